Source: an optimization exercise on an open RTL-to-GDS flow (aim: small area, a short achievable clock period and few clock cycles). Production flows keep margins and buffers that such runs may drop. Function was checked by simulation only, so behaviour that the tests miss may differ from the original. Order is by start time. A run may have started before the one above it ended, and the first run may already hold edits. Not every run is shown, and edits may drop behaviour that the tests do not exercise.

<file path="design/flow/run.sh">
#!/bin/bash
# synth_recipe.tcl (not shown) runs the flow's synth.tcl, then flattens the netlist and writes it again
# the make line also repeats each setting of config.mk as NAME=value (left out here)
make -C /OpenROAD-flow-scripts/flow DESIGN_CONFIG=/design/flow/config.mk WORK_HOME=/design/flow/orfs CLKGATE_MAP_FILE= SYNTH_SCRIPT=/design/flow/synth_recipe.tcl finish
</file>
<file path="design/flow/config.mk">
export PLATFORM = sky130hd
export DESIGN_NAME = core_top
export DESIGN_NICKNAME = core_top
export VERILOG_FILES = /design/flow/design.v
export SDC_FILE = /design/flow/constraint.sdc
export NUM_CORES = 4
export LEC_CHECK = 0
export CAP_MARGIN = 20
export CORE_MARGIN = 2
export CORE_UTILIZATION = 30
export PLACE_DENSITY = 0.45
export SLEW_MARGIN = 20
</file>
<file path="design/flow/constraint.sdc">
create_clock -name core_clock -period 15.0 [get_ports {clk_i}]
set_input_delay 3.0000 -clock core_clock [delete_from_list [all_inputs] [get_ports {clk_i}]]
set_output_delay 3.0000 -clock core_clock [all_outputs]
set_load 0.01 [all_outputs]
</file>
<file path="design/flow/design.v">
module core_top(
    input  wire        rst_i,
    input  wire        clk_i,
    output wire        rom_ce_o,
    output wire [31:0] rom_addr_o,
    input  wire [31:0] rom_data_i,
    output wire        ram_ce_o,
    output wire [31:0] ram_addr_o,
    output wire [31:0] ram_wdata_o,
    input  wire [31:0] ram_rdata_i,
    output wire        ram_we_o
);
    wire        ex_stall;      
    wire        mem_stall;     
    wire        id_hazard;     
    wire        id_stall = id_hazard | ex_stall;
    wire        ex_redirect;   
    wire [31:0] ex_target;
    wire        id_redirect;   
    wire [31:0] id_target;
    reg  [31:0] pc;
    reg         ce_q;
    assign rom_addr_o = pc;
    assign rom_ce_o   = ce_q;
    always @(posedge clk_i) begin
        if (rst_i)
            ce_q <= 1'b1;
        if (rst_i)
            pc <= 32'h80;
        else if (ex_redirect)
            pc <= ex_target;
        else if (id_stall)
            pc <= pc;
        else if (id_redirect)
            pc <= id_target;
        else
            pc <= pc + 32'd4;
    end
    reg         d_valid;
    reg  [31:0] d_pc;
    reg  [31:0] d_ins;
    always @(posedge clk_i) begin
        if (rst_i | ex_redirect)
            d_valid <= 1'b0;
        else if (!id_stall)
            d_valid <= ~id_redirect;
        if (!id_stall) begin
            d_pc  <= pc;
            d_ins <= rom_data_i;
        end
    end
    wire [6:0] opc = d_ins[6:0];
    wire [2:0] f3  = d_ins[14:12];
    wire [4:0] rs1 = d_ins[19:15];
    wire [4:0] rs2 = d_ins[24:20];
    wire [4:0] rd  = d_ins[11:7];
    wire i_op    = (opc == 7'b0110011);
    wire i_opimm = (opc == 7'b0010011);
    wire i_lui   = (opc == 7'b0110111);
    wire i_auipc = (opc == 7'b0010111);
    wire i_jal   = (opc == 7'b1101111);
    wire i_jalr  = (opc == 7'b1100111);
    wire i_br    = (opc == 7'b1100011);
    wire i_ld    = (opc == 7'b0000011);
    wire i_st    = (opc == 7'b0100011);
    wire i_csr   = (opc == 7'b1110011) & (f3[1:0] != 2'b00);
    wire i_m     = i_op & (d_ins[31:25] == 7'b0000001);
    wire use1 = i_op | i_opimm | i_jalr | i_br | i_ld | i_st | (i_csr & ~f3[2]);
    wire use2 = i_op | i_br | i_st;
    wire wr_rd = (i_op | i_opimm | i_lui | i_auipc | i_jal | i_jalr | i_ld | i_csr) & (rd != 5'd0);
    wire [31:0] imm_i = {{20{d_ins[31]}}, d_ins[31:20]};
    wire [31:0] imm_s = {{20{d_ins[31]}}, d_ins[31:25], d_ins[11:7]};
    wire [31:0] imm_b = {{19{d_ins[31]}}, d_ins[31], d_ins[7], d_ins[30:25], d_ins[11:8], 1'b0};
    wire [31:0] imm_u = {d_ins[31:12], 12'b0};
    wire [31:0] imm_j = {{11{d_ins[31]}}, d_ins[31], d_ins[19:12], d_ins[20], d_ins[30:21], 1'b0};
    wire [31:0] pc_imm = d_pc + (i_jal ? imm_j : i_br ? imm_b : imm_u);
    wire [31:0] pc_4   = d_pc + 32'd4;
    wire        pred   = i_jal | (i_br & d_ins[31]);
    assign id_redirect = d_valid & pred;
    assign id_target   = pc_imm;
    reg  [31:0] rf [1:31];
    wire        w_wen;
    wire [4:0]  w_rd_w;
    wire [31:0] w_res;
    always @(posedge clk_i) begin
        if (w_wen)
            rf[w_rd_w] <= w_res;
    end
    wire        e_fwd_ok;      
    wire [4:0]  e_rd_w;
    wire [31:0] ex_result;
    wire        m_fwd_ok;
    wire [4:0]  m_rd_w;
    wire [31:0] m_res_w;
    function [31:0] fwd;
        input [4:0]  r;
        input        e_ok;  input [4:0] e_r;  input [31:0] e_v;
        input        m_ok;  input [4:0] m_r;  input [31:0] m_v;
        input        w_ok;  input [4:0] w_r;  input [31:0] w_v;
        input [31:0] rf_v;
        begin
            if (r == 5'd0)                 fwd = 32'd0;
            else if (e_ok && e_r == r)     fwd = e_v;
            else if (m_ok && m_r == r)     fwd = m_v;
            else if (w_ok && w_r == r)     fwd = w_v;
            else                           fwd = rf_v;
        end
    endfunction
    wire [31:0] rf1 = rf[rs1];
    wire [31:0] rf2 = rf[rs2];
    wire [31:0] v1 = fwd(rs1, e_fwd_ok, e_rd_w, ex_result, m_fwd_ok, m_rd_w, m_res_w, w_wen, w_rd_w, w_res, rf1);
    wire [31:0] v2 = fwd(rs2, e_fwd_ok, e_rd_w, ex_result, m_fwd_ok, m_rd_w, m_res_w, w_wen, w_rd_w, w_res, rf2);
    reg         e_valid, e_ld;
    reg  [4:0]  e_rd;
    reg         e_wr;
    reg         m_valid, m_ld, m_wrd;
    reg  [4:0]  m_rd;
    wire e_ld_hit = e_valid & e_ld & e_wr;
    wire m_ld_hit = m_valid & m_ld & m_wrd;
    assign id_hazard = d_valid & (
        (use1 & ((e_ld_hit & (e_rd == rs1)) | (m_ld_hit & (m_rd == rs1)))) |
        (use2 & ((e_ld_hit & (e_rd == rs2)) | (m_ld_hit & (m_rd == rs2)))));
    wire [11:0] csra = d_ins[31:20];
    wire [8:0] csel = {
        csra == 12'hF12,    
        csra == 12'h301,    
        csra == 12'h304,    
        csra == 12'h300,    
        csra == 12'h343,    
        csra == 12'h342,    
        csra == 12'h341,    
        csra == 12'h305,    
        csra == 12'h340};   
    reg  [31:0] e_op1, e_op2, e_aux;
    reg  [2:0]  e_f3;
    reg         e_alt;      
    reg         e_sub;      
    reg         e_alu, e_br, e_pred, e_jalr, e_st, e_csr, e_mul, e_div, e_auxres;
    reg  [8:0]  e_csel;
    always @(posedge clk_i) begin
        if (rst_i | ex_redirect)
            e_valid <= 1'b0;
        else if (!ex_stall)
            e_valid <= d_valid & ~id_hazard;
        if (!ex_stall) begin
            e_rd    <= rd;
            e_wr    <= wr_rd;
            e_ld    <= i_ld;
            e_op1   <= (i_csr & f3[2]) ? {27'd0, rs1} : v1;
            e_op2   <= (i_op | i_br) ? v2 : (i_st ? imm_s : imm_i);
            e_aux   <= i_st ? v2 : (i_lui ? imm_u : ((i_auipc | (i_br & ~pred)) ? pc_imm : pc_4));
            e_f3    <= (i_op | i_opimm | i_br | i_ld | i_st | i_csr) ? f3 : 3'b000;
            e_alt   <= (i_op & d_ins[30]) | (i_opimm & (f3 == 3'b101) & d_ins[30]);
            e_sub   <= (i_op & d_ins[30]) | ((i_op | i_opimm) & (f3[2:1] == 2'b01)) | i_br;
            e_alu   <= (i_op & ~i_m) | i_opimm | i_ld | i_st | i_jalr;
            e_br    <= i_br;
            e_pred  <= pred;
            e_jalr  <= i_jalr;
            e_st    <= i_st;
            e_csr   <= i_csr;
            e_mul   <= i_m & ~f3[2];
            e_div   <= i_m & f3[2];
            e_auxres<= i_lui | i_auipc | i_jal | i_jalr;
            e_csel  <= csel;
        end
    end
    wire [31:0] a = e_op1;
    wire [31:0] b = e_op2;
    wire [31:0] b_x = b ^ {32{e_sub}};
    wire [32:0] sum = {1'b0, a} + {1'b0, b_x} + {32'd0, e_sub};
    wire        lt_u = ~sum[32];
    wire        lt_s = (a[31] ^ b[31]) ? a[31] : sum[31];
    wire        eq   = (a == b);
    function [31:0] rev32;
        input [31:0] x;
        integer k;
        begin
            for (k = 0; k < 32; k = k + 1) rev32[k] = x[31-k];
        end
    endfunction
    wire        shl   = (e_f3 == 3'b001);
    wire [31:0] sh_in = shl ? rev32(a) : a;
    wire [32:0] sh_x  = {e_alt & a[31], sh_in};
    wire [32:0] sh_r  = $signed(sh_x) >>> b[4:0];
    wire [31:0] sh_o  = shl ? rev32(sh_r[31:0]) : sh_r[31:0];
    reg [31:0] alu_o;
    always @(*) begin
        case (e_f3)
            3'b000: alu_o = sum[31:0];
            3'b001: alu_o = sh_o;
            3'b010: alu_o = {31'd0, lt_s};
            3'b011: alu_o = {31'd0, lt_u};
            3'b100: alu_o = a ^ b;
            3'b101: alu_o = sh_o;
            3'b110: alu_o = a | b;
            default: alu_o = a & b;
        endcase
    end
    reg taken;
    always @(*) begin
        case (e_f3)
            3'b000: taken = eq;
            3'b001: taken = ~eq;
            3'b100: taken = lt_s;
            3'b101: taken = ~lt_s;
            3'b110: taken = lt_u;
            default: taken = ~lt_u;
        endcase
    end
    assign ex_redirect = e_valid & ~ex_stall & ((e_br & (taken ^ e_pred)) | e_jalr);
    assign ex_target   = e_jalr ? {sum[31:1], 1'b0} : e_aux;
    reg [31:0] mscratch, mtvec, mepc, mcause, mtval;
    reg        mst_mie, mst_mpie, mie_s, mie_t, mie_e;
    wire [31:0] csr_old =
        ({32{e_csel[0]}} & mscratch) |
        ({32{e_csel[1]}} & mtvec) |
        ({32{e_csel[2]}} & mepc) |
        ({32{e_csel[3]}} & mcause) |
        ({32{e_csel[4]}} & mtval) |
        ({32{e_csel[5]}} & {19'd0, 2'b11, 3'd0, mst_mpie, 3'd0, mst_mie, 3'd0}) |
        ({32{e_csel[6]}} & {20'd0, mie_e, 3'd0, mie_t, 3'd0, mie_s, 3'd0}) |
        ({32{e_csel[7]}} & 32'h4000_1100) |
        ({32{e_csel[8]}} & 32'd22);
    wire [31:0] csr_new = (e_f3[1:0] == 2'b01) ? a :
                          (e_f3[1:0] == 2'b10) ? (csr_old | a) : (csr_old & ~a);
    wire csr_we = e_valid & e_csr & ~ex_stall;
    always @(posedge clk_i) begin
        if (rst_i) begin
            mscratch <= 32'd0; mtvec <= 32'd0; mepc <= 32'd0; mcause <= 32'd0; mtval <= 32'd0;
            mst_mie <= 1'b0; mst_mpie <= 1'b1; mie_s <= 1'b0; mie_t <= 1'b0; mie_e <= 1'b0;
        end else if (csr_we) begin
            if (e_csel[0]) mscratch <= csr_new;
            if (e_csel[1]) mtvec <= csr_new;
            if (e_csel[2]) mepc <= csr_new;
            if (e_csel[3]) mcause <= csr_new;
            if (e_csel[4]) mtval <= csr_new;
            if (e_csel[5]) begin mst_mie <= csr_new[3]; mst_mpie <= csr_new[7]; end
            if (e_csel[6]) begin mie_s <= csr_new[3]; mie_t <= csr_new[7]; mie_e <= csr_new[11]; end
        end
    end
    reg  [1:0]  mcnt;
    reg  [33:0] macc;      
    reg  [32:0] mlo;       
    wire        m_asgn = (e_f3[1:0] == 2'b01) | (e_f3[1:0] == 2'b10);    
    wire        m_bsgn = (e_f3[1:0] == 2'b01);                           
    wire [32:0] ma = {m_asgn & a[31], a};
    wire [32:0] mb = {m_bsgn & b[31], b};
    wire        a_zero = (a == 32'd0);
    wire        b_zero = (b == 32'd0);
    reg  [11:0] mchunk;
    always @(*) begin
        case (mcnt)
            2'd0: mchunk = {1'b0, mb[10:0]};
            2'd1: mchunk = {1'b0, mb[21:11]};
            default: mchunk = {mb[32], mb[32:22]};
        endcase
    end
    wire [44:0] mpp  = $signed(ma) * $signed(mchunk);
    wire [44:0] msum = $signed(mpp) + $signed({{11{macc[33]}}, macc});
    wire        mul_done = (mcnt == 2'd3) | a_zero | b_zero;
    wire [31:0] mul_res  = (a_zero | b_zero) ? 32'd0 :
                           (e_f3[1:0] == 2'b00) ? mlo[31:0] : {macc[30:0], mlo[32]};
    always @(posedge clk_i) begin
        if (rst_i | ~ex_stall) begin
            mcnt <= 2'd0;
            macc <= 34'd0;
        end else if (e_valid & e_mul & ~mul_done) begin
            mcnt <= mcnt + 2'd1;
            macc <= msum[44:11];
            mlo  <= {msum[10:0], mlo[32:11]};
        end
    end
    function [4:0] clz32;
        input [31:0] x;
        reg [31:0] y;
        begin
            y = x;
            clz32[4] = (y[31:16] == 16'd0); y = clz32[4] ? {y[15:0], 16'd0} : y;
            clz32[3] = (y[31:24] == 8'd0);  y = clz32[3] ? {y[23:0], 8'd0}  : y;
            clz32[2] = (y[31:28] == 4'd0);  y = clz32[2] ? {y[27:0], 4'd0}  : y;
            clz32[1] = (y[31:30] == 2'd0);  y = clz32[1] ? {y[29:0], 2'd0}  : y;
            clz32[0] = ~y[31];
        end
    endfunction
    reg  [1:0]  dst;        
    reg  [31:0] drem, ddvs, dq;
    reg  [5:0]  dd;         
    reg  [4:0]  dcnt;       
    reg         dqneg, drneg;
    wire        d_sgn = ~e_f3[0];
    wire        d_isrem = e_f3[1];
    wire        d_aneg = d_sgn & a[31];
    wire        d_bneg = d_sgn & b[31];
    wire [31:0] d_aabs = d_aneg ? (32'd0 - a) : a;
    wire [31:0] d_babs = d_bneg ? (32'd0 - b) : b;
    wire [5:0]  d_diff = {1'b0, clz32(d_babs)} - {1'b0, clz32(d_aabs)};
    wire [31:0] d_dvs  = (dst == 2'd1) ? (ddvs << dd[4:0]) : ddvs;
    wire [32:0] d_sub  = {1'b0, drem} - {1'b0, d_dvs};
    wire        d_ge   = ~d_sub[32];
    wire        d_special = (dst == 2'd0) & (b_zero | a_zero);
    wire        d_small   = (dst == 2'd1) & dd[5];
    wire        div_done  = d_special | d_small | (dst == 2'd3);
    wire [31:0] d_q = dqneg ? (32'd0 - dq) : dq;
    wire [31:0] d_r = drneg ? (32'd0 - drem) : drem;
    reg  [31:0] div_res;
    always @(*) begin
        if (dst == 2'd0)
            div_res = b_zero ? (d_isrem ? a : 32'hFFFF_FFFF) : 32'd0;
        else if (dst == 2'd1)
            div_res = d_isrem ? a : 32'd0;
        else
            div_res = d_isrem ? d_r : d_q;
    end
    always @(posedge clk_i) begin
        if (rst_i | ~ex_stall)
            dst <= 2'd0;
        else if (e_valid & e_div & ~div_done) begin
            case (dst)
                2'd0: begin
                    drem  <= d_aabs;
                    ddvs  <= d_babs;
                    dq    <= 32'd0;
                    dd    <= d_diff;
                    dqneg <= d_aneg ^ d_bneg;
                    drneg <= d_aneg;
                    dst   <= 2'd1;
                end
                default: begin
                    if (d_ge) drem <= d_sub[31:0];
                    dq   <= {dq[30:0], d_ge};
                    ddvs <= {1'b0, d_dvs[31:1]};
                    if (dst == 2'd1) begin
                        dcnt <= dd[4:0];
                        dst  <= (dd[4:0] == 5'd0) ? 2'd3 : 2'd2;
                    end else begin
                        dcnt <= dcnt - 5'd1;
                        if (dcnt == 5'd1) dst <= 2'd3;
                    end
                end
            endcase
        end
    end
    wire ex_busy = e_valid & ((e_mul & ~mul_done) | (e_div & ~div_done));
    assign ex_stall = ex_busy | mem_stall;
    assign ex_result = e_auxres ? e_aux :
                       e_csr    ? csr_old :
                       e_mul    ? mul_res :
                       e_div    ? div_res : alu_o;
    assign e_fwd_ok = e_valid & e_wr & ~e_ld;
    assign e_rd_w   = e_rd;
    reg  [31:0] m_res;      
    reg  [31:0] m_wdata;
    reg  [3:0]  m_mask;
    reg  [2:0]  m_f3;
    reg         m_st, m_ce, m_wr, m_ph;
    wire        e_mem = e_ld | e_st;
    wire [1:0]  e_alo = sum[1:0];
    always @(posedge clk_i) begin
        if (rst_i) begin
            m_valid <= 1'b0;
            m_ce <= 1'b0;
            m_wr <= 1'b0;
            m_ph <= 1'b0;
        end else if (mem_stall) begin
            m_wr <= 1'b1;
            m_ph <= 1'b1;
        end else begin
            m_valid <= e_valid & ~ex_busy;
            m_ce    <= e_valid & ~ex_busy & e_mem;
            m_wr    <= e_valid & ~ex_busy & e_st & (e_f3[1:0] == 2'b10);
            m_ph    <= 1'b0;
        end
        if (mem_stall) begin
            m_wdata <= (ram_rdata_i & ~{{8{m_mask[3]}}, {8{m_mask[2]}}, {8{m_mask[1]}}, {8{m_mask[0]}}}) |
                       (m_wdata & {{8{m_mask[3]}}, {8{m_mask[2]}}, {8{m_mask[1]}}, {8{m_mask[0]}}});
        end else begin
            m_rd    <= e_rd;
            m_wrd   <= e_wr;
            m_ld    <= e_ld;
            m_st    <= e_st;
            m_f3    <= e_f3;
            m_res   <= e_mem ? sum[31:0] : ex_result;
            m_wdata <= (e_f3[1:0] == 2'b00) ? {4{e_aux[7:0]}} :
                       (e_f3[1:0] == 2'b01) ? {2{e_aux[15:0]}} : e_aux;
            m_mask  <= (e_f3[1:0] == 2'b00) ? (4'b0001 << e_alo) :
                       (e_f3[1:0] == 2'b01) ? (e_alo[1] ? 4'b1100 : 4'b0011) : 4'b1111;
        end
    end
    assign mem_stall = m_valid & m_st & (m_f3[1:0] != 2'b10) & ~m_ph;
    assign m_fwd_ok = m_valid & m_wrd & ~m_ld;
    assign m_rd_w   = m_rd;
    assign m_res_w  = m_res;
    assign ram_ce_o    = m_ce;
    assign ram_we_o    = m_wr;
    assign ram_addr_o  = m_res;
    assign ram_wdata_o = m_wdata;
    reg         w_valid, w_wrd, w_ld;
    reg  [4:0]  w_rd;
    reg  [2:0]  w_f3;
    reg  [1:0]  w_alo;
    reg  [31:0] w_data;
    always @(posedge clk_i) begin
        if (rst_i)
            w_valid <= 1'b0;
        else
            w_valid <= m_valid & ~mem_stall;
        w_rd   <= m_rd;
        w_wrd  <= m_wrd;
        w_ld   <= m_ld;
        w_f3   <= m_f3;
        w_alo  <= m_res[1:0];
        w_data <= m_ld ? ram_rdata_i : m_res;
    end
    wire [31:0] w_sh = w_data >> {w_alo, 3'b000};
    wire [31:0] w_ldv = (w_f3[1:0] == 2'b00) ? {{24{~w_f3[2] & w_sh[7]}}, w_sh[7:0]} :
                        (w_f3[1:0] == 2'b01) ? {{16{~w_f3[2] & w_sh[15]}}, w_sh[15:0]} : w_data;
    assign w_res  = w_ld ? w_ldv : w_data;
    assign w_wen  = w_valid & w_wrd;
    assign w_rd_w = w_rd;
endmodule
</file>
==> impl_metrics.py, run 1 <==
metrics = {
    "logic_synthesis": {
        "syn_area_um2": 109000,
        "ys_types": 105,
        "syn_nets": 10100,
        "ys_ff_latch": 1698,
        "synth_enable_flop_cells": 1402,
        "yosys_warnings": 1,
        "ys_async_sr_fraction_pct": 0,
        "syn_avg_cell_area_um2": 11.6,
        "yosysSeqAreaShare_pct": 44.1,
        "synth_ff_type": "edfxtp_1",
        "postSynthCellCount": 9390,
    },
    "critical_path": {
        "reg2reg_slack_ns": 5.77,
        "crit_start": "mcnt[0]",
        "r2r-start": "mcnt[0]",
        "rr_worst_depth": 27,
        "cpPeakStageDelay_ns": 0.59,
        "criticalPathCategory": "reg -> reg",
        "endpoint_kind": "flip-flop",
        "crit_arrival_ns": 9.97,
        "cp_max_fo": 33,
        "cp-start-kind": "flip-flop",
        "crit_slowest_cell": "a221oi_1",
        "cp.required_ns": 15.74,
    },
    "timing": {
        "worst_slew_pin_slew_ns": 1.36,
        "rsz0062_at_grt": "false",
        "final_max_slew_viol_count": 0,
        "hold_viol_final": 0,
        "fin_crit_ns": 9.23,
        "setup_viol": 0,
        "fin_crit_sh_pct": 61.5,
        "whs_ns": 0.361,
        "max_freq_ghz": 0.108,
        "fin_worst_skew_ns": 0.137,
        "relSlewSlack_pct": 9.09,
        "tns_ns": 0,
    },
    "route": {
        "vias_per_cell": 5.89,
        "first_iter_violations": 10700,
        "dr.pass1.iters": 6,
        "wl_um": 501000,
        "wl_per_cell_um": 34.8,
        "drcViolationCount": 0,
        "antenna_left": 0,
        "vias": 84700,
    },
    "floorplanning": {
        "core_um2": 362000,
        "dieArea_um2": 368000,
        "ios": 165,
        "rows": 221,
        "die_w_um": 607,
        "start_util_pct": 30.1,
        "fp.dieH_um": 607,
    },
    "global_route": {
        "first_global_vias": 83200,
        "antenna_found_initial": 37,
        "track_usage_pct": 26.6,
        "grt_max_degree": 152,
        "use_met1_pct": 35.8,
        "grt_pass1_wl_um": 686000,
        "grt-busiest-layer": "met2",
        "globalRouteOverflowTotal": 0,
        "use_met2_pct": 41.2,
        "use_met3_pct": 5.75,
    },
    "run_status": {
        "outcome": "complete, no violations",
    },
    "clocking": {
        "cts-root-buf": "clkbuf_16",
        "cts-buffers-inserted": 207,
        "path_clk_slew_ns": 0.06,
        "postCtsSetupRepairBufs": 0,
        "htree_levels": 4,
        "clock_path_buffers": 4,
        "holdBufCountCts": 0,
        "cts-resized-gates": 0,
        "clkLatencyLatePin_ns": 1.00,
        "cts_sinks": 1698,
        "cts_tree": "done",
    },
    "cells_and_area": {
        "final_layout_size_suffix_gt1_share_pct": 15.6,
        "syn2layout_area_growth_pct": 13.7,
        "nets": 10100,
        "final_util_pct": 34.2,
    },
    "place": {
        "io_buffers": 163,
        "hpwlAfterDp_um": 351000,
        "finalWeightedCongestion": 1.03,
    },
    "min_path": {
        "hold_depth": 0,
        "hp-class": "reg -> reg",
        "min_from": "m_f3[2]",
    },
    "flow_run": {
        "maxCapViolations": 0,
    },
}
## sequential cells by signal (all words and copies together) (netlist names), 6 cells and up, named ones only
name	flops
drem	32
d_pc	32
ddvs	32
e_op2	32
mcause	32
mtval	32
mtvec	32
pc	32
m_res	32
dq	32
mscratch	32
macc	34
mepc	32
rf	992
e_op1	32
e_aux	32
w_data	32
d_ins	32
mlo	33
dd	6
e_csel	9
## cell usage in the layout, fill, tap and decap left out, types with 118 or more instances in the layout
cell type and n:
a211oi_1 323, nand3_1 118, xnor2_1 195, dfxtp_1 285, clkdlybuf4s50_1 162, nand2_1 873, a21oi_1 526, ha_1 282
nor2_1 819, mux2i_1 321, o21ai_0 451, buf_4 303, inv_1 480, edfxtp_1 1402, clkbuf_16 211, xor2_1 132
mux4_2 625, fa_1 386
## kinds of logic (layout without fill, tap and decap cells)
group,count (synthesis),after routing,synth area share [%]
XOR/XNOR,333,333,2.68
AND/OR/NAND/NOR,2407,2407,9.86
buffers and inverters,1197,1368,4.16
multiplexers,1020,1020,16.6
flip-flops,1698,1698,44.1
adder cells (fa/ha/maj),670,670,10.3
AO/OA/AOI/OAI,2064,2064,12.3
other,1,25,0.00344
## final cells by class
type	instances	area, um^2
fillers	35700	238000
multi-input cells	6495	57000
flip-flops and latches	1698	48100
well taps	4794	6000
clock buffers	247	5450
repair buffers	474	4050
inverters	514	1940
clock inverters	133	1380
diodes	24	60.1
## routing by layer
layer | part of all wire [%] | vias to the layer above
li1 | - | 35200
met1 | 42 | 44000
met2 | 45 | 4434
met3 | 8.7 | 951
met4 | 5.0 | 14
met5 | 0.019 | -
## synth_stat cells, types with 18 or more instances
| master | count | area share [%] |
|---|---|---|
| edfxtp_1 | 1402 | 39 |
| nand2_1 | 882 | 3.0 |
| nor2_1 | 854 | 2.9 |
| mux4_2 | 625 | 13 |
| a21oi_1 | 537 | 2.5 |
| clkbuf_1 | 525 | 1.8 |
| inv_1 | 483 | 1.7 |
| o21ai_0 | 462 | 2.1 |
| fa_1 | 386 | 7.1 |
| a211oi_1 | 328 | 2.3 |
| mux2i_1 | 321 | 2.9 |
| dfxtp_1 | 296 | 5.4 |
| ha_1 | 284 | 3.3 |
| xnor2_1 | 200 | 1.6 |
| buf_1 | 136 | 0.47 |
| xor2_1 | 133 | 1.1 |
| nand3_1 | 119 | 0.55 |
| a21o_1 | 85 | 0.59 |
| and2_1 | 84 | 0.48 |
| nor3_1 | 81 | 0.37 |
| o211ai_1 | 75 | 0.52 |
| mux2_2 | 73 | 0.75 |
| a22oi_1 | 69 | 0.48 |
| o31ai_1 | 68 | 0.47 |
| and3_1 | 48 | 0.28 |
| nand2b_1 | 44 | 0.25 |
| or3_1 | 44 | 0.25 |
| a221oi_1 | 42 | 0.34 |
| o22ai_1 | 42 | 0.24 |
| nor2b_1 | 39 | 0.22 |
| nand3b_1 | 38 | 0.26 |
| nand4_1 | 38 | 0.22 |
| nor4_1 | 36 | 0.21 |
| a31oi_1 | 34 | 0.20 |
| o21a_1 | 33 | 0.23 |
| o221ai_1 | 31 | 0.25 |
| a222oi_1 | 27 | 0.25 |
| o41ai_1 | 27 | 0.22 |
| or4_1 | 27 | 0.19 |
| clkinv_1 | 24 | 0.083 |
| a22o_1 | 19 | 0.15 |
| buf_2 | 18 | 0.083 |
## per-stage QoR
stage	cells	instance area (um^2)	setup WS, ns
final	14400	124000	5.77
after global routing	14400	124000	5.19
after CTS	14400	124000	5.78
after detailed placement	14000	117000	5.81
after global placement	14000	117000	5.76
after floorplan	9390	109000	6.46
## final timing paths
| path | endpoint |
|---|---|
| worst min-delay path | w_f3[2] |
| worst max-delay path | macc[33] |
| worst max register to register | macc[33] |
| worst min register to register | w_f3[2] |
## critical path, delay by kind of cell, from the launching register on
family / cells / cell delay, ns
flops: 1 / 0.41
fa+ha+maj: 8 / 3.14
compound gates: 8 / 2.89
simple gates: 8 / 2.31
buf+inv: 3 / 0.34
Testbench counts, summed over its fixed seeds: cycles 109,824.
Power of run 1 is not shown: the default activity estimate is doubtful for this run.
==> run 2, diff against run 1 <==
--- a/design/flow/design.v
+++ b/design/flow/design.v
@@ -65,6 +65,7 @@
     wire i_st    = (opc == 7'b0100011);
     wire i_csr   = (opc == 7'b1110011) & (f3[1:0] != 2'b00);
     wire i_m     = i_op & (d_ins[31:25] == 7'b0000001);
+    wire i_alu   = (i_op & ~i_m) | i_opimm;
     wire use1 = i_op | i_opimm | i_jalr | i_br | i_ld | i_st | (i_csr & ~f3[2]);
     wire use2 = i_op | i_br | i_st;
     wire wr_rd = (i_op | i_opimm | i_lui | i_auipc | i_jal | i_jalr | i_ld | i_csr) & (rd != 5'd0);
@@ -92,30 +93,22 @@
     wire        m_fwd_ok;
     wire [4:0]  m_rd_w;
     wire [31:0] m_res_w;
-    function [31:0] fwd;
-        input [4:0]  r;
-        input        e_ok;  input [4:0] e_r;  input [31:0] e_v;
-        input        m_ok;  input [4:0] m_r;  input [31:0] m_v;
-        input        w_ok;  input [4:0] w_r;  input [31:0] w_v;
-        input [31:0] rf_v;
-        begin
-            if (r == 5'd0)                 fwd = 32'd0;
-            else if (e_ok && e_r == r)     fwd = e_v;
-            else if (m_ok && m_r == r)     fwd = m_v;
-            else if (w_ok && w_r == r)     fwd = w_v;
-            else                           fwd = rf_v;
-        end
-    endfunction
     wire [31:0] rf1 = rf[rs1];
     wire [31:0] rf2 = rf[rs2];
-    wire [31:0] v1 = fwd(rs1, e_fwd_ok, e_rd_w, ex_result, m_fwd_ok, m_rd_w, m_res_w, w_wen, w_rd_w, w_res, rf1);
-    wire [31:0] v2 = fwd(rs2, e_fwd_ok, e_rd_w, ex_result, m_fwd_ok, m_rd_w, m_res_w, w_wen, w_rd_w, w_res, rf2);
-    reg         e_valid, e_ld;
+    wire hitE1 = e_fwd_ok & (e_rd_w == rs1);
+    wire hitE2 = e_fwd_ok & (e_rd_w == rs2);
+    wire hitM1 = m_fwd_ok & (m_rd_w == rs1);
+    wire hitM2 = m_fwd_ok & (m_rd_w == rs2);
+    wire hitW1 = w_wen & (w_rd_w == rs1);
+    wire hitW2 = w_wen & (w_rd_w == rs2);
+    wire [31:0] o1 = hitM1 ? m_res_w : hitW1 ? w_res : (rs1 == 5'd0) ? 32'd0 : rf1;
+    wire [31:0] o2 = hitM2 ? m_res_w : hitW2 ? w_res : (rs2 == 5'd0) ? 32'd0 : rf2;
+    reg         e_valid, e_ld, e_mul;
     reg  [4:0]  e_rd;
     reg         e_wr;
     reg         m_valid, m_ld, m_wrd;
     reg  [4:0]  m_rd;
-    wire e_ld_hit = e_valid & e_ld & e_wr;
+    wire e_ld_hit = e_valid & (e_ld | e_mul) & e_wr;
     wire m_ld_hit = m_valid & m_ld & m_wrd;
     assign id_hazard = d_valid & (
         (use1 & ((e_ld_hit & (e_rd == rs1)) | (m_ld_hit & (m_rd == rs1)))) |
@@ -131,12 +124,21 @@
         csra == 12'h341,    
         csra == 12'h305,    
         csra == 12'h340};   
+    wire        op1_imm = i_csr & f3[2];
+    wire [31:0] o1x = op1_imm ? {27'd0, rs1} : o1;
+    wire        sel1E = hitE1 & ~op1_imm;
+    wire        op2_reg = i_op | i_br;
+    wire [31:0] o2x = op2_reg ? o2 : (i_st ? imm_s : imm_i);
+    wire        sel2E = hitE2 & op2_reg;
+    wire [31:0] ax  = i_st ? o2 : (i_lui ? imm_u : ((i_auipc | (i_br & ~pred)) ? pc_imm : pc_4));
+    wire        selAE = hitE2 & i_st;
     reg  [31:0] e_op1, e_op2, e_aux;
     reg  [2:0]  e_f3;
     reg         e_alt;      
     reg         e_sub;      
-    reg         e_alu, e_br, e_pred, e_jalr, e_st, e_csr, e_mul, e_div, e_auxres;
+    reg         e_br, e_pred, e_jalr, e_st, e_csr, e_div;
     reg  [8:0]  e_csel;
+    reg         r_add, r_sh, r_slt, r_sltu, r_xor, r_or, r_and, r_aux, r_csr, r_md;
     always @(posedge clk_i) begin
         if (rst_i | ex_redirect)
             e_valid <= 1'b0;
@@ -146,13 +148,12 @@
             e_rd    <= rd;
             e_wr    <= wr_rd;
             e_ld    <= i_ld;
-            e_op1   <= (i_csr & f3[2]) ? {27'd0, rs1} : v1;
-            e_op2   <= (i_op | i_br) ? v2 : (i_st ? imm_s : imm_i);
-            e_aux   <= i_st ? v2 : (i_lui ? imm_u : ((i_auipc | (i_br & ~pred)) ? pc_imm : pc_4));
-            e_f3    <= (i_op | i_opimm | i_br | i_ld | i_st | i_csr) ? f3 : 3'b000;
-            e_alt   <= (i_op & d_ins[30]) | (i_opimm & (f3 == 3'b101) & d_ins[30]);
-            e_sub   <= (i_op & d_ins[30]) | ((i_op | i_opimm) & (f3[2:1] == 2'b01)) | i_br;
-            e_alu   <= (i_op & ~i_m) | i_opimm | i_ld | i_st | i_jalr;
+            e_op1   <= sel1E ? ex_result : o1x;
+            e_op2   <= sel2E ? ex_result : o2x;
+            e_aux   <= selAE ? ex_result : ax;
+            e_f3    <= f3;
+            e_alt   <= d_ins[30];
+            e_sub   <= (i_op & ~i_m & d_ins[30]) | (i_alu & (f3[2:1] == 2'b01)) | i_br;
             e_br    <= i_br;
             e_pred  <= pred;
             e_jalr  <= i_jalr;
@@ -160,8 +161,17 @@
             e_csr   <= i_csr;
             e_mul   <= i_m & ~f3[2];
             e_div   <= i_m & f3[2];
-            e_auxres<= i_lui | i_auipc | i_jal | i_jalr;
             e_csel  <= csel;
+            r_add   <= i_alu & (f3 == 3'b000);
+            r_sh    <= i_alu & (f3[1:0] == 2'b01);
+            r_slt   <= i_alu & (f3 == 3'b010);
+            r_sltu  <= i_alu & (f3 == 3'b011);
+            r_xor   <= i_alu & (f3 == 3'b100);
+            r_or    <= i_alu & (f3 == 3'b110);
+            r_and   <= i_alu & (f3 == 3'b111);
+            r_aux   <= i_lui | i_auipc | i_jal | i_jalr;
+            r_csr   <= i_csr;
+            r_md    <= i_m;
         end
     end
     wire [31:0] a = e_op1;
@@ -178,24 +188,11 @@
             for (k = 0; k < 32; k = k + 1) rev32[k] = x[31-k];
         end
     endfunction
-    wire        shl   = (e_f3 == 3'b001);
+    wire        shl   = ~e_f3[2];
     wire [31:0] sh_in = shl ? rev32(a) : a;
-    wire [32:0] sh_x  = {e_alt & a[31], sh_in};
+    wire [32:0] sh_x  = {e_f3[2] & e_alt & a[31], sh_in};
     wire [32:0] sh_r  = $signed(sh_x) >>> b[4:0];
     wire [31:0] sh_o  = shl ? rev32(sh_r[31:0]) : sh_r[31:0];
-    reg [31:0] alu_o;
-    always @(*) begin
-        case (e_f3)
-            3'b000: alu_o = sum[31:0];
-            3'b001: alu_o = sh_o;
-            3'b010: alu_o = {31'd0, lt_s};
-            3'b011: alu_o = {31'd0, lt_u};
-            3'b100: alu_o = a ^ b;
-            3'b101: alu_o = sh_o;
-            3'b110: alu_o = a | b;
-            default: alu_o = a & b;
-        endcase
-    end
     reg taken;
     always @(*) begin
         case (e_f3)
@@ -207,7 +204,7 @@
             default: taken = ~lt_u;
         endcase
     end
-    assign ex_redirect = e_valid & ~ex_stall & ((e_br & (taken ^ e_pred)) | e_jalr);
+    assign ex_redirect = e_valid & ~mem_stall & ((e_br & (taken ^ e_pred)) | e_jalr);
     assign ex_target   = e_jalr ? {sum[31:1], 1'b0} : e_aux;
     reg [31:0] mscratch, mtvec, mepc, mcause, mtval;
     reg        mst_mie, mst_mpie, mie_s, mie_t, mie_e;
@@ -223,7 +220,7 @@
         ({32{e_csel[8]}} & 32'd22);
     wire [31:0] csr_new = (e_f3[1:0] == 2'b01) ? a :
                           (e_f3[1:0] == 2'b10) ? (csr_old | a) : (csr_old & ~a);
-    wire csr_we = e_valid & e_csr & ~ex_stall;
+    wire csr_we = e_valid & e_csr & ~mem_stall;
     always @(posedge clk_i) begin
         if (rst_i) begin
             mscratch <= 32'd0; mtvec <= 32'd0; mepc <= 32'd0; mcause <= 32'd0; mtval <= 32'd0;
@@ -238,38 +235,6 @@
             if (e_csel[6]) begin mie_s <= csr_new[3]; mie_t <= csr_new[7]; mie_e <= csr_new[11]; end
         end
     end
-    reg  [1:0]  mcnt;
-    reg  [33:0] macc;      
-    reg  [32:0] mlo;       
-    wire        m_asgn = (e_f3[1:0] == 2'b01) | (e_f3[1:0] == 2'b10);    
-    wire        m_bsgn = (e_f3[1:0] == 2'b01);                           
-    wire [32:0] ma = {m_asgn & a[31], a};
-    wire [32:0] mb = {m_bsgn & b[31], b};
-    wire        a_zero = (a == 32'd0);
-    wire        b_zero = (b == 32'd0);
-    reg  [11:0] mchunk;
-    always @(*) begin
-        case (mcnt)
-            2'd0: mchunk = {1'b0, mb[10:0]};
-            2'd1: mchunk = {1'b0, mb[21:11]};
-            default: mchunk = {mb[32], mb[32:22]};
-        endcase
-    end
-    wire [44:0] mpp  = $signed(ma) * $signed(mchunk);
-    wire [44:0] msum = $signed(mpp) + $signed({{11{macc[33]}}, macc});
-    wire        mul_done = (mcnt == 2'd3) | a_zero | b_zero;
-    wire [31:0] mul_res  = (a_zero | b_zero) ? 32'd0 :
-                           (e_f3[1:0] == 2'b00) ? mlo[31:0] : {macc[30:0], mlo[32]};
-    always @(posedge clk_i) begin
-        if (rst_i | ~ex_stall) begin
-            mcnt <= 2'd0;
-            macc <= 34'd0;
-        end else if (e_valid & e_mul & ~mul_done) begin
-            mcnt <= mcnt + 2'd1;
-            macc <= msum[44:11];
-            mlo  <= {msum[10:0], mlo[32:11]};
-        end
-    end
     function [4:0] clz32;
         input [31:0] x;
         reg [31:0] y;
@@ -282,71 +247,169 @@
             clz32[0] = ~y[31];
         end
     endfunction
-    reg  [1:0]  dst;        
-    reg  [31:0] drem, ddvs, dq;
+    reg  [2:0]  st;         
+    reg  [31:0] drem;       
+    reg  [32:0] ddvs;       
+    reg  [31:0] dq;         
     reg  [5:0]  dd;         
-    reg  [4:0]  dcnt;       
+    reg  [4:0]  dcnt;
     reg         dqneg, drneg;
-    wire        d_sgn = ~e_f3[0];
-    wire        d_isrem = e_f3[1];
-    wire        d_aneg = d_sgn & a[31];
-    wire        d_bneg = d_sgn & b[31];
-    wire [31:0] d_aabs = d_aneg ? (32'd0 - a) : a;
-    wire [31:0] d_babs = d_bneg ? (32'd0 - b) : b;
-    wire [5:0]  d_diff = {1'b0, clz32(d_babs)} - {1'b0, clz32(d_aabs)};
-    wire [31:0] d_dvs  = (dst == 2'd1) ? (ddvs << dd[4:0]) : ddvs;
-    wire [32:0] d_sub  = {1'b0, drem} - {1'b0, d_dvs};
-    wire        d_ge   = ~d_sub[32];
-    wire        d_special = (dst == 2'd0) & (b_zero | a_zero);
-    wire        d_small   = (dst == 2'd1) & dd[5];
-    wire        div_done  = d_special | d_small | (dst == 2'd3);
-    wire [31:0] d_q = dqneg ? (32'd0 - dq) : dq;
-    wire [31:0] d_r = drneg ? (32'd0 - drem) : drem;
-    reg  [31:0] div_res;
+    reg  [32:0] mS, mC;     
+    reg         mcin;
+    wire        a_zero = (a == 32'd0);
+    wire        b_zero = (b == 32'd0);
+    wire        is_md  = e_mul | e_div;
+    wire        asgn   = e_div ? ~e_f3[0] : (e_f3[1] ^ e_f3[0]);
+    wire        bsgn   = e_div ? ~e_f3[0] : (e_f3[1:0] == 2'b01);
+    wire        aneg   = asgn & a[31];
+    wire        bneg   = bsgn & b[31];
+    wire [31:0] a_abs  = aneg ? (32'd0 - a) : a;
+    wire [31:0] b_abs  = bneg ? (32'd0 - b) : b;
+    wire [4:0]  clz_a  = clz32(a ^ {32{aneg}});
+    wire [4:0]  clz_b  = clz32(b ^ {32{bneg}});
+    wire [5:0]  d_diff = {1'b0, clz_b} - {1'b0, clz_a} + {5'd0, aneg};
+    wire [31:0] ma  = drem;
+    wire [15:0] mch = ddvs[15:0];
+    wire [48:0] pp0 = {17'd0, ma & {32{mch[0]}}};
+    wire [48:0] pp1 = {16'd0, ma & {32{mch[1]}}, mcin};
+    wire [48:0] pp2 = {15'd0, ma & {32{mch[2]}}, 2'd0};
+    wire [48:0] pp3 = {14'd0, ma & {32{mch[3]}}, 3'd0};
+    wire [48:0] pp4 = {13'd0, ma & {32{mch[4]}}, 4'd0};
+    wire [48:0] pp5 = {12'd0, ma & {32{mch[5]}}, 5'd0};
+    wire [48:0] pp6 = {11'd0, ma & {32{mch[6]}}, 6'd0};
+    wire [48:0] pp7 = {10'd0, ma & {32{mch[7]}}, 7'd0};
+    wire [48:0] pp8 = {9'd0, ma & {32{mch[8]}}, 8'd0};
+    wire [48:0] pp9 = {8'd0, ma & {32{mch[9]}}, 9'd0};
+    wire [48:0] pp10 = {7'd0, ma & {32{mch[10]}}, 10'd0};
+    wire [48:0] pp11 = {6'd0, ma & {32{mch[11]}}, 11'd0};
+    wire [48:0] pp12 = {5'd0, ma & {32{mch[12]}}, 12'd0};
+    wire [48:0] pp13 = {4'd0, ma & {32{mch[13]}}, 13'd0};
+    wire [48:0] pp14 = {3'd0, ma & {32{mch[14]}}, 14'd0};
+    wire [48:0] pp15 = {2'd0, ma & {32{mch[15]}}, 15'd0};
+    wire [48:0] ppS = {16'd0, mS};
+    wire [48:0] ppC = {16'd0, mC};
+    wire [48:0] cs0_0s = pp0 ^ pp1 ^ pp2;
+    wire [48:0] cs0_0c = {((pp0 & pp1) | (pp0 & pp2) | (pp1 & pp2))} << 1;
+    wire [48:0] cs0_1s = pp3 ^ pp4 ^ pp5;
+    wire [48:0] cs0_1c = {((pp3 & pp4) | (pp3 & pp5) | (pp4 & pp5))} << 1;
+    wire [48:0] cs0_2s = pp6 ^ pp7 ^ pp8;
+    wire [48:0] cs0_2c = {((pp6 & pp7) | (pp6 & pp8) | (pp7 & pp8))} << 1;
+    wire [48:0] cs0_3s = pp9 ^ pp10 ^ pp11;
+    wire [48:0] cs0_3c = {((pp9 & pp10) | (pp9 & pp11) | (pp10 & pp11))} << 1;
+    wire [48:0] cs0_4s = pp12 ^ pp13 ^ pp14;
+    wire [48:0] cs0_4c = {((pp12 & pp13) | (pp12 & pp14) | (pp13 & pp14))} << 1;
+    wire [48:0] cs0_5s = pp15 ^ ppS ^ ppC;
+    wire [48:0] cs0_5c = {((pp15 & ppS) | (pp15 & ppC) | (ppS & ppC))} << 1;
+    wire [48:0] cs1_0s = cs0_0s ^ cs0_0c ^ cs0_1s;
+    wire [48:0] cs1_0c = {((cs0_0s & cs0_0c) | (cs0_0s & cs0_1s) | (cs0_0c & cs0_1s))} << 1;
+    wire [48:0] cs1_1s = cs0_1c ^ cs0_2s ^ cs0_2c;
+    wire [48:0] cs1_1c = {((cs0_1c & cs0_2s) | (cs0_1c & cs0_2c) | (cs0_2s & cs0_2c))} << 1;
+    wire [48:0] cs1_2s = cs0_3s ^ cs0_3c ^ cs0_4s;
+    wire [48:0] cs1_2c = {((cs0_3s & cs0_3c) | (cs0_3s & cs0_4s) | (cs0_3c & cs0_4s))} << 1;
+    wire [48:0] cs1_3s = cs0_4c ^ cs0_5s ^ cs0_5c;
+    wire [48:0] cs1_3c = {((cs0_4c & cs0_5s) | (cs0_4c & cs0_5c) | (cs0_5s & cs0_5c))} << 1;
+    wire [48:0] cs2_0s = cs1_0s ^ cs1_0c ^ cs1_1s;
+    wire [48:0] cs2_0c = {((cs1_0s & cs1_0c) | (cs1_0s & cs1_1s) | (cs1_0c & cs1_1s))} << 1;
+    wire [48:0] cs2_1s = cs1_1c ^ cs1_2s ^ cs1_2c;
+    wire [48:0] cs2_1c = {((cs1_1c & cs1_2s) | (cs1_1c & cs1_2c) | (cs1_2s & cs1_2c))} << 1;
+    wire [48:0] cs3_0s = cs2_0s ^ cs2_0c ^ cs2_1s;
+    wire [48:0] cs3_0c = {((cs2_0s & cs2_0c) | (cs2_0s & cs2_1s) | (cs2_0c & cs2_1s))} << 1;
+    wire [48:0] cs3_1s = cs2_1c ^ cs1_3s ^ cs1_3c;
+    wire [48:0] cs3_1c = {((cs2_1c & cs1_3s) | (cs2_1c & cs1_3c) | (cs1_3s & cs1_3c))} << 1;
+    wire [48:0] cs4_0s = cs3_0s ^ cs3_0c ^ cs3_1s;
+    wire [48:0] cs4_0c = {((cs3_0s & cs3_0c) | (cs3_0s & cs3_1s) | (cs3_0c & cs3_1s))} << 1;
+    wire [48:0] cs5_0s = cs4_0s ^ cs4_0c ^ cs3_1c;
+    wire [48:0] cs5_0c = {((cs4_0s & cs4_0c) | (cs4_0s & cs3_1c) | (cs4_0c & cs3_1c))} << 1;
+    wire [48:0] msum_s = cs5_0s;
+    wire [48:0] msum_c = cs5_0c;
+    wire [16:0] mlow = {1'b0, msum_s[15:0]} + {1'b0, msum_c[15:0]};
+    reg         mz;
+    wire [31:0] hx1   = mS[31:0] ^ {32{dqneg}};
+    wire [31:0] hx2   = mC[31:0] ^ {32{dqneg}};
+    wire [1:0]  hk    = dqneg ? ({1'b0, ~mcin} + {1'b0, mz}) : {1'b0, mcin};
+    wire [31:0] hx3   = {30'd0, hk};
+    wire [31:0] hs    = hx1 ^ hx2 ^ hx3;
+    wire [31:0] hc    = {((hx1 & hx2) | (hx1 & hx3) | (hx2 & hx3)), 1'b0};
+    wire [31:0] mhi   = hs + hc;
+    wire [33:0] d_sub = {2'b0, drem} - {1'b0, ddvs};
+    wire        d_ge  = ~d_sub[33];
+    wire [31:0] d_q   = dqneg ? (32'd0 - dq) : dq;
+    wire [31:0] d_r   = drneg ? (32'd0 - drem) : drem;
+    wire        md_special = (st == 3'd0) & (a_zero | b_zero);
+    wire        d_small    = (st == 3'd1) & dd[5];
+    wire        m_lowres = (e_f3[1:0] == 2'b00) | ~dqneg;
+    wire        md_done = md_special | (e_div & d_small) | (st == 3'd5) |
+                          ((st == 3'd4) & (e_div | m_lowres));
+    reg  [31:0] md_res;
     always @(*) begin
-        if (dst == 2'd0)
-            div_res = b_zero ? (d_isrem ? a : 32'hFFFF_FFFF) : 32'd0;
-        else if (dst == 2'd1)
-            div_res = d_isrem ? a : 32'd0;
+        if (st == 3'd0)
+            md_res = (e_div & b_zero) ? (e_f3[1] ? a : 32'hFFFF_FFFF) : 32'd0;
+        else if (e_mul)
+            md_res = (e_f3[1:0] == 2'b00) ? dq : mhi;
+        else if (st == 3'd1)
+            md_res = e_f3[1] ? a : 32'd0;
         else
-            div_res = d_isrem ? d_r : d_q;
+            md_res = e_f3[1] ? d_r : d_q;
     end
     always @(posedge clk_i) begin
-        if (rst_i | ~ex_stall)
-            dst <= 2'd0;
-        else if (e_valid & e_div & ~div_done) begin
-            case (dst)
-                2'd0: begin
-                    drem  <= d_aabs;
-                    ddvs  <= d_babs;
+        if (rst_i | ~ex_stall) begin
+            st <= 3'd0;
+        end else if (e_valid & is_md & ~md_done) begin
+            case (st)
+                3'd0: begin
+                    drem  <= a_abs;
+                    ddvs  <= {1'b0, b_abs};
                     dq    <= 32'd0;
                     dd    <= d_diff;
-                    dqneg <= d_aneg ^ d_bneg;
-                    drneg <= d_aneg;
-                    dst   <= 2'd1;
+                    dqneg <= aneg ^ bneg;
+                    drneg <= aneg;
+                    mS    <= 33'd0;
+                    mC    <= 33'd0;
+                    mcin  <= 1'b0;
+                    st    <= 3'd1;
                 end
-                default: begin
-                    if (d_ge) drem <= d_sub[31:0];
-                    dq   <= {dq[30:0], d_ge};
-                    ddvs <= {1'b0, d_dvs[31:1]};
-                    if (dst == 2'd1) begin
+                3'd1, 3'd2: begin
+                    if (e_mul) begin
+                        mS   <= msum_s[48:16];
+                        mC   <= msum_c[48:16];
+                        mcin <= mlow[16];
+                        dq   <= {mlow[15:0], dq[31:16]};
+                        ddvs <= {16'd0, ddvs[32:16]};
+                        st   <= (st == 3'd1) ? 3'd2 : 3'd4;
+                    end else if (st == 3'd1) begin
+                        ddvs <= ddvs << dd[4:0];
                         dcnt <= dd[4:0];
-                        dst  <= (dd[4:0] == 5'd0) ? 2'd3 : 2'd2;
-                    end else begin
-                        dcnt <= dcnt - 5'd1;
-                        if (dcnt == 5'd1) dst <= 2'd3;
+                        st   <= 3'd3;
                     end
                 end
+                3'd4: begin       
+                    mz <= (dq == 32'd0);
+                    st <= 3'd5;
+                end
+                default: begin    
+                    if (d_ge) drem <= d_sub[31:0];
+                    dq   <= {dq[30:0], d_ge};
+                    ddvs <= {1'b0, ddvs[32:1]};
+                    dcnt <= dcnt - 5'd1;
+                    if (dcnt == 5'd0) st <= 3'd4;
+                end
             endcase
         end
     end
-    wire ex_busy = e_valid & ((e_mul & ~mul_done) | (e_div & ~div_done));
+    wire ex_busy = e_valid & is_md & ~md_done;
     assign ex_stall = ex_busy | mem_stall;
-    assign ex_result = e_auxres ? e_aux :
-                       e_csr    ? csr_old :
-                       e_mul    ? mul_res :
-                       e_div    ? div_res : alu_o;
-    assign e_fwd_ok = e_valid & e_wr & ~e_ld;
+    assign ex_result =
+        ({32{r_add}}  & sum[31:0]) |
+        ({32{r_sh}}   & sh_o) |
+        ({32{r_slt}}  & {31'd0, lt_s}) |
+        ({32{r_sltu}} & {31'd0, lt_u}) |
+        ({32{r_xor}}  & (a ^ b)) |
+        ({32{r_or}}   & (a | b)) |
+        ({32{r_and}}  & (a & b)) |
+        ({32{r_aux}}  & e_aux) |
+        ({32{r_csr}}  & csr_old) |
+        ({32{r_md & ~e_mul}} & md_res);
+    assign e_fwd_ok = e_valid & e_wr & ~e_ld & ~e_mul;
     assign e_rd_w   = e_rd;
     reg  [31:0] m_res;      
     reg  [31:0] m_wdata;
@@ -379,7 +442,7 @@
             m_ld    <= e_ld;
             m_st    <= e_st;
             m_f3    <= e_f3;
-            m_res   <= e_mem ? sum[31:0] : ex_result;
+            m_res   <= e_mem ? sum[31:0] : e_mul ? md_res : ex_result;
             m_wdata <= (e_f3[1:0] == 2'b00) ? {4{e_aux[7:0]}} :
                        (e_f3[1:0] == 2'b01) ? {2{e_aux[15:0]}} : e_aux;
             m_mask  <= (e_f3[1:0] == 2'b00) ? (4'b0001 << e_alo) :
==> design/flow/flow/run.sh (new file) <==
#!/bin/bash
# The standard ORFS layout (standard.sh), unchanged except that the
# timing repair steps (floorplan, CTS, global route) aim 10 ns below the
# clock period instead of at it, so that they keep shortening the critical
# paths. All of make's output goes to flow_orfs.log; each ORFS step also
# keeps its own log under orfs/logs/.
set -euo pipefail
bash standard.sh SETUP_SLACK_MARGIN=10 finish > flow_orfs.log 2>&1
==> design/flow/standard.sh (new file) <==
#!/bin/bash
# synth_recipe.tcl (not shown) runs the flow's synth.tcl, then flattens the netlist and writes it again
# the make line also repeats each setting of config.mk as NAME=value (left out here)
make -C /OpenROAD-flow-scripts/flow DESIGN_CONFIG=/design/flow/config.mk WORK_HOME=/design/flow/orfs CLKGATE_MAP_FILE= SYNTH_SCRIPT=/design/flow/synth_recipe.tcl "${@:-finish}"
removed: design/flow/run.sh
==> run 2 against run 1 <==
Net effect:
- count of clock-buffer cells in the layout increased by 4
- register-to-register slack improved by 3.6 ns
- area after synthesis increased by 6.4%
- non-clock buffer count increased by 181
- worst setup slack improved by 3.6 ns
- synthesized cell count increased by 7.9%
- clock skew decreased by 0.044 ns
- via count increased by 6.9%
- die area increased by 6.4%
- final cell count increased by 8.2%
- first-iteration DRC count increased by 5.8%
- global-route usage decreased by 0.12 points
- critical path type unchanged
- highest routed layer unchanged
==> impl_metrics.py, run 2 <==
metrics = {
    "logic_synthesis": {
        "ys_ff_latch": 1705,
        "yosysMostFrequentCell": "edfxtp_1",
        "synthMuxAreaShare_pct": 15.0,
        "yosysTopAreaCell": "edfxtp_1",
        "synth_ff_type": "edfxtp_1",
        "synth_top_family_by_area": "multiplexers",
        "yosys.area.top_type_share_pct": 37.4,
        "synth_enable_flop_cells": 1444,
        "syn_nets": 11100,
        "ys_types": 103,
        "synthTopCellsByCount": "edfxtp_1, inv_1, nor2_1",
        "syn_area_um2": 116000,
        "yosys.area_share.simple_pct": 10.5,
        "synth_xor_area_share_pct": 3.00,
        "synth_area_leaders": "edfxtp_1, mux4_2, fa_1",
        "synth-compound-area-share_pct": 12.2,
        "synth_fa_ha_area_share_pct": 12.4,
        "yosysSeqAreaShare_pct": 41.9,
        "ys_async_sr_fraction_pct": 0,
        "syn_avg_cell_area_um2": 11.5,
        "yosys_warnings": 1,
        "postSynthCellCount": 10100,
    },
    "floorplanning": {
        "dieArea_um2": 392000,
        "rows": 228,
        "fp.dieH_um": 626,
        "start_util_pct": 30.1,
        "die_w_um": 626,
        "ios": 165,
        "core_um2": 385000,
    },
    "timing": {
        "relSlewSlack_pct": 19.3,
        "rsz0062_at_grt": "true",
        "fin_worst_skew_ns": 0.0930,
        "hold_viol_final": 0,
        "worst_slew_pin_slew_ns": 1.21,
        "tns_ns": 0,
        "setup_viol": 0,
        "fin_crit_sh_pct": 37.4,
        "max_freq_ghz": 0.178,
        "fin_crit_ns": 5.60,
        "final_max_slew_viol_count": 0,
        "whs_ns": 0.369,
    },
    "clocking": {
        "clkLatencyLatePin_ns": 0.94,
        "holdBufCountCts": 0,
        "cts_sinks": 1705,
        "path_clk_slew_ns": 0.06,
        "htree_levels": 4,
        "cts_tree": "done",
        "clock_path_buffers": 4,
        "cts-buffers-inserted": 199,
        "cts-root-buf": "clkbuf_16",
    },
    "flow_run": {
        "maxCapViolations": 0,
    },
    "cells_and_area": {
        "largest_registers": "rf (992), ddvs (33)",
        "largest_reg_flops": 992,
        "layout.cells.non_filler": 15600,
        "mostFrequentLayoutCells": "edfxtp_1, inv_1, nand2_1",
        "layout_commonest_cell": "edfxtp_1",
        "nets": 11100,
        "top_register": "rf",
        "syn2layout_area_growth_pct": 15.5,
        "final_layout_size_suffix_gt1_share_pct": 17.7,
    },
    "global_route": {
        "first_global_vias": 90000,
        "antenna_found_initial": 36,
        "grt_max_degree": 90,
        "globalRouteOverflowTotal": 0,
        "grt_pass1_wl_um": 733000,
        "track_usage_pct": 26.5,
    },
    "critical_path": {
        "cp.required_ns": 15.59,
        "cp-start-kind": "flip-flop",
        "cp_max_fo": 16,
        "endpoint_kind": "flip-flop",
        "criticalPathCategory": "reg -> reg",
        "crit_arrival_ns": 6.20,
    },
    "route": {
        "wl_per_cell_um": 34.2,
        "vias_per_cell": 5.82,
        "wl_um": 532000,
        "antenna_left": 0,
        "first_iter_violations": 11300,
        "dr.pass1.iters": 6,
        "drcViolationCount": 0,
        "vias": 90500,
    },
    "min_path": {
        "hp-class": "reg -> reg",
    },
    "run_status": {
        "outcome": "complete, no violations",
    },
    "place": {
        "finalWeightedCongestion": 0.982,
        "io_buffers": 163,
        "dp_cells": 15000,
        "hpwlAfterDp_um": 364000,
    },
}
[run 2: changes by cell type in the layout (fill, tap and decap cells not counted), moves of 71 or more]
cell	delta
a22oi_1	+77
and2_1	+385
buf_4	+98
fa_1	+100
inv_1	+250
mux2i_1	-71
nand2_1	-181
nor2_1	-132
[run 2: kinds of logic after synthesis]
| logic type | count (synthesis) |
|---|---|
| compound gates | 2140 |
| xor+xnor | 397 |
| fa+ha+maj | 857 |
| buf+inv | 1540 |
| flops | 1705 |
| mux | 954 |
| other cells | 1 |
| simple gates | 2536 |
[run 2: layer usage]
metal / global-route usage, % / routed length, um
met2: 40.0 / 232000
met3: 4.87 / 44100
met1: 36.6 / 226000
met4: 12.8 / 30500
met5: 0 / 136
[run 2: area by class of cell]
type / count / area (um^2)
Clock inverter: 111 / 1090
Fill cell: 38100 / 251000
Tap cell: 5175 / 6470
Inverter: 769 / 2950
Sequential cell: 1705 / 48700
Timing Repair Buffer: 655 / 6470
Antenna cell: 8 / 20.0
Multi-Input combinational cell: 6886 / 63100
Clock buffer: 251 / 5340
[run 2: worst paths after layout]
kind / start / end / slack [ns] / cells past startpoint
max: drem[14] / dq[31] / 9.40 / 15
min: m_f3[2] / w_f3[2] / 0.37 / 0
max reg2reg: drem[14] / dq[31] / 9.40 / 15
min reg2reg: m_f3[2] / w_f3[2] / 0.37 / 0
[run 2: metrics by stage]
stage               area (um^2)  utilization (%)  setup slack (ns)
floorplan                116000                -              9.74
global placement         124000             32.2              7.92
detailed placement       124000             32.2              8.03
CTS                      133000             34.5              9.41
global route             134000             34.8              9.28
finish                   134000             34.8              9.40
[run 2: repair_timing]
| action | CTS | global route |
|---|---|---|
| pin swaps | 48 | 69 |
| setup buffers | 99 | 42 |
| setup endpoints to repair | 378 | 150 |
| cloned | 21 | 3 |
| resized for setup | 322 | 130 |
[run 2: worst max-delay path: stages (launching register included)]
cell and delay, ns:
edfxtp_1 0.68, buf_4 0.40, nand2_1 0.12, fa_1 0.49, fa_1 0.56, fa_1 0.48, fa_1 0.62, inv_1 0.08
fa_1 0.48, inv_1 0.05, fa_1 0.48, inv_1 0.05, ha_1 0.35, a21oi_2 0.18, xor2_1 0.19, o21ai_1 0.09
Testbench counts for the RTL of run 2, summed over its fixed seeds: cycles 110,901.
Power of run 2 is not shown: the default activity estimate is doubtful for this run.
==> run 3, diff against run 2 <==
--- a/design/flow/design.v
+++ b/design/flow/design.v
@@ -22,6 +22,9 @@
     reg         ce_q;
     assign rom_addr_o = pc;
     assign rom_ce_o   = ce_q;
+    reg         btb_v;
+    reg  [29:0] btb_pc, btb_tgt;
+    wire        btb_hit = btb_v & (pc[31:2] == btb_pc);
     always @(posedge clk_i) begin
         if (rst_i)
             ce_q <= 1'b1;
@@ -33,12 +36,15 @@
             pc <= pc;
         else if (id_redirect)
             pc <= id_target;
+        else if (btb_hit)
+            pc <= {btb_tgt, 2'b00};
         else
             pc <= pc + 32'd4;
     end
     reg         d_valid;
     reg  [31:0] d_pc;
     reg  [31:0] d_ins;
+    reg         d_btb;      
     always @(posedge clk_i) begin
         if (rst_i | ex_redirect)
             d_valid <= 1'b0;
@@ -47,6 +53,7 @@
         if (!id_stall) begin
             d_pc  <= pc;
             d_ins <= rom_data_i;
+            d_btb <= btb_hit;
         end
     end
     wire [6:0] opc = d_ins[6:0];
@@ -77,8 +84,15 @@
     wire [31:0] pc_imm = d_pc + (i_jal ? imm_j : i_br ? imm_b : imm_u);
     wire [31:0] pc_4   = d_pc + 32'd4;
     wire        pred   = i_jal | (i_br & d_ins[31]);
-    assign id_redirect = d_valid & pred;
-    assign id_target   = pc_imm;
+    always @(posedge clk_i) begin
+        if (rst_i)
+            btb_v <= 1'b0;
+        else if (d_valid & pred & ~d_btb & i_br) begin
+            btb_v   <= 1'b1;
+            btb_pc  <= d_pc[31:2];
+            btb_tgt <= pc_imm[31:2];
+        end
+    end
     reg  [31:0] rf [1:31];
     wire        w_wen;
     wire [4:0]  w_rd_w;
@@ -109,10 +123,9 @@
     reg         m_valid, m_ld, m_wrd;
     reg  [4:0]  m_rd;
     wire e_ld_hit = e_valid & (e_ld | e_mul) & e_wr;
-    wire m_ld_hit = m_valid & m_ld & m_wrd;
     assign id_hazard = d_valid & (
-        (use1 & ((e_ld_hit & (e_rd == rs1)) | (m_ld_hit & (m_rd == rs1)))) |
-        (use2 & ((e_ld_hit & (e_rd == rs2)) | (m_ld_hit & (m_rd == rs2)))));
+        (use1 & e_ld_hit & (e_rd == rs1)) |
+        (use2 & e_ld_hit & (e_rd == rs2)));
     wire [11:0] csra = d_ins[31:20];
     wire [8:0] csel = {
         csra == 12'hF12,    
@@ -136,14 +149,32 @@
     reg  [2:0]  e_f3;
     reg         e_alt;      
     reg         e_sub;      
-    reg         e_br, e_pred, e_jalr, e_st, e_csr, e_div;
+    reg         e_jalr, e_st, e_csr, e_div;
+    reg         c_eq, c_ne, c_lt, c_ge, c_ltu, c_geu, c_jr;
     reg  [8:0]  e_csel;
     reg         r_add, r_sh, r_slt, r_sltu, r_xor, r_or, r_and, r_aux, r_csr, r_md;
+    wire [31:0] jr_sum  = e_aux + imm_i;
+    wire        jr_fast = i_jalr & e_valid & e_wr & r_aux & (e_rd == rs1);
+    assign id_redirect = d_valid & ((pred & ~d_btb) | jr_fast);
+    assign id_target   = jr_fast ? {jr_sum[31:1], 1'b0} : pc_imm;
+    wire id_go = d_valid & ~id_hazard;
+    wire bp_pos  = i_br & ~pred;    
+    wire bp_neg = i_br & pred;     
     always @(posedge clk_i) begin
-        if (rst_i | ex_redirect)
+        if (rst_i | ex_redirect) begin
             e_valid <= 1'b0;
-        else if (!ex_stall)
-            e_valid <= d_valid & ~id_hazard;
+            c_eq <= 1'b0; c_ne <= 1'b0; c_lt <= 1'b0; c_ge <= 1'b0;
+            c_ltu <= 1'b0; c_geu <= 1'b0; c_jr <= 1'b0;
+        end else if (!ex_stall) begin
+            e_valid <= id_go;
+            c_eq  <= id_go & ((bp_pos & (f3 == 3'b000)) | (bp_neg & (f3 == 3'b001)));
+            c_ne  <= id_go & ((bp_pos & (f3 == 3'b001)) | (bp_neg & (f3 == 3'b000)));
+            c_lt  <= id_go & ((bp_pos & (f3 == 3'b100)) | (bp_neg & (f3 == 3'b101)));
+            c_ge  <= id_go & ((bp_pos & (f3 == 3'b101)) | (bp_neg & (f3 == 3'b100)));
+            c_ltu <= id_go & ((bp_pos & (f3 == 3'b110)) | (bp_neg & (f3 == 3'b111)));
+            c_geu <= id_go & ((bp_pos & (f3 == 3'b111)) | (bp_neg & (f3 == 3'b110)));
+            c_jr  <= id_go & i_jalr & ~jr_fast;
+        end
         if (!ex_stall) begin
             e_rd    <= rd;
             e_wr    <= wr_rd;
@@ -154,8 +185,6 @@
             e_f3    <= f3;
             e_alt   <= d_ins[30];
             e_sub   <= (i_op & ~i_m & d_ins[30]) | (i_alu & (f3[2:1] == 2'b01)) | i_br;
-            e_br    <= i_br;
-            e_pred  <= pred;
             e_jalr  <= i_jalr;
             e_st    <= i_st;
             e_csr   <= i_csr;
@@ -180,7 +209,6 @@
     wire [32:0] sum = {1'b0, a} + {1'b0, b_x} + {32'd0, e_sub};
     wire        lt_u = ~sum[32];
     wire        lt_s = (a[31] ^ b[31]) ? a[31] : sum[31];
-    wire        eq   = (a == b);
     function [31:0] rev32;
         input [31:0] x;
         integer k;
@@ -193,18 +221,38 @@
     wire [32:0] sh_x  = {e_f3[2] & e_alt & a[31], sh_in};
     wire [32:0] sh_r  = $signed(sh_x) >>> b[4:0];
     wire [31:0] sh_o  = shl ? rev32(sh_r[31:0]) : sh_r[31:0];
-    reg taken;
+    reg  [31:0] cl0, ce0;
+    reg  [15:0] cl1, ce1;
+    reg  [7:0]  cl2, ce2;
+    reg  [3:0]  cl3, ce3;
+    reg  [1:0]  cl4, ce4;
+    integer ci;
     always @(*) begin
-        case (e_f3)
-            3'b000: taken = eq;
-            3'b001: taken = ~eq;
-            3'b100: taken = lt_s;
-            3'b101: taken = ~lt_s;
-            3'b110: taken = lt_u;
-            default: taken = ~lt_u;
-        endcase
+        cl0 = ~a & b;
+        ce0 = ~(a ^ b);
+        for (ci = 0; ci < 16; ci = ci + 1) begin
+            cl1[ci] = cl0[2*ci+1] | (ce0[2*ci+1] & cl0[2*ci]);
+            ce1[ci] = ce0[2*ci+1] & ce0[2*ci];
+        end
+        for (ci = 0; ci < 8; ci = ci + 1) begin
+            cl2[ci] = cl1[2*ci+1] | (ce1[2*ci+1] & cl1[2*ci]);
+            ce2[ci] = ce1[2*ci+1] & ce1[2*ci];
+        end
+        for (ci = 0; ci < 4; ci = ci + 1) begin
+            cl3[ci] = cl2[2*ci+1] | (ce2[2*ci+1] & cl2[2*ci]);
+            ce3[ci] = ce2[2*ci+1] & ce2[2*ci];
+        end
+        for (ci = 0; ci < 2; ci = ci + 1) begin
+            cl4[ci] = cl3[2*ci+1] | (ce3[2*ci+1] & cl3[2*ci]);
+            ce4[ci] = ce3[2*ci+1] & ce3[2*ci];
+        end
     end
-    assign ex_redirect = e_valid & ~mem_stall & ((e_br & (taken ^ e_pred)) | e_jalr);
+    wire        c_lu = cl4[1] | (ce4[1] & cl4[0]);
+    wire        c_eqv = ce4[1] & ce4[0];
+    wire        c_ls = (a[31] ^ b[31]) ? a[31] : c_lu;
+    assign ex_redirect = ~mem_stall & (
+        (c_eq & c_eqv) | (c_ne & ~c_eqv) | (c_lt & c_ls) | (c_ge & ~c_ls) |
+        (c_ltu & c_lu) | (c_geu & ~c_lu) | c_jr);
     assign ex_target   = e_jalr ? {sum[31:1], 1'b0} : e_aux;
     reg [31:0] mscratch, mtvec, mepc, mcause, mtval;
     reg        mst_mie, mst_mpie, mie_s, mie_t, mie_e;
@@ -269,68 +317,44 @@
     wire [4:0]  clz_b  = clz32(b ^ {32{bneg}});
     wire [5:0]  d_diff = {1'b0, clz_b} - {1'b0, clz_a} + {5'd0, aneg};
     wire [31:0] ma  = drem;
-    wire [15:0] mch = ddvs[15:0];
-    wire [48:0] pp0 = {17'd0, ma & {32{mch[0]}}};
-    wire [48:0] pp1 = {16'd0, ma & {32{mch[1]}}, mcin};
-    wire [48:0] pp2 = {15'd0, ma & {32{mch[2]}}, 2'd0};
-    wire [48:0] pp3 = {14'd0, ma & {32{mch[3]}}, 3'd0};
-    wire [48:0] pp4 = {13'd0, ma & {32{mch[4]}}, 4'd0};
-    wire [48:0] pp5 = {12'd0, ma & {32{mch[5]}}, 5'd0};
-    wire [48:0] pp6 = {11'd0, ma & {32{mch[6]}}, 6'd0};
-    wire [48:0] pp7 = {10'd0, ma & {32{mch[7]}}, 7'd0};
-    wire [48:0] pp8 = {9'd0, ma & {32{mch[8]}}, 8'd0};
-    wire [48:0] pp9 = {8'd0, ma & {32{mch[9]}}, 9'd0};
-    wire [48:0] pp10 = {7'd0, ma & {32{mch[10]}}, 10'd0};
-    wire [48:0] pp11 = {6'd0, ma & {32{mch[11]}}, 11'd0};
-    wire [48:0] pp12 = {5'd0, ma & {32{mch[12]}}, 12'd0};
-    wire [48:0] pp13 = {4'd0, ma & {32{mch[13]}}, 13'd0};
-    wire [48:0] pp14 = {3'd0, ma & {32{mch[14]}}, 14'd0};
-    wire [48:0] pp15 = {2'd0, ma & {32{mch[15]}}, 15'd0};
-    wire [48:0] ppS = {16'd0, mS};
-    wire [48:0] ppC = {16'd0, mC};
-    wire [48:0] cs0_0s = pp0 ^ pp1 ^ pp2;
-    wire [48:0] cs0_0c = {((pp0 & pp1) | (pp0 & pp2) | (pp1 & pp2))} << 1;
-    wire [48:0] cs0_1s = pp3 ^ pp4 ^ pp5;
-    wire [48:0] cs0_1c = {((pp3 & pp4) | (pp3 & pp5) | (pp4 & pp5))} << 1;
-    wire [48:0] cs0_2s = pp6 ^ pp7 ^ pp8;
-    wire [48:0] cs0_2c = {((pp6 & pp7) | (pp6 & pp8) | (pp7 & pp8))} << 1;
-    wire [48:0] cs0_3s = pp9 ^ pp10 ^ pp11;
-    wire [48:0] cs0_3c = {((pp9 & pp10) | (pp9 & pp11) | (pp10 & pp11))} << 1;
-    wire [48:0] cs0_4s = pp12 ^ pp13 ^ pp14;
-    wire [48:0] cs0_4c = {((pp12 & pp13) | (pp12 & pp14) | (pp13 & pp14))} << 1;
-    wire [48:0] cs0_5s = pp15 ^ ppS ^ ppC;
-    wire [48:0] cs0_5c = {((pp15 & ppS) | (pp15 & ppC) | (ppS & ppC))} << 1;
-    wire [48:0] cs1_0s = cs0_0s ^ cs0_0c ^ cs0_1s;
-    wire [48:0] cs1_0c = {((cs0_0s & cs0_0c) | (cs0_0s & cs0_1s) | (cs0_0c & cs0_1s))} << 1;
-    wire [48:0] cs1_1s = cs0_1c ^ cs0_2s ^ cs0_2c;
-    wire [48:0] cs1_1c = {((cs0_1c & cs0_2s) | (cs0_1c & cs0_2c) | (cs0_2s & cs0_2c))} << 1;
-    wire [48:0] cs1_2s = cs0_3s ^ cs0_3c ^ cs0_4s;
-    wire [48:0] cs1_2c = {((cs0_3s & cs0_3c) | (cs0_3s & cs0_4s) | (cs0_3c & cs0_4s))} << 1;
-    wire [48:0] cs1_3s = cs0_4c ^ cs0_5s ^ cs0_5c;
-    wire [48:0] cs1_3c = {((cs0_4c & cs0_5s) | (cs0_4c & cs0_5c) | (cs0_5s & cs0_5c))} << 1;
-    wire [48:0] cs2_0s = cs1_0s ^ cs1_0c ^ cs1_1s;
-    wire [48:0] cs2_0c = {((cs1_0s & cs1_0c) | (cs1_0s & cs1_1s) | (cs1_0c & cs1_1s))} << 1;
-    wire [48:0] cs2_1s = cs1_1c ^ cs1_2s ^ cs1_2c;
-    wire [48:0] cs2_1c = {((cs1_1c & cs1_2s) | (cs1_1c & cs1_2c) | (cs1_2s & cs1_2c))} << 1;
-    wire [48:0] cs3_0s = cs2_0s ^ cs2_0c ^ cs2_1s;
-    wire [48:0] cs3_0c = {((cs2_0s & cs2_0c) | (cs2_0s & cs2_1s) | (cs2_0c & cs2_1s))} << 1;
-    wire [48:0] cs3_1s = cs2_1c ^ cs1_3s ^ cs1_3c;
-    wire [48:0] cs3_1c = {((cs2_1c & cs1_3s) | (cs2_1c & cs1_3c) | (cs1_3s & cs1_3c))} << 1;
-    wire [48:0] cs4_0s = cs3_0s ^ cs3_0c ^ cs3_1s;
-    wire [48:0] cs4_0c = {((cs3_0s & cs3_0c) | (cs3_0s & cs3_1s) | (cs3_0c & cs3_1s))} << 1;
-    wire [48:0] cs5_0s = cs4_0s ^ cs4_0c ^ cs3_1c;
-    wire [48:0] cs5_0c = {((cs4_0s & cs4_0c) | (cs4_0s & cs3_1c) | (cs4_0c & cs3_1c))} << 1;
-    wire [48:0] msum_s = cs5_0s;
-    wire [48:0] msum_c = cs5_0c;
-    wire [16:0] mlow = {1'b0, msum_s[15:0]} + {1'b0, msum_c[15:0]};
-    reg         mz;
+    wire [7:0]  mch = ddvs[7:0];
+    wire [40:0] pp0 = {9'd0, ma & {32{mch[0]}}};
+    wire [40:0] pp1 = {8'd0, ma & {32{mch[1]}}, mcin};
+    wire [40:0] pp2 = {7'd0, ma & {32{mch[2]}}, 2'd0};
+    wire [40:0] pp3 = {6'd0, ma & {32{mch[3]}}, 3'd0};
+    wire [40:0] pp4 = {5'd0, ma & {32{mch[4]}}, 4'd0};
+    wire [40:0] pp5 = {4'd0, ma & {32{mch[5]}}, 5'd0};
+    wire [40:0] pp6 = {3'd0, ma & {32{mch[6]}}, 6'd0};
+    wire [40:0] pp7 = {2'd0, ma & {32{mch[7]}}, 7'd0};
+    wire [40:0] ppS = {8'd0, mS};
+    wire [40:0] ppC = {8'd0, mC};
+    wire [40:0] cs0_0s = pp0 ^ pp1 ^ pp2;
+    wire [40:0] cs0_0c = {((pp0 & pp1) | (pp0 & pp2) | (pp1 & pp2))} << 1;
+    wire [40:0] cs0_1s = pp3 ^ pp4 ^ pp5;
+    wire [40:0] cs0_1c = {((pp3 & pp4) | (pp3 & pp5) | (pp4 & pp5))} << 1;
+    wire [40:0] cs0_2s = pp6 ^ pp7 ^ ppS;
+    wire [40:0] cs0_2c = {((pp6 & pp7) | (pp6 & ppS) | (pp7 & ppS))} << 1;
+    wire [40:0] cs1_0s = cs0_0s ^ cs0_0c ^ cs0_1s;
+    wire [40:0] cs1_0c = {((cs0_0s & cs0_0c) | (cs0_0s & cs0_1s) | (cs0_0c & cs0_1s))} << 1;
+    wire [40:0] cs1_1s = cs0_1c ^ cs0_2s ^ cs0_2c;
+    wire [40:0] cs1_1c = {((cs0_1c & cs0_2s) | (cs0_1c & cs0_2c) | (cs0_2s & cs0_2c))} << 1;
+    wire [40:0] cs2_0s = cs1_0s ^ cs1_0c ^ cs1_1s;
+    wire [40:0] cs2_0c = {((cs1_0s & cs1_0c) | (cs1_0s & cs1_1s) | (cs1_0c & cs1_1s))} << 1;
+    wire [40:0] cs3_0s = cs2_0s ^ cs2_0c ^ cs1_1c;
+    wire [40:0] cs3_0c = {((cs2_0s & cs2_0c) | (cs2_0s & cs1_1c) | (cs2_0c & cs1_1c))} << 1;
+    wire [40:0] cs4_0s = cs3_0s ^ cs3_0c ^ ppC;
+    wire [40:0] cs4_0c = {((cs3_0s & cs3_0c) | (cs3_0s & ppC) | (cs3_0c & ppC))} << 1;
+    wire [40:0] msum_s = cs4_0s;
+    wire [40:0] msum_c = cs4_0c;
+    wire [8:0]  mlow = {1'b0, msum_s[7:0]} + {1'b0, msum_c[7:0]};
+    wire        mz    = (dq == 32'd0);
     wire [31:0] hx1   = mS[31:0] ^ {32{dqneg}};
     wire [31:0] hx2   = mC[31:0] ^ {32{dqneg}};
     wire [1:0]  hk    = dqneg ? ({1'b0, ~mcin} + {1'b0, mz}) : {1'b0, mcin};
     wire [31:0] hx3   = {30'd0, hk};
     wire [31:0] hs    = hx1 ^ hx2 ^ hx3;
     wire [31:0] hc    = {((hx1 & hx2) | (hx1 & hx3) | (hx2 & hx3)), 1'b0};
-    wire [31:0] mhi   = hs + hc;
+    wire [31:0] mhi   = mS[31:0] + mC[31:0] + {31'd0, mcin};
     wire [33:0] d_sub = {2'b0, drem} - {1'b0, ddvs};
     wire        d_ge  = ~d_sub[33];
     wire [31:0] d_q   = dqneg ? (32'd0 - dq) : dq;
@@ -366,25 +390,29 @@
                     mS    <= 33'd0;
                     mC    <= 33'd0;
                     mcin  <= 1'b0;
+                    dcnt  <= 5'd3;
                     st    <= 3'd1;
                 end
-                3'd1, 3'd2: begin
+                3'd1: begin
                     if (e_mul) begin
-                        mS   <= msum_s[48:16];
-                        mC   <= msum_c[48:16];
-                        mcin <= mlow[16];
-                        dq   <= {mlow[15:0], dq[31:16]};
-                        ddvs <= {16'd0, ddvs[32:16]};
-                        st   <= (st == 3'd1) ? 3'd2 : 3'd4;
-                    end else if (st == 3'd1) begin
+                        mS   <= msum_s[40:8];
+                        mC   <= msum_c[40:8];
+                        mcin <= mlow[8];
+                        dq   <= {mlow[7:0], dq[31:8]};
+                        ddvs <= {8'd0, ddvs[32:8]};
+                        dcnt <= dcnt - 5'd1;
+                        if (dcnt[1:0] == 2'd0) st <= 3'd4;
+                    end else begin
                         ddvs <= ddvs << dd[4:0];
                         dcnt <= dd[4:0];
                         st   <= 3'd3;
                     end
                 end
                 3'd4: begin       
-                    mz <= (dq == 32'd0);
-                    st <= 3'd5;
+                    mS[31:0] <= hs;
+                    mC[31:0] <= hc;
+                    mcin     <= 1'b0;
+                    st       <= 3'd5;
                 end
                 default: begin    
                     if (d_ge) drem <= d_sub[31:0];
@@ -412,55 +440,67 @@
     assign e_fwd_ok = e_valid & e_wr & ~e_ld & ~e_mul;
     assign e_rd_w   = e_rd;
     reg  [31:0] m_res;      
-    reg  [31:0] m_wdata;
+    reg  [31:0] p_addr, p_wdata;
     reg  [3:0]  m_mask;
     reg  [2:0]  m_f3;
-    reg         m_st, m_ce, m_wr, m_ph;
+    reg         m_st, m_ph, p_ce, p_we;
     wire        e_mem = e_ld | e_st;
     wire [1:0]  e_alo = sum[1:0];
+    wire        e_go  = e_valid & ~ex_busy;
+    wire        m_sub1 = m_valid & m_st & (m_f3[1:0] != 2'b10) & ~m_ph;
+    wire [31:0] m_bmask = {{8{m_mask[3]}}, {8{m_mask[2]}}, {8{m_mask[1]}}, {8{m_mask[0]}}};
+    wire [31:0] m_merged = (ram_rdata_i & ~m_bmask) | (p_wdata & m_bmask);
+    assign mem_stall = m_sub1 & e_go & e_mem;
     always @(posedge clk_i) begin
         if (rst_i) begin
             m_valid <= 1'b0;
-            m_ce <= 1'b0;
-            m_wr <= 1'b0;
             m_ph <= 1'b0;
+            p_ce <= 1'b0;
+            p_we <= 1'b0;
         end else if (mem_stall) begin
-            m_wr <= 1'b1;
             m_ph <= 1'b1;
+            p_we <= 1'b1;
         end else begin
-            m_valid <= e_valid & ~ex_busy;
-            m_ce    <= e_valid & ~ex_busy & e_mem;
-            m_wr    <= e_valid & ~ex_busy & e_st & (e_f3[1:0] == 2'b10);
+            m_valid <= e_go;
             m_ph    <= 1'b0;
+            if (m_sub1) begin
+                p_ce <= 1'b1;
+                p_we <= 1'b1;
+            end else begin
+                p_ce <= e_go & e_mem;
+                p_we <= e_go & e_st & (e_f3[1:0] == 2'b10);
+            end
         end
-        if (mem_stall) begin
-            m_wdata <= (ram_rdata_i & ~{{8{m_mask[3]}}, {8{m_mask[2]}}, {8{m_mask[1]}}, {8{m_mask[0]}}}) |
-                       (m_wdata & {{8{m_mask[3]}}, {8{m_mask[2]}}, {8{m_mask[1]}}, {8{m_mask[0]}}});
+        if (m_sub1) begin
+            p_wdata <= m_merged;
         end else begin
+            p_addr  <= sum[31:0];
+            p_wdata <= (e_f3[1:0] == 2'b00) ? {4{e_aux[7:0]}} :
+                       (e_f3[1:0] == 2'b01) ? {2{e_aux[15:0]}} : e_aux;
+        end
+        if (!mem_stall) begin
             m_rd    <= e_rd;
             m_wrd   <= e_wr;
             m_ld    <= e_ld;
             m_st    <= e_st;
             m_f3    <= e_f3;
-            m_res   <= e_mem ? sum[31:0] : e_mul ? md_res : ex_result;
-            m_wdata <= (e_f3[1:0] == 2'b00) ? {4{e_aux[7:0]}} :
-                       (e_f3[1:0] == 2'b01) ? {2{e_aux[15:0]}} : e_aux;
+            m_res   <= e_mul ? md_res : ex_result;
             m_mask  <= (e_f3[1:0] == 2'b00) ? (4'b0001 << e_alo) :
                        (e_f3[1:0] == 2'b01) ? (e_alo[1] ? 4'b1100 : 4'b0011) : 4'b1111;
         end
     end
-    assign mem_stall = m_valid & m_st & (m_f3[1:0] != 2'b10) & ~m_ph;
-    assign m_fwd_ok = m_valid & m_wrd & ~m_ld;
+    wire [31:0] m_sh  = ram_rdata_i >> {p_addr[1:0], 3'b000};
+    wire [31:0] m_ldv = (m_f3[1:0] == 2'b00) ? {{24{~m_f3[2] & m_sh[7]}}, m_sh[7:0]} :
+                        (m_f3[1:0] == 2'b01) ? {{16{~m_f3[2] & m_sh[15]}}, m_sh[15:0]} : ram_rdata_i;
+    assign m_fwd_ok = m_valid & m_wrd;
     assign m_rd_w   = m_rd;
-    assign m_res_w  = m_res;
-    assign ram_ce_o    = m_ce;
-    assign ram_we_o    = m_wr;
-    assign ram_addr_o  = m_res;
-    assign ram_wdata_o = m_wdata;
-    reg         w_valid, w_wrd, w_ld;
+    assign m_res_w  = m_ld ? m_ldv : m_res;
+    assign ram_ce_o    = p_ce;
+    assign ram_we_o    = p_we;
+    assign ram_addr_o  = p_addr;
+    assign ram_wdata_o = p_wdata;
+    reg         w_valid, w_wrd;
     reg  [4:0]  w_rd;
-    reg  [2:0]  w_f3;
-    reg  [1:0]  w_alo;
     reg  [31:0] w_data;
     always @(posedge clk_i) begin
         if (rst_i)
@@ -469,15 +509,9 @@
             w_valid <= m_valid & ~mem_stall;
         w_rd   <= m_rd;
         w_wrd  <= m_wrd;
-        w_ld   <= m_ld;
-        w_f3   <= m_f3;
-        w_alo  <= m_res[1:0];
-        w_data <= m_ld ? ram_rdata_i : m_res;
-    end
-    wire [31:0] w_sh = w_data >> {w_alo, 3'b000};
-    wire [31:0] w_ldv = (w_f3[1:0] == 2'b00) ? {{24{~w_f3[2] & w_sh[7]}}, w_sh[7:0]} :
-                        (w_f3[1:0] == 2'b01) ? {{16{~w_f3[2] & w_sh[15]}}, w_sh[15:0]} : w_data;
-    assign w_res  = w_ld ? w_ldv : w_data;
+        w_data <= m_res_w;
+    end
+    assign w_res  = w_data;
     assign w_wen  = w_valid & w_wrd;
     assign w_rd_w = w_rd;
 endmodule
==> design/flow/flow/run.sh (replaced) <==
#!/bin/bash
# The standard ORFS layout (standard.sh), unchanged except that the
# timing repair steps (floorplan, CTS, global route) aim 10.6 ns below the
# clock period instead of at it, so that they keep shortening the critical
# paths. All of make's output goes to flow_orfs.log; each ORFS step also
# keeps its own log under orfs/logs/.
set -euo pipefail
bash standard.sh SETUP_SLACK_MARGIN=10.6 finish > flow_orfs.log 2>&1
--- a/design/flow/config.mk
+++ b/design/flow/config.mk
@@ -7,6 +7,6 @@
 export LEC_CHECK = 0
 export CAP_MARGIN = 20
 export CORE_MARGIN = 2
-export CORE_UTILIZATION = 30
-export PLACE_DENSITY = 0.45
+export CORE_UTILIZATION = 50
+export PLACE_DENSITY = 0.65
 export SLEW_MARGIN = 20
==> run 3 against run 2 <==
Net effect:
- die area decreased by 41%
- worst hold slack improved by 0.068 ns
- core utilization up 23 points
- sequential share of layout area increased by 2.8 points
- sequential cell count increased by 93
- final cell count is 14% lower
==> impl_metrics.py, run 3 <==
metrics = {
    "timing": {
        "tns_ns": 0,
        "max_freq_ghz": 0.206,
        "final_max_slew_viol_count": 0,
        "fin_crit_ns": 4.85,
        "setup_viol": 0,
        "fin_worst_skew_ns": 0.0800,
        "relSlewSlack_pct": 19.6,
        "worst_slew_pin_slew_ns": 1.19,
        "hold_viol_final": 0,
        "rsz0062_at_grt": "true",
        "fin_crit_sh_pct": 32.3,
        "layout_setup_ws_ns": 10.15,
    },
    "logic_synthesis": {
        "syn_area_um2": 114000,
        "syn_avg_cell_area_um2": 11.4,
        "yosys.area.top_type_share_pct": 40.4,
        "synthTopCellsByCount": "edfxtp_1, nand2_1, nor2_1",
        "yosysTopAreaCell": "edfxtp_1",
        "synth_area_leaders": "edfxtp_1, mux4_2, dfxtp_1",
        "ys_async_sr_fraction_pct": 0,
        "ys_types": 101,
        "yosys_warnings": 1,
        "ys_ff_latch": 1798,
        "yosysMostFrequentCell": "edfxtp_1",
        "postSynthCellCount": 9995,
        "synth_enable_flop_cells": 1535,
        "yosysSeqAreaShare_pct": 45.0,
        "synth_ff_type": "edfxtp_1",
        "syn_nets": 10600,
    },
    "clocking": {
        "path_clk_slew_ns": 0.07,
        "cts-root-buf": "clkbuf_16",
        "cts-buffers-inserted": 193,
        "clkLatencyLatePin_ns": 0.89,
        "cts_sinks": 1798,
        "holdBufCountCts": 0,
        "clock_path_buffers": 3,
        "cts_tree": "done",
        "htree_levels": 4,
    },
    "run_status": {
        "outcome": "complete, no violations",
    },
    "floorplanning": {
        "dieArea_um2": 232000,
        "rows": 175,
        "core_um2": 227000,
        "fp.dieH_um": 482,
        "die_w_um": 482,
        "ios": 165,
        "start_util_pct": 50.2,
    },
    "critical_path": {
        "criticalPathCategory": "reg -> reg",
        "cpPeakStageDelay_ns": 0.72,
        "crit_start": "e_op2[16]",
        "endpoint_kind": "flip-flop",
        "cp-start-kind": "flip-flop",
        "crit_arrival_ns": 5.43,
        "cp_cell_sequence": "nor2_1, nand2_1, a2111oi_2, or3_4, or4_4, inv_4, a32o_1, and3b_2, a221oi_2, a21bo_2, ha_4, inv_4, ha_4, fa_2, a21o_1, a21oi_2, xnor2_1",
        "cp_max_fo": 7,
        "crit_buf_inv": 2,
        "cp.required_ns": 15.59,
        "critical_path.top_delay_family": "simple AND/OR/NAND/NOR gates",
        "crit_slowest_cell": "edfxtp_1",
        "r2r-start": "e_op2[16]",
    },
    "place": {
        "pre_cts_slack_ns": 8.21,
        "dp_cells": 12700,
        "finalWeightedCongestion": 1.06,
        "hpwlAfterDp_um": 341000,
        "io_buffers": 163,
    },
    "cells_and_area": {
        "mostFrequentLayoutCells": "edfxtp_1, nand2_1, nor2_1",
        "final_layout_size_suffix_gt1_share_pct": 22.1,
        "top_register": "rf",
        "multi_input_area_um2": 60300,
        "largest_registers": "rf (992), ddvs (33), mC (33)",
        "num-fill-cells": 18600,
        "layout.cells.non_filler": 13400,
        "layout_commonest_cell": "edfxtp_1",
        "nets": 10900,
        "seq_area_um2": 51500,
        "largest_reg_flops": 992,
        "syn2layout_area_growth_pct": 15.6,
        "final_util_pct": 58.1,
    },
    "route": {
        "dr.pass1.iters": 7,
        "wl_per_cell_um": 37.4,
        "drcViolationCount": 0,
        "vias": 93600,
        "wl_um": 501000,
        "first_iter_violations": 14500,
        "antenna_left": 0,
        "vias_per_cell": 6.98,
    },
    "global_route": {
        "grt_pass1_wl_um": 690000,
        "grt_max_degree": 109,
        "first_global_vias": 89500,
        "track_usage_pct": 42.3,
        "antenna_found_initial": 19,
        "globalRouteOverflowTotal": 0,
    },
    "flow_run": {
        "maxCapViolations": 0,
    },
    "min_path": {
        "min_from": "m_wrd",
        "hp-class": "reg -> reg",
    },
}
run 3: cell count changes after synthesis, moves of 91 or more:
cell      before   now
inv_1        752   604
nand2_1      698   817
a211oi_1     310   421
and2_1       481   164
fa_1         491   251
edfxtp_1    1444  1535
run 3: cells by family (layout without fill, tap and decap cells):
logic type	Yosys count	in the layout	synth area share, %
compound gates	2470	2471	14.7
xor+xnor	404	404	3.10
fa+ha+maj	577	577	7.98
buf+inv	1387	1770	4.70
flops	1798	1798	45.0
mux	903	903	14.4
other cells	1	13	0.00329
simple gates	2455	2456	10.0
run 3: layer usage:
metal  share of wire [%]  wire (um)  track usage, %
met5              0.0082         41               0
met4                 7.7      38300            26.2
met3                  11      56800            10.7
met2                  44     222000            64.1
met1                  37     183000            54.4
run 3: cell type report:
class                           instances  share of cell area, %
Antenna cell                           12                 0.0228
Clock buffer                          232                   3.88
Clock inverter                        127                   1.06
Inverter                              618                   1.88
Multi-Input combinational cell       6812                   45.7
Sequential cell                      1798                   39.1
Tap cell                             3009                   2.86
Timing Repair Buffer                  787                   5.46
Timing Repair inverter                  6                 0.0456
run 3: through the flow:
step,area (um^2),hold WS (ns)
4_1_cts,129000,0.430
3_3_place_gp,119000,0.424
6_report,132000,0.437
3_5_place_dp,119000,0.411
2_1_floorplan,114000,0.386
5_1_grt,132000,0.443
run 3: path summary, 6_finish.rpt:
| kind | endpoint | cells past startpoint | slack (ns) |
|---|---|---|---|
| setup reg to reg | dd[4] | 17 | 10.15 |
| setup / recovery | dd[4] | 17 | 10.15 |
| hold reg to reg | w_wrd | 0 | 0.44 |
| hold / removal | w_wrd | 0 | 0.44 |
run 3: worst register-to-register path, stage by stage, from the launching register on:
cell and delay [ns]:
edfxtp_1 0.72, nor2_1 0.23, nand2_1 0.34, a2111oi_2 0.13, or3_4 0.41, or4_4 0.52, inv_4 0.07, a32o_1 0.16
and3b_2 0.25, a221oi_2 0.26, a21bo_2 0.29, ha_4 0.28, inv_4 0.04, ha_4 0.16, fa_2 0.35, a21o_1 0.19
a21oi_2 0.14, xnor2_1 0.08
run 3: what timing repair did:
item / CTS / global route
gates cloned: 12 / 9
buffers inserted: 222 / 108
hold endpoints to repair: 0 / 0
resized for setup: 935 / 307
pin swaps: 81 / 134
endpoints found under the setup margin: 952 / 521
Testbench counts for the RTL of run 3, summed over its fixed seeds: cycles 102,724.
Power of run 3 is not shown: the default activity estimate is doubtful for this run.
==> run 4, diff against run 3 <==
--- a/design/flow/design.v
+++ b/design/flow/design.v
@@ -87,7 +87,7 @@
     always @(posedge clk_i) begin
         if (rst_i)
             btb_v <= 1'b0;
-        else if (d_valid & pred & ~d_btb & i_br) begin
+        else if (d_valid & pred & ~d_btb & i_br & ~(brz & ~brz_tk)) begin
             btb_v   <= 1'b1;
             btb_pc  <= d_pc[31:2];
             btb_tgt <= pc_imm[31:2];
@@ -153,13 +153,19 @@
     reg         c_eq, c_ne, c_lt, c_ge, c_ltu, c_geu, c_jr;
     reg  [8:0]  e_csel;
     reg         r_add, r_sh, r_slt, r_sltu, r_xor, r_or, r_and, r_aux, r_csr, r_md;
+    reg         e_asgn, e_bsgn;    
     wire [31:0] jr_sum  = e_aux + imm_i;
     wire        jr_fast = i_jalr & e_valid & e_wr & r_aux & (e_rd == rs1);
-    assign id_redirect = d_valid & ((pred & ~d_btb) | jr_fast);
-    assign id_target   = jr_fast ? {jr_sum[31:1], 1'b0} : pc_imm;
+    wire        e_addz  = e_valid & e_wr & r_add & ~e_sub;
+    wire        brz     = i_br & (f3[2:1] == 2'b00) & e_addz &
+                          (((rs2 == 5'd0) & (e_rd == rs1)) | ((rs1 == 5'd0) & (e_rd == rs2)));
+    wire        zsum    = &(~(e_op1 ^ e_op2 ^ {e_op1[30:0] | e_op2[30:0], 1'b0}));
+    wire        brz_tk  = f3[0] ^ zsum;
+    assign id_redirect = d_valid & (brz ? (brz_tk ^ d_btb) : ((pred & ~d_btb) | jr_fast));
+    assign id_target   = jr_fast ? {jr_sum[31:1], 1'b0} : (brz & ~brz_tk) ? pc_4 : pc_imm;
     wire id_go = d_valid & ~id_hazard;
-    wire bp_pos  = i_br & ~pred;    
-    wire bp_neg = i_br & pred;     
+    wire bp_pos  = i_br & ~brz & ~pred;    
+    wire bp_neg = i_br & ~brz & pred;     
     always @(posedge clk_i) begin
         if (rst_i | ex_redirect) begin
             e_valid <= 1'b0;
@@ -201,6 +207,8 @@
             r_aux   <= i_lui | i_auipc | i_jal | i_jalr;
             r_csr   <= i_csr;
             r_md    <= i_m;
+            e_asgn  <= f3[2] ? ~f3[0] : (f3[1] ^ f3[0]);
+            e_bsgn  <= f3[2] ? ~f3[0] : (f3[1:0] == 2'b01);
         end
     end
     wire [31:0] a = e_op1;
@@ -307,10 +315,8 @@
     wire        a_zero = (a == 32'd0);
     wire        b_zero = (b == 32'd0);
     wire        is_md  = e_mul | e_div;
-    wire        asgn   = e_div ? ~e_f3[0] : (e_f3[1] ^ e_f3[0]);
-    wire        bsgn   = e_div ? ~e_f3[0] : (e_f3[1:0] == 2'b01);
-    wire        aneg   = asgn & a[31];
-    wire        bneg   = bsgn & b[31];
+    wire        aneg   = e_asgn & a[31];
+    wire        bneg   = e_bsgn & b[31];
     wire [31:0] a_abs  = aneg ? (32'd0 - a) : a;
     wire [31:0] b_abs  = bneg ? (32'd0 - b) : b;
     wire [4:0]  clz_a  = clz32(a ^ {32{aneg}});
--- a/design/flow/config.mk
+++ b/design/flow/config.mk
@@ -7,6 +7,6 @@
 export LEC_CHECK = 0
 export CAP_MARGIN = 20
 export CORE_MARGIN = 2
-export CORE_UTILIZATION = 50
-export PLACE_DENSITY = 0.65
+export CORE_UTILIZATION = 60
+export PLACE_DENSITY = 0.75
 export SLEW_MARGIN = 20
==> run 4 against run 3 <==
Net effect:
- the flow now stops in 5_1_grt
- area after synthesis is 0.68% higher
- synthesized cell count is 1.5% higher
==> impl_metrics.py, run 4 <==
metrics = {
    "global_route": {
        "globalRouteOverflowTotal": 99,
        "track_usage_pct": 65.9,
        "first_global_vias": 110000,
        "grt_max_degree": 105,
        "grt_pass1_wl_um": 888000,
    },
    "logic_synthesis": {
        "ys_ff_latch": 1800,
        "yosysSeqAreaShare_pct": 44.8,
        "ys_types": 104,
        "yosysMostFrequentCell": "edfxtp_1",
        "yosysTopAreaCell": "edfxtp_1",
        "syn_nets": 10800,
        "yosys.area.top_type_share_pct": 40.2,
        "syn_avg_cell_area_um2": 11.3,
        "ys_async_sr_fraction_pct": 0,
        "synth_ff_type": "edfxtp_1",
        "syn_area_um2": 115000,
        "synthTopCellsByCount": "edfxtp_1, nor2_1, nand2_1",
        "synth_enable_flop_cells": 1537,
        "postSynthCellCount": 10100,
        "yosys_warnings": 1,
        "synth_area_leaders": "edfxtp_1, mux4_2, dfxtp_1",
    },
    "floorplanning": {
        "fp.dieH_um": 441,
        "die_w_um": 441,
        "ios": 165,
        "rows": 160,
        "start_util_pct": 60.4,
    },
    "clocking": {
        "clock_path_buffers": 3,
        "htree_levels": 4,
        "cts_sinks": 1800,
        "cts-buffers-inserted": 185,
        "holdBufCountCts": 0,
        "cts-root-buf": "clkbuf_16",
    },
    "run_status": {
        "firstError": "[ERROR GRT-0116] Global routing finished with congestion. Check the congestion regions in the DRC Viewer.",
        "lastStage": "5_1_grt",
        "outcome": "stopped before the end",
    },
    "place": {
        "io_buffers": 163,
        "hpwlAfterDp_um": 360000,
        "finalWeightedCongestion": 1.10,
    },
}
==> run 4: cell types whose count changed after synthesis, moves of 29 or more <==
cell	delta
a211oi_1	-29
a21oi_1	+95
and3_1	+50
inv_1	-44
nor2_1	+97
o21ai_0	-32
==> run 4: timing repair <==
item,in CTS
cloned,17
buffers inserted,232
resized for setup,945
pin swaps,106
endpoints found under the setup margin,940
==> run 4: through the flow <==
| stage | instances | cell area, um^2 | setup WS [ns] | utilization, % |
|---|---|---|---|---|
| after CTS | 12900 | 130000 | 10.47 | 68.1 |
| after detailed placement | 12300 | 119000 | 8.55 | 62.7 |
| after global placement | 12300 | 119000 | 8.68 | 62.7 |
| after floorplan | 10100 | 115000 | 9.79 | - |
==> run 4: per-layer routing <==
layer	GRT usage [%]	GRT overflow
met3	45.2	9
met5	23.6	3
met4	57.3	45
met2	84.0	42
met1	71.3	0
==> run 4: worst min path at each step <==
| stage | start | end | slack (ns) | depth (start not counted) |
|---|---|---|---|---|
| 3_3_place_gp | m_wrd | w_wrd | 0.42 | 0 |
| 2_1_floorplan | m_wrd | w_wrd | 0.40 | 0 |
| 3_5_place_dp | m_wrd | w_wrd | 0.44 | 0 |
| 4_1_cts | m_wrd | w_wrd | 0.41 | 0 |
==> run 4: cells by family after synthesis <==
| family | Yosys count | synth area share (%) |
|---|---|---|
| mux | 888 | 14.2 |
| compound gates | 2524 | 14.8 |
| fa+ha+maj | 578 | 7.94 |
| flops | 1800 | 44.8 |
| buf+inv | 1346 | 4.55 |
| xor+xnor | 442 | 3.37 |
| simple gates | 2564 | 10.3 |
| other cells | 1 | 0.00327 |
Testbench counts for the RTL of run 4, summed over its fixed seeds: cycles 99,816.
==> run 5, diff against run 4 <==
--- a/design/flow/design.v
+++ b/design/flow/design.v
@@ -307,7 +307,7 @@
     reg  [31:0] drem;       
     reg  [32:0] ddvs;       
     reg  [31:0] dq;         
-    reg  [5:0]  dd;         
+    reg  [4:0]  dza, dzb;   
     reg  [4:0]  dcnt;
     reg         dqneg, drneg;
     reg  [32:0] mS, mC;     
@@ -321,7 +321,7 @@
     wire [31:0] b_abs  = bneg ? (32'd0 - b) : b;
     wire [4:0]  clz_a  = clz32(a ^ {32{aneg}});
     wire [4:0]  clz_b  = clz32(b ^ {32{bneg}});
-    wire [5:0]  d_diff = {1'b0, clz_b} - {1'b0, clz_a} + {5'd0, aneg};
+    wire [5:0]  dd     = {1'b0, dzb} - {1'b0, dza} + {5'd0, drneg};
     wire [31:0] ma  = drem;
     wire [7:0]  mch = ddvs[7:0];
     wire [40:0] pp0 = {9'd0, ma & {32{mch[0]}}};
@@ -390,7 +390,8 @@
                     drem  <= a_abs;
                     ddvs  <= {1'b0, b_abs};
                     dq    <= 32'd0;
-                    dd    <= d_diff;
+                    dza   <= clz_a;
+                    dzb   <= clz_b;
                     dqneg <= aneg ^ bneg;
                     drneg <= aneg;
                     mS    <= 33'd0;
--- a/design/flow/config.mk
+++ b/design/flow/config.mk
@@ -7,6 +7,6 @@
 export LEC_CHECK = 0
 export CAP_MARGIN = 20
 export CORE_MARGIN = 2
-export CORE_UTILIZATION = 60
-export PLACE_DENSITY = 0.75
+export CORE_UTILIZATION = 50
+export PLACE_DENSITY = 0.65
 export SLEW_MARGIN = 20
==> run 5 against run 4 <==
Net effect:
- the run now finishes clean
- synthesized cell count fell by 1.1%
- area after synthesis fell by 0.42%
==> impl_metrics.py, run 5 <==
metrics = {
    "cells_and_area": {
        "seq_area_um2": 51700,
        "multi_input_area_um2": 60300,
        "layout_commonest_cell": "edfxtp_1",
        "mostFrequentLayoutCells": "edfxtp_1, nand2_1, nor2_1",
        "top_register": "rf",
        "largest_reg_flops": 992,
        "syn2layout_area_growth_pct": 15.2,
        "num-fill-cells": 18600,
        "final_layout_size_suffix_gt1_share_pct": 20.5,
        "nets": 10900,
        "largest_registers": "rf (992), ddvs (33), mC (33)",
    },
    "timing": {
        "rsz0062_at_grt": "true",
        "fin_crit_ns": 4.59,
        "worst_slew_pin_slew_ns": 1.33,
        "fin_worst_skew_ns": 0.0975,
        "max_freq_ghz": 0.218,
        "final_max_slew_viol_count": 0,
        "setup_viol": 0,
        "fin_crit_sh_pct": 30.6,
        "relSlewSlack_pct": 10.4,
        "hold_viol_final": 0,
        "tns_ns": 0,
        "whs_ns": 0.412,
    },
    "min_path": {
        "hp-class": "reg -> reg",
    },
    "global_route": {
        "antenna_found_initial": 27,
        "use_met2_pct": 63.1,
        "grt_max_degree": 105,
        "globalRouteOverflowTotal": 0,
        "first_global_vias": 89300,
        "grt-busiest-layer": "met2",
        "use_met1_pct": 54.0,
        "grt_pass1_wl_um": 688000,
        "use_met3_pct": 10.4,
        "track_usage_pct": 42.0,
    },
    "clocking": {
        "cts_sinks": 1804,
        "holdBufCountCts": 0,
        "path_clk_slew_ns": 0.06,
        "cts_tree": "done",
        "clkLatencyLatePin_ns": 0.87,
        "cts-buffers-inserted": 192,
        "htree_levels": 4,
        "clock_path_buffers": 3,
        "cts-root-buf": "clkbuf_16",
    },
    "logic_synthesis": {
        "syn_avg_cell_area_um2": 11.4,
        "yosysSeqAreaShare_pct": 45.1,
        "synth_ff_type": "edfxtp_1",
        "syn_area_um2": 114000,
        "ys_async_sr_fraction_pct": 0,
        "synth_enable_flop_cells": 1541,
        "synthMuxAreaShare_pct": 14.4,
        "yosys.area_share.simple_pct": 10.1,
        "yosys.area.top_type_share_pct": 40.5,
        "synth_top_family_by_area": "compound AO/OA/AOI/OAI gates",
        "synth_area_leaders": "edfxtp_1, mux4_2, dfxtp_1",
        "synthTopCellsByCount": "edfxtp_1, nand2_1, nor2_1",
        "yosysMostFrequentCell": "edfxtp_1",
        "postSynthCellCount": 10000,
        "synth_xor_area_share_pct": 3.43,
        "yosys_warnings": 1,
        "ys_ff_latch": 1804,
        "syn_nets": 10700,
        "yosysTopAreaCell": "edfxtp_1",
        "synth-compound-area-share_pct": 14.5,
        "synth_fa_ha_area_share_pct": 7.99,
        "ys_types": 96,
    },
    "route": {
        "vias_per_cell": 7.03,
        "first_iter_violations": 14500,
        "vias": 94300,
        "antenna_left": 0,
        "drcViolationCount": 0,
        "dr.pass1.iters": 9,
        "wl_um": 499000,
        "wl_per_cell_um": 37.2,
    },
    "floorplanning": {
        "dieArea_um2": 232000,
        "die_w_um": 482,
        "start_util_pct": 50.3,
        "rows": 175,
        "core_um2": 227000,
        "fp.dieH_um": 482,
        "ios": 165,
    },
    "critical_path": {
        "criticalPathCategory": "reg -> out",
        "cp_max_fo": 1,
        "crit_slowest_cell": "edfxtp_1",
        "cpPeakStageDelay_ns": 0.59,
        "critical_path.top_delay_family": "flip-flops",
        "cp.required_ns": 12.00,
        "crit_buf_inv": 1,
        "cp_cell_sequence": "buf_6",
        "crit_arrival_ns": 1.59,
        "endpoint_kind": "output pin",
        "cp-start-kind": "flip-flop",
    },
    "flow_run": {
        "maxCapViolations": 0,
    },
    "place": {
        "io_buffers": 163,
        "finalWeightedCongestion": 1.09,
        "hpwlAfterDp_um": 342000,
    },
    "run_status": {
        "outcome": "complete, no violations",
    },
}
## run 5: changes by cell type after synthesis, moves of 28 or more
cell | before | now
and2_1 | 150 | 178
o21ai_0 | 438 | 471
buf_1 | 78 | 116
xor2_1 | 173 | 203
a211oi_2 | 32 | 1
nor3_1 | 126 | 93
clkbuf_1 | 610 | 578
nor2_1 | 840 | 745
nand2_1 | 800 | 863
a21oi_1 | 632 | 566
## run 5: area by class of cell
cell class,instances,share of cell area [%]
multi-input combinational,6900,45.8
sequential,1804,39.3
timing repair buffer,750,5.28
clock buffer,235,3.88
tap,3009,2.86
inverter,575,1.78
clock inverter,116,1.12
antenna,17,0.0323
## run 5: what timing repair did
item,in CTS,in global routing
gates cloned,13,5
buffers inserted,180,100
resized for setup,837,249
pin swaps,66,85
endpoints found under the setup margin,889,508
## run 5: final timing paths
| check | slack (ns) | start | depth (start not counted) | to |
|---|---|---|---|---|
| worst max-delay path | 10.41 | p_addr[4] | 1 | ram_addr_o[4] |
| worst min-delay path | 0.41 | m_wrd | 0 | w_wrd |
| worst max register to register | 10.42 | e_op2[0] | 13 | e_op2[6] |
| worst min register to register | 0.41 | m_wrd | 0 | w_wrd |
## run 5: logic make-up (layout without fill, tap and decap cells)
group,after synthesis,count (layout)
compound gates,2474,2475
buf+inv,1336,1676
fa+ha+maj,580,580
xor+xnor,447,447
simple gates,2492,2496
mux,901,901
flops,1804,1804
other cells,1,18
## run 5: per-stage QoR
step	instances	setup WS (ns)	utilization, %	instance area, um^2
final	13400	10.41	57.9	132000
after global routing	13400	10.38	57.9	132000
after CTS	13300	10.39	57.0	130000
after detailed placement	12700	8.98	52.7	120000
after global placement	12700	8.98	52.7	120000
after floorplan	10000	9.79	-	115000
## run 5: per-layer routing
layer	up-vias	routed length (um)
li1	38400	-
met1	47400	180000
met2	6914	219000
met3	1585	57700
met4	24	42200
met5	-	180
Testbench counts for the RTL of run 5, summed over its fixed seeds: cycles 99,816.
Power of run 5 is not shown: the default activity estimate is doubtful for this run.
==> run 6, diff against run 5 <==
--- a/design/flow/design.v
+++ b/design/flow/design.v
@@ -22,9 +22,13 @@
     reg         ce_q;
     assign rom_addr_o = pc;
     assign rom_ce_o   = ce_q;
-    reg         btb_v;
-    reg  [29:0] btb_pc, btb_tgt;
-    wire        btb_hit = btb_v & (pc[31:2] == btb_pc);
+    wire [31:0] fi      = rom_data_i;
+    wire        f_pred  = (fi[6:0] == 7'b1100011) & fi[31] & fi[7] & (&fi[30:28]);
+    wire [7:0]  f_imm   = {fi[27:25], fi[11:8], 1'b0};
+    wire [8:0]  f_low   = {1'b0, pc[7:0]} + {1'b0, f_imm};
+    wire [23:0] pc_hi_m = pc[31:8] - 24'd1;
+    wire [23:0] f_hi    = f_low[8] ? pc[31:8] : pc_hi_m;
+    wire [31:0] f_target = {f_hi, f_low[7:0]};
     always @(posedge clk_i) begin
         if (rst_i)
             ce_q <= 1'b1;
@@ -36,8 +40,8 @@
             pc <= pc;
         else if (id_redirect)
             pc <= id_target;
-        else if (btb_hit)
-            pc <= {btb_tgt, 2'b00};
+        else if (f_pred)
+            pc <= f_target;
         else
             pc <= pc + 32'd4;
     end
@@ -53,7 +57,7 @@
         if (!id_stall) begin
             d_pc  <= pc;
             d_ins <= rom_data_i;
-            d_btb <= btb_hit;
+            d_btb <= f_pred;
         end
     end
     wire [6:0] opc = d_ins[6:0];
@@ -84,15 +88,6 @@
     wire [31:0] pc_imm = d_pc + (i_jal ? imm_j : i_br ? imm_b : imm_u);
     wire [31:0] pc_4   = d_pc + 32'd4;
     wire        pred   = i_jal | (i_br & d_ins[31]);
-    always @(posedge clk_i) begin
-        if (rst_i)
-            btb_v <= 1'b0;
-        else if (d_valid & pred & ~d_btb & i_br & ~(brz & ~brz_tk)) begin
-            btb_v   <= 1'b1;
-            btb_pc  <= d_pc[31:2];
-            btb_tgt <= pc_imm[31:2];
-        end
-    end
     reg  [31:0] rf [1:31];
     wire        w_wen;
     wire [4:0]  w_rd_w;
==> run 6 against run 5 <==
Net effect:
- worst hold slack better by 0.021 ns
- die area down 1.1%
- first-iteration DRC count up 9.3%
- sequential share of layout area down 0.66 points
- count of clock-buffer cells in the layout down 4
- critical path depth up 11
==> impl_metrics.py, run 6 <==
metrics = {
    "cells_and_area": {
        "seq_area_um2": 49900,
        "final_layout_size_suffix_gt1_share_pct": 20.5,
        "top_register": "rf",
        "largest_reg_flops": 992,
        "mostFrequentLayoutCells": "edfxtp_1, nand2_1, nor2_1",
        "final_util_pct": 57.5,
        "largest_registers": "rf (992), ddvs (33), mC (33)",
        "multi_input_area_um2": 60400,
        "layout_commonest_cell": "edfxtp_1",
        "num-fill-cells": 18500,
        "syn2layout_area_growth_pct": 14.3,
        "finalInstanceArea_um2": 129000,
        "nets": 10800,
    },
    "floorplanning": {
        "start_util_pct": 50.3,
        "ios": 165,
        "rows": 174,
        "dieArea_um2": 230000,
        "core_um2": 225000,
        "die_w_um": 480,
        "fp.dieH_um": 480,
    },
    "global_route": {
        "globalRouteOverflowTotal": 0,
        "first_global_vias": 89400,
        "track_usage_pct": 40.8,
        "use_met1_pct": 53.9,
        "use_met3_pct": 11.5,
        "grt-busiest-layer": "met2",
        "grt_pass1_wl_um": 671000,
        "use_met2_pct": 60.7,
        "grt_max_degree": 170,
        "antenna_found_initial": 38,
    },
    "timing": {
        "whs_ns": 0.433,
        "tns_ns": 0,
        "setup_viol": 0,
        "fin_crit_ns": 4.71,
        "fin_crit_sh_pct": 31.4,
        "final_max_slew_viol_count": 0,
        "worst_slew_pin_slew_ns": 1.29,
        "hold_viol_final": 0,
        "max_freq_ghz": 0.212,
        "relSlewSlack_pct": 13.6,
        "fin_worst_skew_ns": 0.0958,
        "rsz0062_at_grt": "true",
    },
    "route": {
        "wl_per_cell_um": 36.1,
        "wl_um": 481000,
        "vias": 94000,
        "vias_per_cell": 7.05,
        "first_iter_violations": 15800,
        "antenna_left": 0,
        "dr.pass1.iters": 11,
        "drcViolationCount": 0,
    },
    "logic_synthesis": {
        "synth_area_leaders": "edfxtp_1, mux4_2, dfxtp_1",
        "syn_avg_cell_area_um2": 11.3,
        "yosysSeqAreaShare_pct": 44.0,
        "yosys.area.top_type_share_pct": 39.3,
        "ys_ff_latch": 1743,
        "synthTopCellsByCount": "edfxtp_1, nor2_1, nand2_1",
        "synth_ff_type": "edfxtp_1",
        "synth_enable_flop_cells": 1481,
        "ys_types": 100,
        "postSynthCellCount": 10000,
        "yosys_warnings": 1,
        "yosysTopAreaCell": "edfxtp_1",
        "ys_async_sr_fraction_pct": 0,
        "yosysMostFrequentCell": "edfxtp_1",
        "syn_nets": 10700,
        "syn_area_um2": 113000,
    },
    "run_status": {
        "outcome": "complete, no violations",
    },
    "clocking": {
        "path_clk_slew_ns": 0.06,
        "cts-root-buf": "clkbuf_16",
        "clkLatencyLatePin_ns": 0.94,
        "clock_path_buffers": 3,
        "htree_levels": 4,
        "cts_tree": "done",
        "cts-buffers-inserted": 191,
        "cts_sinks": 1743,
    },
    "critical_path": {
        "crit_arrival_ns": 5.48,
        "crit_start": "rom_data_i[2]",
        "criticalPathCategory": "in -> reg",
        "endpoint_kind": "flip-flop",
        "r2r-start": "ddvs[0]",
        "cp_max_fo": 3,
        "cp-start-kind": "input port",
        "cp.required_ns": 15.77,
    },
    "min_path": {
        "min_from": "m_rd[0]",
        "hp-class": "reg -> reg",
    },
    "place": {
        "io_buffers": 163,
        "finalWeightedCongestion": 1.05,
        "dpl-instance-area_um2": 118000,
        "hpwlAfterDp_um": 321000,
    },
    "flow_run": {
        "maxCapViolations": 0,
    },
}
run 6: worst max-delay path: stages:
cell     delay [ns]
buf_2          0.11
and4b_2        0.29
nand4_1        0.11
buf_6          0.17
or4_4          0.48
or3_4          0.36
o41ai_2        0.20
o21ai_1        0.16
xnor2_1        0.16
o21ai_1        0.13
o22ai_1        0.09
a32o_1         0.21
run 6: what timing repair did:
action,in CTS,in global routing
cloned,7,4
setup buffers,154,93
hold buffers,0,0
resized for setup,846,225
pin swaps,86,96
endpoints found under the setup margin,684,381
run 6: per-stage QoR:
stage               cells  setup WS, ns
CTS                 13200         10.36
global placement    12700          8.64
finish              13300         10.29
detailed placement  12700          8.64
floorplan           10000          9.86
global route        13300         10.22
run 6: path summary, 6_finish.rpt:
check | end | slack, ns | cells past startpoint
setup / recovery | pc[31] | 10.29 | 12
hold / removal | w_rd[0] | 0.43 | 0
setup reg to reg | dq[31] | 10.44 | 16
hold reg to reg | w_rd[0] | 0.43 | 0
run 6: layout make-up:
class	count	share of cell area, %
timing repair inverter	3	0.0165
sequential	1743	38.6
clock inverter	127	1.21
antenna	15	0.0290
multi-input combinational	6920	46.7
tap	2992	2.90
inverter	600	1.86
timing repair buffer	697	4.77
clock buffer	231	3.86
run 6: routing by layer:
layer	share of wire, %	routed length (um)	vias to the layer above
met3	13	60300	1532
met5	0.080	386	-
met2	44	210000	6893
met4	6.9	33000	30
met1	37	177000	47200
li1	-	-	38300
run 6: cell families after synthesis:
logic type / synth area share [%]
other cells: 0.00332
fa+ha+maj: 8.17
simple gates: 10.3
mux: 14.6
xor+xnor: 2.99
flops: 44.0
compound gates: 15.3
buf+inv: 4.71
Testbench counts for the RTL of run 6, summed over its fixed seeds: cycles 98,240.
Power of run 6 is not shown: the default activity estimate is doubtful for this run.
==> run 7, diff against run 6 <==
--- a/design/flow/design.v
+++ b/design/flow/design.v
@@ -22,13 +22,9 @@
     reg         ce_q;
     assign rom_addr_o = pc;
     assign rom_ce_o   = ce_q;
-    wire [31:0] fi      = rom_data_i;
-    wire        f_pred  = (fi[6:0] == 7'b1100011) & fi[31] & fi[7] & (&fi[30:28]);
-    wire [7:0]  f_imm   = {fi[27:25], fi[11:8], 1'b0};
-    wire [8:0]  f_low   = {1'b0, pc[7:0]} + {1'b0, f_imm};
-    wire [23:0] pc_hi_m = pc[31:8] - 24'd1;
-    wire [23:0] f_hi    = f_low[8] ? pc[31:8] : pc_hi_m;
-    wire [31:0] f_target = {f_hi, f_low[7:0]};
+    reg         btb_v;
+    reg  [29:0] btb_pc, btb_tgt;
+    wire        btb_hit = btb_v & (pc[31:2] == btb_pc);
     always @(posedge clk_i) begin
         if (rst_i)
             ce_q <= 1'b1;
@@ -40,8 +36,8 @@
             pc <= pc;
         else if (id_redirect)
             pc <= id_target;
-        else if (f_pred)
-            pc <= f_target;
+        else if (btb_hit)
+            pc <= {btb_tgt, 2'b00};
         else
             pc <= pc + 32'd4;
     end
@@ -57,7 +53,7 @@
         if (!id_stall) begin
             d_pc  <= pc;
             d_ins <= rom_data_i;
-            d_btb <= f_pred;
+            d_btb <= btb_hit;
         end
     end
     wire [6:0] opc = d_ins[6:0];
@@ -88,6 +84,15 @@
     wire [31:0] pc_imm = d_pc + (i_jal ? imm_j : i_br ? imm_b : imm_u);
     wire [31:0] pc_4   = d_pc + 32'd4;
     wire        pred   = i_jal | (i_br & d_ins[31]);
+    always @(posedge clk_i) begin
+        if (rst_i)
+            btb_v <= 1'b0;
+        else if (d_valid & pred & ~d_btb & i_br & ~(brz & ~brz_tk)) begin
+            btb_v   <= 1'b1;
+            btb_pc  <= d_pc[31:2];
+            btb_tgt <= pc_imm[31:2];
+        end
+    end
     reg  [31:0] rf [1:31];
     wire        w_wen;
     wire [4:0]  w_rd_w;
==> design/flow/flow/run.sh (replaced) <==
#!/bin/bash
# The standard ORFS layout (standard.sh), unchanged except that the
# timing repair steps (floorplan, CTS, global route) aim 10.5 ns below the
# clock period instead of at it, so that they keep shortening the critical
# paths. All of make's output goes to flow_orfs.log; each ORFS step also
# keeps its own log under orfs/logs/.
set -euo pipefail
bash standard.sh SETUP_SLACK_MARGIN=10.5 finish > flow_orfs.log 2>&1
==> run 7 against run 6 <==
Net effect:
- non-clock buffer count up 9
- still clean
- largest cell class unchanged
- critical endpoint is now e_op2[6]
- area after synthesis increased by 1.1%
- final cell count rose by 0.38%
==> impl_metrics.py, run 7 <==
metrics = {
    "run_status": {
        "outcome": "complete, no violations",
    },
    "route": {
        "vias_per_cell": 6.97,
        "wl_per_cell_um": 37.5,
        "wl_um": 502000,
        "vias": 93300,
        "dr.pass1.iters": 10,
        "antenna_left": 0,
        "first_iter_violations": 13900,
        "drcViolationCount": 0,
    },
    "critical_path": {
        "critical_path.top_delay_family": "compound AO/OA/AOI/OAI gates",
        "r2r-start": "e_op1[2]",
        "cpPeakStageDelay_ns": 0.69,
        "rr_worst_depth": 10,
        "cp-start-kind": "input port",
        "path_depth": 8,
        "reg2reg_slack_ns": 10.38,
        "critPathCapture": "e_op2[6]",
        "rr_endpoint": "e_op1[2]",
        "crit_slowest_cell": "clkdlybuf4s50_1",
        "crit_start": "ram_rdata_i[22]",
        "cp_cell_sequence": "clkdlybuf4s50_1, mux2i_1, a21oi_1, o221ai_4, o21ai_2, o21ai_1, mux2_2, o21ai_2",
        "endpoint_kind": "flip-flop",
        "crit_arrival_ns": 5.35,
        "cp_common_cell": "o21ai_2",
        "cp_max_fo": 4,
        "criticalPathCategory": "in -> reg",
        "cp.required_ns": 15.64,
        "crit_buf_inv": 1,
    },
    "logic_synthesis": {
        "yosys.area.top_type_share_pct": 40.5,
        "yosysTopAreaCell": "edfxtp_1",
        "yosysSeqAreaShare_pct": 45.1,
        "synth_area_leaders": "edfxtp_1, mux4_2, dfxtp_1",
        "syn_avg_cell_area_um2": 11.4,
        "yosysMostFrequentCell": "edfxtp_1",
        "syn_area_um2": 114000,
        "ys_ff_latch": 1804,
        "synth_enable_flop_cells": 1541,
        "syn_nets": 10700,
        "yosys_warnings": 1,
        "postSynthCellCount": 10000,
        "synthTopCellsByCount": "edfxtp_1, nand2_1, nor2_1",
        "synth_ff_type": "edfxtp_1",
        "ys_async_sr_fraction_pct": 0,
        "ys_types": 96,
    },
    "cells_and_area": {
        "top_register": "rf",
        "largest_reg_flops": 992,
        "final_layout_size_suffix_gt1_share_pct": 19.9,
        "finalInstanceArea_um2": 131000,
        "nets": 10800,
        "mostFrequentLayoutCells": "edfxtp_1, nand2_1, nor2_1",
        "largest_registers": "rf (992), ddvs (33), mC (33)",
        "final_util_pct": 57.7,
        "layout_commonest_cell": "edfxtp_1",
        "syn2layout_area_growth_pct": 14.6,
    },
    "timing": {
        "worst_slew_pin_slew_ns": 1.23,
        "hold_viol_final": 0,
        "rsz0062_at_grt": "true",
        "fin_worst_skew_ns": 0.103,
        "fin_crit_ns": 4.71,
        "setup_viol": 0,
        "relSlewSlack_pct": 17.2,
        "max_freq_ghz": 0.212,
        "final_max_slew_viol_count": 0,
        "fin_crit_sh_pct": 31.4,
        "tns_ns": 0,
    },
    "flow_run": {
        "maxCapViolations": 0,
    },
    "global_route": {
        "grt_max_degree": 106,
        "grt_pass1_wl_um": 693000,
        "antenna_found_initial": 29,
        "first_global_vias": 89800,
        "globalRouteOverflowTotal": 0,
        "track_usage_pct": 42.3,
    },
    "clocking": {
        "cts-root-buf": "clkbuf_16",
        "htree_levels": 4,
        "clock_path_buffers": 3,
        "cts_tree": "done",
        "path_clk_slew_ns": 0.06,
        "cts_sinks": 1804,
        "clkLatencyLatePin_ns": 0.92,
        "cts-buffers-inserted": 193,
    },
    "place": {
        "hpwlAfterDp_um": 345000,
        "finalWeightedCongestion": 1.09,
        "io_buffers": 163,
        "dpl-instance-area_um2": 120000,
    },
    "floorplanning": {
        "dieArea_um2": 232000,
        "fp.dieH_um": 482,
        "ios": 165,
        "die_w_um": 482,
        "start_util_pct": 50.3,
        "core_um2": 227000,
        "rows": 175,
    },
    "min_path": {
        "hp-class": "reg -> reg",
    },
}
run 7: what timing repair did:
action,4_1_cts,5_1_grt
endpoints found under the hold margin,0,0
buffers inserted,187,49
gates resized for setup,764,227
cloned,11,6
pin swaps,41,61
endpoints found under the setup margin,923,429
hold buffers,0,0
run 7: kinds of logic (layout without fill, tap and decap cells):
group,count (synthesis),in the layout,share of synthesized area [%]
flops,1804,1804,45.1
compound gates,2474,2475,14.5
other cells,1,21,0.00328
xor+xnor,447,447,3.43
fa+ha+maj,580,580,7.99
simple gates,2492,2494,10.1
mux,901,901,14.4
buf+inv,1336,1647,4.51
run 7: worst min-delay path by stage:
stage / slack [ns] / to / start / cells after the start
floorplan: 0.35 / w_wrd / m_wrd / 0
global placement: 0.38 / w_wrd / m_wrd / 0
detailed placement: 0.37 / w_wrd / m_wrd / 0
CTS: 0.39 / w_wrd / m_wrd / 0
global route: 0.41 / w_wrd / m_wrd / 0
finish: 0.41 / w_wrd / m_wrd / 0
run 7: per-stage QoR:
| stage | instances | hold slack, ns | worst slack [ns] |
|---|---|---|---|
| CTS | 13300 | 0.393 | 10.27 |
| finish | 13400 | 0.406 | 10.29 |
| global route | 13400 | 0.414 | 10.34 |
| floorplan | 10000 | 0.348 | 9.79 |
| global placement | 12700 | 0.385 | 8.26 |
| detailed placement | 12700 | 0.366 | 8.63 |
run 7: area by class of cell:
class / count / area, um^2
sequential: 1804 / 51700
multi-input combinational: 6898 / 60100
antenna: 20 / 50.0
inverter: 575 / 2310
timing repair buffer: 706 / 6570
clock buffer: 241 / 5150
clock inverter: 125 / 1400
tap: 3009 / 3760
fill: 18800 / 96200
run 7: worst reg2reg max path, delay by kind of cell, from the launching register on:
kind | cells | cell delay, ns
buf+inv | 2 | 0.48
compound gates | 3 | 1.29
mux | 4 | 1.80
flops | 1 | 0.59
simple gates | 1 | 0.08
run 7: per-layer routing:
| layer | share of wire (%) | GRT usage, % |
|---|---|---|
| met1 | 36 | 54.0 |
| met2 | 44 | 63.2 |
| met3 | 11 | 10.5 |
| met4 | 9.0 | 30.2 |
| met5 | 0.052 | 0 |
Testbench counts for the RTL of run 7, summed over its fixed seeds: cycles 99,816.
Power of run 7 is not shown: the default activity estimate is doubtful for this run.

-- static timing again, ports no longer ideal --
The results above use ideal ports. As a check the final layouts listed here were re-extracted and re-timed, cells and wires unchanged. Step 1 (the two cells are an assumption about what drives the block):
set clk [get_ports {clk_i}]
set_driving_cell -lib_cell sky130_fd_sc_hd__clkbuf_16 $clk
set_driving_cell -lib_cell sky130_fd_sc_hd__buf_2 [delete_from_list [all_inputs] $clk]
Step 2 times the ports against the registers' clock, not the clock port: input delays grow and output delays shrink by t, the midpoint of the rising clock arrivals with the driver on. a / b / c = ideal / step 1 / step 2; a / b = the first two.
run | t, ns | setup slack, ns | worst hold slack (ns) | clock arrival spread, ns | slew at the worst register clock pin (ns)
run 1 | 1.044 | 5.773 / 5.773 / 5.773 | 0.361 / 0.361 / 0.361 | 0.149 / 0.149 | 0.07 / 0.07
run 2 | 0.987 | 9.397 / 9.397 / 9.219 | 0.369 / 0.369 / 0.369 | 0.121 / 0.122 | 0.07 / 0.07
run 3 | 0.964 | 10.152 / 10.152 / 9.577 | 0.437 / 0.437 / 0.437 | 0.089 / 0.090 | 0.08 / 0.08
run 5 | 0.920 | 10.414 / 10.322 / 9.695 | 0.412 / 0.412 / 0.412 | 0.116 / 0.116 | 0.07 / 0.07
run 6 | 0.999 | 10.290 / 10.309 / 9.358 | 0.433 / 0.433 / 0.433 | 0.102 / 0.103 | 0.08 / 0.08
run 7 | 0.962 | 10.292 / 10.270 / 9.383 | 0.406 / 0.406 / 0.406 | 0.108 / 0.108 | 0.07 / 0.07
After both steps setup and hold are still met in every run listed. The setup slack of run 6, which loses most, moves by +0.019 ns with the drivers and by -0.932 ns with both steps.
